What follows belongs to an exercise in optimizing a design on an open flow for small area; a production flow would make more cautious choices.
Where RTL was checked, it was by simulation tests only, not by an equivalence proof against the original.
Runs are listed by start time; runs that overlapped did not see each other's results, and the first one shown may already differ from the original design.
Some runs may be left out. An edit can pass the tests and still lose a function that they never use.
The RTL of run 5 was laid out without a check of its function.
Power is estimated from default activity; no workload was simulated.

$ cat config.mk
export PLATFORM = sky130hd
export DESIGN_NAME = odrive_periph
export DESIGN_NICKNAME = odrive_periph
export VERILOG_FILES = /design/flow/design.v
export SDC_FILE = /design/flow/constraint.sdc
export NUM_CORES = 4
export LEC_CHECK = 0
export CAP_MARGIN = 20
export CORE_MARGIN = 2
export CORE_UTILIZATION = 40
export SLEW_MARGIN = 20
$ cat constraint.sdc
create_clock -name core_clock -period 10.0 [get_ports {clk}]
set_input_delay 2.0000 -clock core_clock [delete_from_list [all_inputs] [get_ports {clk}]]
set_output_delay 2.0000 -clock core_clock [all_outputs]
set_load 0.01 [all_outputs]
$ cat design.v
`timescale 1 ps / 1 ps
module Servo  (
		input  wire        clk,            
		input  wire        reset_n,        
		input  wire [3:0]  MMS_addr,       
		input  wire        MMS_write,      
		input  wire [31:0] MMS_writedata,  
		output reg  [0:2]  Udrive,       
		output reg  [0:2]  Ldrive,       
		output reg         irqout        
	);
	reg [15:0] compvalhightoset[2:0];
	reg [15:0] compvallowtoset[2:0];
	reg [15:0] maxctrvaltoset;
	reg updateon0;
	reg updateonmax;
	reg trigon0;
	reg trigonmax;
	reg update;
	reg updateAck;
	integer i;
	reg CPUDone;
	reg En;
	always @(posedge clk or negedge reset_n) begin : proc_MMSinterface
		if(~reset_n) begin
			for (i = 0; i < 3; i = i + 1) begin
				compvalhightoset[i] <= 16'hFFFF;
				compvallowtoset[i] <= 16'h0000;
			end
			maxctrvaltoset <= 16'hFFFF;
			updateon0 <= 1'b0;
			updateonmax <= 1'b0;
			trigon0 <= 1'b0;
			trigonmax <= 1'b0;
			update <= 1'b0;
			En <= 1'b0;
			CPUDone <= 1'b0;
		end else begin
			if(updateAck) begin
				update <= 1'b0;
				CPUDone <= 1'b1;
			end else begin
				if(irqout) begin
					if(!CPUDone) begin
						En <= 1'b0;
					end
					CPUDone <= 1'b0;
				end
			end
			if(MMS_write) begin
				case (MMS_addr)
					4'h0:
						compvallowtoset[0] <= MMS_writedata[15:0];
					4'h1:
						compvalhightoset[0] <= MMS_writedata[15:0];
					4'h2:
						compvallowtoset[1] <= MMS_writedata[15:0];
					4'h3:
						compvalhightoset[1] <= MMS_writedata[15:0];
					4'h4:
						compvallowtoset[2] <= MMS_writedata[15:0];
					4'h5:
						compvalhightoset[2] <= MMS_writedata[15:0];
					4'h8:
						maxctrvaltoset <= MMS_writedata[15:0];
					4'h9:
						En <= MMS_writedata[0];
					4'hA:
						updateon0 <= MMS_writedata[0];
					4'hB:
						updateonmax <= MMS_writedata[0];
					4'hC:
						trigon0 <= MMS_writedata[0];
					4'hD:
						trigonmax <= MMS_writedata[0];
					4'hF:
						update <= MMS_writedata[0];
					default :  ;
				endcase
			end
		end
	end
	reg [15:0] compvalhigh[2:0];
	reg [15:0] compvallow[2:0];
	reg [15:0] ctr;
	reg [15:0] maxctrval;
	reg countup;
	always @(posedge clk or negedge reset_n) begin : proc_modulator
		if(~reset_n) begin
			ctr <= 16'h0000;
			countup <= 1'b1;
			for (i = 0; i < 3; i = i + 1) begin
				compvalhigh[i] <= 16'hFFFF;
				compvallow[i] <= 16'h0000;
			end
			maxctrval <= 16'hFFFF;
			updateAck <= 1'b0;
			irqout <= 1'b0;
		end else begin
			irqout <= 1'b0;
			if(!update) begin
				updateAck <= 1'b0;
			end
			if(countup) begin
				if(ctr == maxctrval) begin
					countup <= 0;
					if(update & !updateAck & updateonmax) begin
						updateAck <= 1'b1;
						for (i = 0; i < 3; i = i + 1) begin
							compvalhigh[i] <= compvalhightoset[i];
							compvallow[i] <= compvallowtoset[i];
						end
					end
					if(trigonmax) begin
						irqout <= 1'b1;
					end
				end else begin
					ctr <= ctr + 1;
				end
			end else begin
				if(ctr == 16'h0000) begin
					countup <= 1;
					if(update & !updateAck & updateon0) begin
						updateAck <= 1'b1;
						for (i = 0; i < 3; i = i + 1) begin
							compvalhigh[i] <= compvalhightoset[i];
							compvallow[i] <= compvallowtoset[i];
						end
					end
					if(trigon0) begin
						irqout <= 1'b1;
					end
				end else begin
					ctr <= ctr - 1;
				end
			end
			if(maxctrvaltoset != maxctrval) begin
				maxctrval <= maxctrvaltoset;
				ctr <= 16'h0000;
				countup <= 1'b1;
			end
		end
	end
	always @(posedge clk or negedge reset_n) begin : proc_compare
		if(~reset_n) begin
			Udrive[0] <= 1'b0;
			Ldrive[0] <= 1'b0;
			Udrive[1] <= 1'b0;
			Ldrive[1] <= 1'b0;
			Udrive[2] <= 1'b0;
			Ldrive[2] <= 1'b0;
		end else begin
			Udrive[0] <= (ctr > compvalhigh[0]) & En;
			Ldrive[0] <= (ctr < compvallow[0] ) & En;
			Udrive[1] <= (ctr > compvalhigh[1]) & En;
			Ldrive[1] <= (ctr < compvallow[1] ) & En;
			Udrive[2] <= (ctr > compvalhigh[2]) & En;
			Ldrive[2] <= (ctr < compvallow[2] ) & En;
		end
	end
endmodule
`timescale 1 ps / 1 ps
module QEI #(
		parameter AUTO_CLOCK_SINK_CLOCK_RATE = "-1"
	) (
		input  wire        clk,           
		input  wire        reset_n,       
		input  wire        MMS_read,      
		output reg [31:0] MMS_readdata,  
		input  wire        MMS_write,
		input  wire [31:0] MMS_writedata,
		input  wire [1:0]  MMS_addr,
		input  wire [0:2]  encABZ          
	);
	reg [31:0] count;
	reg clearOnZ;
	reg revDir;
	reg quadA;
	reg quadB;
	reg encZ;
	reg encAreg;
	reg encBreg;
	reg encZreg;
	always @(posedge clk) encAreg <= encABZ[0];
	always @(posedge clk) encBreg <= encABZ[1];
	always @(posedge clk) encZreg <= encABZ[2];
	always @(posedge clk) quadA <= encAreg;
	always @(posedge clk) quadB <= encBreg;
	always @(posedge clk) encZ <= encZreg;
	reg quadA_delayed, quadB_delayed;
	always @(posedge clk) quadA_delayed <= quadA;
	always @(posedge clk) quadB_delayed <= quadB;
	wire count_enable = quadA ^ quadA_delayed ^ quadB ^ quadB_delayed;
	wire count_direction = quadA ^ quadB_delayed;
	always @(posedge clk or negedge reset_n) begin : proc_count
		if(~reset_n) begin
			count <= 32'h00000000;
			clearOnZ <= 1'b0;
			revDir <= 1'b0;
		end else begin
			if(count_enable) begin
				if(count_direction ^ revDir)
					count<=count+1;
				else
					count<=count-1;
			end
			if(clearOnZ & encZ) begin
				count <= 32'h00000000;
				clearOnZ <= 1'b0;
			end
			if(MMS_write) begin
				case (MMS_addr)
					2'h0:
						count <= MMS_writedata;
					2'h1:
						clearOnZ <= MMS_writedata[0];
					2'h2:
						revDir <= MMS_writedata[0];
					default :  ;
				endcase
			end
		end
	end
	always @(*) begin : proc_MMSread
		MMS_readdata <= 32'h00000000;
		case (MMS_addr)
			2'h0:
				MMS_readdata <= count;
			2'h1:
				MMS_readdata[0] <= clearOnZ;
			2'h2:
				MMS_readdata[0] <= revDir;
			default :  ;
		endcase
	end
endmodule
`timescale 1 ps / 1 ps
module Triggered_ADC_Sequencer 
	(
		input  wire        clk,                  
		input  wire        reset_n,              
		input  wire        chout_ready,          
		output wire        chout_valid,          
		output wire [4:0]  chout_data,           
		output wire        chout_startofpacket,  
		output wire        chout_endofpacket,    
		output reg         irq_out,              
		input  wire        MMS_read,             
		input  wire        MMS_write,            
		input  wire [4:0]  MMS_address,          
		output reg [31:0] MMS_readdata,         
		input  wire [31:0] MMS_writedata,        
		input  wire        resp_valid,           
		input  wire [11:0] resp_data,            
		input  wire [4:0]  resp_channel,         
		input  wire        resp_startofpacket,   
		input  wire        resp_endofpacket,     
		input  wire        trig_in               
	);
	localparam REG_EN = 5'h0;
	localparam REG_IRQFLAG = 5'h1;
	localparam REG_MAXSEQ = 5'h2;
	reg [11:0] samp_store [0:7];
	reg En;
	reg [2:0] max_seq;
	reg [4:0] ch_map [0:7];
	always @(posedge clk or negedge reset_n) begin : proc_MMSwrite
		if(~reset_n) begin
			max_seq <= 3'd0;
			irq_out <= 1'b0;
			En <= 1'b0;
		end else begin
			if(MMS_write) begin
				if(MMS_address < 5'h10) begin
					case (MMS_address)
						REG_EN:
							En <= MMS_writedata[0];
						REG_IRQFLAG:
							irq_out <= MMS_writedata[0];
						REG_MAXSEQ:
							max_seq <= MMS_writedata[2:0];
					endcase
				end else if(MMS_address >= 5'h10 && MMS_address < 5'h18) begin
					ch_map[MMS_address & 5'h0F] <= MMS_writedata[4:0];
				end
			end
			if(resp_endofpacket & resp_valid) begin
				irq_out <= 1'b1;
			end
		end
	end
	always @(*) begin : proc_MMSread
		MMS_readdata <= 32'b00000000000000000000000000000000;
		if(MMS_address < 5'h10) begin
			case (MMS_address)
				REG_EN:
					MMS_readdata[0]  <= En;
				REG_IRQFLAG:
					MMS_readdata[0]  <= irq_out;
				REG_MAXSEQ:
					MMS_readdata[2:0]  <= max_seq;
			endcase
		end else if(MMS_address >= 5'h10 && MMS_address < 5'h18) begin
			MMS_readdata[4:0] <= ch_map[MMS_address & 5'h0F];
		end else if(MMS_address >= 5'h18) begin
			MMS_readdata[11:0] <= samp_store[MMS_address[2:0]];
		end
	end
	reg [2:0] sequence_ctr;
	reg seq_running;
	always @(posedge clk or negedge reset_n) begin : proc_sequence
		if(~reset_n) begin
			sequence_ctr <= 3'b000;
			seq_running <= 1'b0;
		end else begin
			if(~En | chout_endofpacket & chout_valid & chout_ready) begin
				seq_running <= 1'b0;
			end
			if(trig_in & En) begin
				seq_running <= 1'b1;
			end
			if(chout_valid & chout_ready) begin
				sequence_ctr <= sequence_ctr + 3'd1;
				if(sequence_ctr == max_seq) begin
					sequence_ctr <= 3'd0;
				end
			end
			if(~En) begin
				sequence_ctr <= 3'b000;
			end
		end
	end
	assign chout_data = ch_map[sequence_ctr];
	assign chout_valid = seq_running;
	assign chout_startofpacket = sequence_ctr == 3'b000;
	assign chout_endofpacket = sequence_ctr == max_seq;
	reg [2:0] resp_ctr;
	always @(posedge clk or negedge reset_n) begin : proc_resp
		if(~reset_n) begin
			resp_ctr <= 3'b000;
		end else begin
			if(resp_startofpacket) begin
				samp_store[3'd0] <= resp_data;
				resp_ctr <= 3'd1;
			end else if(resp_valid) begin
				samp_store[resp_ctr] <= resp_data;
				resp_ctr <= resp_ctr + 3'd1;
			end
		end
	end
endmodule
`timescale 1 ps / 1 ps
module odrive_periph (
		input  wire        clk,
		input  wire        reset_n,
		input  wire [7:0]  addr,
		input  wire        wr,
		input  wire        rd,
		input  wire [31:0] wdata,
		output reg  [31:0] rdata,
		output wire [11:0] pwm_u,
		output wire [11:0] pwm_l,
		output wire [3:0]  pwm_irq,
		input  wire [1:0]  enc_a,
		input  wire [1:0]  enc_b,
		input  wire [1:0]  enc_z,
		input  wire [1:0]  adc_cmd_ready,
		output wire [1:0]  adc_cmd_valid,
		output wire [9:0]  adc_cmd_ch,
		output wire [1:0]  adc_cmd_sop,
		output wire [1:0]  adc_cmd_eop,
		input  wire [1:0]  adc_resp_valid,
		input  wire [23:0] adc_resp_data,
		input  wire [1:0]  adc_resp_sop,
		input  wire [1:0]  adc_resp_eop,
		output wire [1:0]  adc_irq
	);
	wire sel_adc1 = addr[7:5] == 3'b000;
	wire sel_adc0 = addr[7:5] == 3'b001;
	wire [3:0] sel_pwm;
	assign sel_pwm[0] = addr[7:4] == 4'h7;
	assign sel_pwm[1] = addr[7:4] == 4'h6;
	assign sel_pwm[2] = addr[7:4] == 4'h5;
	assign sel_pwm[3] = addr[7:4] == 4'h4;
	wire sel_qei1 = addr[7:2] == 6'b100010;
	wire sel_qei0 = addr[7:2] == 6'b100011;
	genvar k;
	generate
		for (k = 0; k < 4; k = k + 1) begin : g_pwm
			wire [0:2] u;
			wire [0:2] l;
			Servo u_pwm (
				.clk           (clk),
				.reset_n       (reset_n),
				.MMS_addr      (addr[3:0]),
				.MMS_write     (wr & sel_pwm[k]),
				.MMS_writedata (wdata),
				.Udrive        (u),
				.Ldrive        (l),
				.irqout        (pwm_irq[k])
			);
			assign pwm_u[3*k+0] = u[0];
			assign pwm_u[3*k+1] = u[1];
			assign pwm_u[3*k+2] = u[2];
			assign pwm_l[3*k+0] = l[0];
			assign pwm_l[3*k+1] = l[1];
			assign pwm_l[3*k+2] = l[2];
		end
	endgenerate
	wire [31:0] qei_rd [0:1];
	wire [1:0] sel_qei = {sel_qei1, sel_qei0};
	generate
		for (k = 0; k < 2; k = k + 1) begin : g_qei
			QEI u_qei (
				.clk           (clk),
				.reset_n       (reset_n),
				.MMS_read      (rd & sel_qei[k]),
				.MMS_readdata  (qei_rd[k]),
				.MMS_write     (wr & sel_qei[k]),
				.MMS_writedata (wdata),
				.MMS_addr      (addr[1:0]),
				.encABZ        ({enc_a[k], enc_b[k], enc_z[k]})
			);
		end
	endgenerate
	wire [31:0] adc_rd [0:1];
	wire [1:0] sel_adc = {sel_adc1, sel_adc0};
	wire [1:0] adc_trig = {pwm_irq[2], pwm_irq[0]};
	generate
		for (k = 0; k < 2; k = k + 1) begin : g_adc
			Triggered_ADC_Sequencer u_adc (
				.clk                 (clk),
				.reset_n             (reset_n),
				.chout_ready         (adc_cmd_ready[k]),
				.chout_valid         (adc_cmd_valid[k]),
				.chout_data          (adc_cmd_ch[5*k +: 5]),
				.chout_startofpacket (adc_cmd_sop[k]),
				.chout_endofpacket   (adc_cmd_eop[k]),
				.irq_out             (adc_irq[k]),
				.MMS_read            (rd & sel_adc[k]),
				.MMS_write           (wr & sel_adc[k]),
				.MMS_address         (addr[4:0]),
				.MMS_readdata        (adc_rd[k]),
				.MMS_writedata       (wdata),
				.resp_valid          (adc_resp_valid[k]),
				.resp_data           (adc_resp_data[12*k +: 12]),
				.resp_channel        (5'd0),
				.resp_startofpacket  (adc_resp_sop[k]),
				.resp_endofpacket    (adc_resp_eop[k]),
				.trig_in             (adc_trig[k])
			);
		end
	endgenerate
	always @(*) begin
		rdata = 32'h00000000;
		if (sel_adc0) rdata = adc_rd[0];
		if (sel_adc1) rdata = adc_rd[1];
		if (sel_qei0) rdata = qei_rd[0];
		if (sel_qei1) rdata = qei_rd[1];
	end
endmodule
$ cat run.sh
#!/bin/bash
# synth_recipe.tcl (not shown) runs the flow's synth.tcl, then flattens the netlist and writes it again
# the make line also repeats each setting of config.mk as NAME=value (left out here)
make -C /OpenROAD-flow-scripts/flow DESIGN_CONFIG=/design/flow/config.mk WORK_HOME=/design/flow/orfs CLKGATE_MAP_FILE= SYNTH_SCRIPT=/design/flow/synth_recipe.tcl finish
==> run notes, run 1 <==
The flow ran to the end and the layout has no timing, DRC or antenna violations. Of all nets on the critical path, the largest fanout is 26. The number of buffers inserted during clock tree synthesis is 155. The synthesized netlist net count is 6861. During I/O placement, the number of pins put on the boundary was 160. Summing all multi-input logic gate instances after layout gives 0.0299 sq mm. The data arrival time of the critical path is 5.79 ns. For this design, the sink count on the clock tree is 1404. Measured along the x axis, the die boundary spans 422 microns. Input and output buffers added on the ports amount to 158. The final count of pins violating max slew is 0. The post-route netlist has 22.3% of its cells at a drive strength greater than 1. The upper clock frequency limit is 0.128 GHz. Counting flops with a built-in enable in the synthesized netlist gives 272. The area growth from synthesis to layout came out at 12.8%. The number of standard cells after synthesis is 6321. The number of rows in the core area is 153. In the final layout, flip-flops and latches occupy 0.0371 sq mm.

CTS built an H-tree with a depth of 4. The part of the Yosys area used for sequential elements came out at 53.0%. The setup clock skew after layout is 0.0361 ns. After layout, the worst path uses 77.9% of the clock period. The number of register bits inferred by synthesis is 1404. After clock tree synthesis, the setup repair step added 0 buffers. The detailed placement HPWL is 124000 microns.

The power share of the combinational group came out at 21.8%. The number of global-route vias before repair came out at 47763. The critical path class is in -> out. Once detail routing completed, the nets flagged for antenna violations numbered 0. For this design the ratio of total power to cell area is 207 mW/mm^2. The quantity of gates resized following cts came out at 0.

The number of nets at the end of the flow came out at 6857. The post-synthesis cell area came out at 0.0699 sq mm. The number of antenna violations at the first check in global routing is 10. At the worst endpoint, the required time is 8.00 ns. The number of setup violations in the final report came out at 0. The largest buffer count on any clock path is 3. The detail-routed via count per cell is 5.48. The most used flip-flop cell after synthesis is dfrtp_1. The leakage power total came out at 33.0 nW. The last weighted congestion value of the routability-driven placer came out at 0.874.

The fraction of synthesis flops using an asynchronous set or reset pin is 79.5%. The number of design-rule violations left by the first detailed-router iteration came out at 4043. Setup repair after global routing left no endpoint under its margin.

The clock slew at the register clock pins of the worst setup and hold paths came out at 0.06 ns. The height of the die came out at 422 microns. The cell internal power dissipation is 0.0111 W.

The analysis attributes to net switching a power of 0.00516 W. The sort of element at the end of the critical path is a primary output. The number of hold violations in the final report came to 0.

The sum of routed wire length over all layers came out at 193000 microns. Averaged over all synthesized cells, the footprint is 11.1 sq um. The final core area utilization is 45.4%.

The die outline area is 0.178 sq mm. The pin count of the biggest net entering global routing came out at 179. The worst hold path belongs to the class reg -> reg. TritonCTS built the clock tree. The root buffer cell is clkbuf_16. The total overflow left after global routing is 0. The Yosys warning count came out at 10. The hold buffer count at cts is 0. The total via count after detailed routing came out at 48120.

The first detailed-routing pass took 5 iterations. The time the final worst path needs with I/O delays and setup came out at 7.79 ns. The number of distinct library cell variants in the gate-level netlist after synthesis came out at 75. The largest voltage drop on the vdd net is 197 uV. Once the floorplan was initialized, standard cells occupied 40.2% of the core. Sequential cells account for 42.2% of the total power. The combined global-route utilization of all metal layers came out at 21.5%.

The latest clock arrival within the worst-skew pair came out at 0.82 ns. The worst max-slew margin expressed relative to the limit is 25.7%. The DRC violation count after routing is 0. The transition at the pin with the smallest max-transition slack came out at 1.11 ns. Counting the fill cells in the layout gives 16214.

STA classifies the critical path startpoint as an input pin. The max-capacitance violation count is 0. The core region is 0.174 sq mm. Of the total power, the clock network draws 36.0%. The final routed wire length divided by cell count is 22.0 microns. The global-route wire length before repair is 295000 microns. The sum of negative setup slack is 0 ns. The switching share of power is 31.7%.
final timing paths:
| kind | start | endpoint | slack, ns | depth (start not counted) |
|---|---|---|---|---|
| max | addr[0] | rdata[9] | 2.21 | 9 |
| min | g_qei[1].u_qei.encAreg | g_qei[1].u_qei.quadA | 0.33 | 0 |
| max reg2reg | g_pwm[0].u_pwm.ctr[5] | g_pwm[0].u_pwm.compvallow[2][0] | 5.54 | 8 |
| min reg2reg | g_qei[1].u_qei.encAreg | g_qei[1].u_qei.quadA | 0.33 | 0 |
| max in group asynchronous | reset_n | g_pwm[3].u_pwm.compvallow[2][5] | 6.23 | 4 |
| min in group asynchronous | reset_n | g_pwm[2].u_pwm.Ldrive[2] | 1.13 | 1 |
power groups by stage:
stage                     Clock, W  Sequential [W]  Combinational [W]
final                      0.00587         0.00688            0.00355
after global routing       0.00624         0.00693            0.00398
after CTS                  0.00600         0.00687            0.00356
after detailed placement         0         0.00697            0.00354
after global placement           0         0.00697            0.00346
after floorplan                  0         0.00653            0.00276
synthesized netlist by cell type (all sizes together) (7+ instances only):
cell | number | share of area [%]
o31a | 14 | 0.18
nand4 | 106 | 0.95
and3 | 40 | 0.36
a22o | 17 | 0.21
clkbuf | 356 | 1.9
o21bai | 13 | 0.14
or2 | 19 | 0.17
xor2 | 141 | 1.8
nor3 | 96 | 0.69
o41ai | 13 | 0.16
a211oi | 60 | 0.64
nand2 | 646 | 3.5
or3 | 19 | 0.18
a21o | 104 | 1.1
nor4 | 69 | 0.63
and2 | 18 | 0.16
o31ai | 23 | 0.25
a221oi | 37 | 0.46
dfrtp | 600 | 21
or4 | 13 | 0.15
and4b | 13 | 0.19
a21oi | 199 | 1.4
ha | 454 | 8.1
inv | 406 | 2.2
a222oi | 11 | 0.16
buf | 48 | 0.35
nand3 | 89 | 0.64
dfstp | 516 | 19
nor2 | 268 | 1.4
o22ai | 17 | 0.15
nand2b | 29 | 0.26
a31oi | 25 | 0.22
xnor2 | 119 | 1.5
o211ai | 13 | 0.14
a22oi | 46 | 0.49
a221o | 16 | 0.23
dfxtp | 16 | 0.46
mux2 | 516 | 8.3
nand3b | 7 | 0.075
mux2i | 71 | 1.0
edfxtp | 272 | 12
nor2b | 42 | 0.38
o21ai | 567 | 4.1
o21a | 86 | 0.92
o2111ai | 14 | 0.18
through the flow:
step | setup slack [ns] | cell area, sq um | total power (W) | hold WS, ns | std cells
2_1_floorplan | 3.87 | 69900 | 0.00929 | 0.310 | 6321
3_3_place_gp | 2.40 | 73500 | 0.0104 | 0.313 | 8484
3_5_place_dp | 2.28 | 73500 | 0.0105 | 0.313 | 8484
4_1_cts | 2.28 | 78800 | 0.0164 | 0.327 | 8774
5_1_grt | 2.08 | 78800 | 0.0172 | 0.332 | 8776
6_report | 2.21 | 78800 | 0.0163 | 0.325 | 8776
worst max-delay path, cell delays in order:
cell	delay [ns]
buf_2	0.55
and2_1	0.55
and2_1	0.88
a22oi_1	0.15
a31oi_1	0.25
nor3_1	0.08
nor3_1	0.50
a221o_1	0.26
clkdlybuf4s50_1	0.56
routing by layer:
metal	global-route usage, %	vias up	wire, microns
met1	28.7	24273	85000
met5	0	-	31
met2	35.7	1195	92300
met3	2.77	324	8830
li1	-	22324	-
met4	7.86	4	6630
layout make-up:
type	instances	area share, %
Timing Repair Buffer	243	2.78
Antenna cell	1	0.00317
Multi-Input combinational cell	4106	37.9
Clock buffer	231	5.77
Sequential cell	1404	47.0
Clock inverter	59	0.951
Tap cell	2325	3.69
Inverter	407	1.94
cell usage in the layout, fill, tap and decap left out, types with 46 or more instances in the layout:
master           count
dfstp_2            516
xnor2_1            118
edfxtp_1           272
ha_1               454
nor3_1              80
inv_1              406
a21oi_1            198
nor4_1              67
dfrtp_1            600
nand3_1             89
mux2i_1             71
mux2_2             516
o21ai_0            558
nand2_1            646
clkbuf_16          158
buf_4               84
xor2_1             141
nor2_1             267
a211oi_1            60
a22oi_1             46
nand4_1            106
a21o_1             104
o21a_1              86
clkdlybuf4s50_1    137
kinds of logic after synthesis:
kind of cell               count (synthesis)  share of synthesized area, %
and+or+nand+nor                         1491                          9.93
AOI/OAI and AO/OA                       1300                          11.5
xor gates and xnor gates                 264                          3.39
adders and majority gates                458                          8.24
muxes                                    593                          9.52
buffers and inverters                    811                          4.45
DFF                                     1404                          53.0
flip-flops by register name, summed over array words and instances (netlist names), 6 cells and up:
signal and flops:
g_pwm.u_pwm.compvallowtoset 192, g_pwm.u_pwm.maxctrval 64, g_pwm.u_pwm.compvallow 192, g_adc.u_adc.resp_ctr 6, g_qei.u_qei.count 64, g_pwm.u_pwm.ctr 64
g_pwm.u_pwm.maxctrvaltoset 64, g_pwm.u_pwm.compvalhightoset 192, g_adc.u_adc.ch_map 80, g_adc.u_adc.max_seq 6, g_pwm.u_pwm.Ldrive 12, g_pwm.u_pwm.Udrive 12
g_adc.u_adc.samp_store 192, g_adc.u_adc.sequence_ctr 6, g_pwm.u_pwm.compvalhigh 192
==> run 2, diff against run 1 <==
--- a/design.v
+++ b/design.v
@@ -1,33 +1,47 @@
 `timescale 1 ps / 1 ps
 module Servo  (
-		input  wire        clk,            
-		input  wire        reset_n,        
-		input  wire [3:0]  MMS_addr,       
-		input  wire        MMS_write,      
-		input  wire [31:0] MMS_writedata,  
-		output reg  [0:2]  Udrive,       
-		output reg  [0:2]  Ldrive,       
-		output reg         irqout        
+		input  wire        clk,
+		input  wire        reset_n,
+		input  wire [3:0]  MMS_addr,
+		input  wire        MMS_write,
+		input  wire [31:0] MMS_writedata,
+		output reg  [0:2]  Udrive,
+		output reg  [0:2]  Ldrive,
+		output reg         irqout
 	);
-	reg [15:0] compvalhightoset[2:0];
-	reg [15:0] compvallowtoset[2:0];
+	wire [15:0] wd = MMS_writedata[15:0];
+	reg [15:0] stg_h0, stg_h1, stg_h2, stg_l0, stg_l1, stg_l2;
+	reg [15:0] act_h0, act_h1, act_h2, act_l0, act_l1, act_l2;
+	reg [2:0]  sv_h, sv_l;    
+	reg [2:0]  av_h, av_l;    
 	reg [15:0] maxctrvaltoset;
-	reg updateon0;
-	reg updateonmax;
-	reg trigon0;
-	reg trigonmax;
-	reg update;
-	reg updateAck;
-	integer i;
-	reg CPUDone;
-	reg En;
+	reg updateon0, updateonmax, trigon0, trigonmax;
+	reg update, updateAck, CPUDone, En;
+	reg [15:0] ctr;
+	reg countup;
+	reg chg;      
+	reg atmax;    
+	wire wr_h0 = MMS_write & (MMS_addr == 4'h1);
+	wire wr_h1 = MMS_write & (MMS_addr == 4'h3);
+	wire wr_h2 = MMS_write & (MMS_addr == 4'h5);
+	wire wr_l0 = MMS_write & (MMS_addr == 4'h0);
+	wire wr_l1 = MMS_write & (MMS_addr == 4'h2);
+	wire wr_l2 = MMS_write & (MMS_addr == 4'h4);
+	wire wr_max = MMS_write & (MMS_addr == 4'h8);
+	always @(posedge clk) begin
+		if (wr_h0) stg_h0 <= wd;
+		if (wr_h1) stg_h1 <= wd;
+		if (wr_h2) stg_h2 <= wd;
+		if (wr_l0) stg_l0 <= wd;
+		if (wr_l1) stg_l1 <= wd;
+		if (wr_l2) stg_l2 <= wd;
+	end
 	always @(posedge clk or negedge reset_n) begin : proc_MMSinterface
 		if(~reset_n) begin
-			for (i = 0; i < 3; i = i + 1) begin
-				compvalhightoset[i] <= 16'hFFFF;
-				compvallowtoset[i] <= 16'h0000;
-			end
+			sv_h <= 3'b000;
+			sv_l <= 3'b000;
 			maxctrvaltoset <= 16'hFFFF;
+			chg <= 1'b0;
 			updateon0 <= 1'b0;
 			updateonmax <= 1'b0;
 			trigon0 <= 1'b0;
@@ -47,115 +61,92 @@
 					CPUDone <= 1'b0;
 				end
 			end
+			sv_h <= sv_h | {wr_h2, wr_h1, wr_h0};
+			sv_l <= sv_l | {wr_l2, wr_l1, wr_l0};
+			chg <= wr_max & (wd != maxctrvaltoset);
+			if (wr_max) maxctrvaltoset <= wd;
 			if(MMS_write) begin
 				case (MMS_addr)
-					4'h0:
-						compvallowtoset[0] <= MMS_writedata[15:0];
-					4'h1:
-						compvalhightoset[0] <= MMS_writedata[15:0];
-					4'h2:
-						compvallowtoset[1] <= MMS_writedata[15:0];
-					4'h3:
-						compvalhightoset[1] <= MMS_writedata[15:0];
-					4'h4:
-						compvallowtoset[2] <= MMS_writedata[15:0];
-					4'h5:
-						compvalhightoset[2] <= MMS_writedata[15:0];
-					4'h8:
-						maxctrvaltoset <= MMS_writedata[15:0];
-					4'h9:
-						En <= MMS_writedata[0];
-					4'hA:
-						updateon0 <= MMS_writedata[0];
-					4'hB:
-						updateonmax <= MMS_writedata[0];
-					4'hC:
-						trigon0 <= MMS_writedata[0];
-					4'hD:
-						trigonmax <= MMS_writedata[0];
-					4'hF:
-						update <= MMS_writedata[0];
-					default :  ;
+					4'h9: En <= MMS_writedata[0];
+					4'hA: updateon0 <= MMS_writedata[0];
+					4'hB: updateonmax <= MMS_writedata[0];
+					4'hC: trigon0 <= MMS_writedata[0];
+					4'hD: trigonmax <= MMS_writedata[0];
+					4'hF: update <= MMS_writedata[0];
+					default : ;
 				endcase
 			end
 		end
 	end
-	reg [15:0] compvalhigh[2:0];
-	reg [15:0] compvallow[2:0];
-	reg [15:0] ctr;
-	reg [15:0] maxctrval;
-	reg countup;
+	function automatic gt16(input [15:0] a, input [15:0] b);
+		integer i;
+		reg g;
+		begin
+			g = 1'b0;
+			for (i = 0; i < 16; i = i + 1)
+				g = (a[i] & ~b[i]) | ((a[i] | ~b[i]) & g);
+			gt16 = g;
+		end
+	endfunction
+	wire at0 = (ctr == 16'h0000);
+	wire at_end = countup ? atmax : at0;
+	wire copy = at_end & update & ~updateAck & (countup ? updateonmax : updateon0);
+	wire irq_n = at_end & (countup ? trigonmax : trigon0);
+	reg [15:0] ctr_step;
+	reg tgl;
+	integer b;
+	always @(*) begin
+		tgl = 1'b1;
+		for (b = 0; b < 16; b = b + 1) begin
+			ctr_step[b] = ctr[b] ^ tgl;
+			tgl = tgl & ~(ctr[b] ^ countup);
+		end
+	end
+	wire [15:0] ctr_n = chg ? 16'h0000 : (at_end ? ctr : ctr_step);
+	wire countup_n = chg | (at_end ? ~countup : countup);
 	always @(posedge clk or negedge reset_n) begin : proc_modulator
 		if(~reset_n) begin
 			ctr <= 16'h0000;
 			countup <= 1'b1;
-			for (i = 0; i < 3; i = i + 1) begin
-				compvalhigh[i] <= 16'hFFFF;
-				compvallow[i] <= 16'h0000;
-			end
-			maxctrval <= 16'hFFFF;
+			atmax <= 1'b0;
+			av_h <= 3'b000;
+			av_l <= 3'b000;
 			updateAck <= 1'b0;
 			irqout <= 1'b0;
 		end else begin
-			irqout <= 1'b0;
-			if(!update) begin
-				updateAck <= 1'b0;
-			end
-			if(countup) begin
-				if(ctr == maxctrval) begin
-					countup <= 0;
-					if(update & !updateAck & updateonmax) begin
-						updateAck <= 1'b1;
-						for (i = 0; i < 3; i = i + 1) begin
-							compvalhigh[i] <= compvalhightoset[i];
-							compvallow[i] <= compvallowtoset[i];
-						end
-					end
-					if(trigonmax) begin
-						irqout <= 1'b1;
-					end
-				end else begin
-					ctr <= ctr + 1;
-				end
-			end else begin
-				if(ctr == 16'h0000) begin
-					countup <= 1;
-					if(update & !updateAck & updateon0) begin
-						updateAck <= 1'b1;
-						for (i = 0; i < 3; i = i + 1) begin
-							compvalhigh[i] <= compvalhightoset[i];
-							compvallow[i] <= compvallowtoset[i];
-						end
-					end
-					if(trigon0) begin
-						irqout <= 1'b1;
-					end
-				end else begin
-					ctr <= ctr - 1;
-				end
-			end
-			if(maxctrvaltoset != maxctrval) begin
-				maxctrval <= maxctrvaltoset;
-				ctr <= 16'h0000;
-				countup <= 1'b1;
+			ctr <= ctr_n;
+			countup <= countup_n;
+			atmax <= (ctr_n == maxctrvaltoset);
+			irqout <= irq_n;
+			if (copy) updateAck <= 1'b1;
+			else if (!update) updateAck <= 1'b0;
+			if (copy) begin
+				av_h <= sv_h;
+				av_l <= sv_l;
 			end
 		end
 	end
+	always @(posedge clk) begin
+		if (copy) begin
+			act_h0 <= stg_h0;
+			act_h1 <= stg_h1;
+			act_h2 <= stg_h2;
+			act_l0 <= stg_l0;
+			act_l1 <= stg_l1;
+			act_l2 <= stg_l2;
+		end
+	end
 	always @(posedge clk or negedge reset_n) begin : proc_compare
 		if(~reset_n) begin
-			Udrive[0] <= 1'b0;
-			Ldrive[0] <= 1'b0;
-			Udrive[1] <= 1'b0;
-			Ldrive[1] <= 1'b0;
-			Udrive[2] <= 1'b0;
-			Ldrive[2] <= 1'b0;
+			Udrive <= 3'b000;
+			Ldrive <= 3'b000;
 		end else begin
-			Udrive[0] <= (ctr > compvalhigh[0]) & En;
-			Ldrive[0] <= (ctr < compvallow[0] ) & En;
-			Udrive[1] <= (ctr > compvalhigh[1]) & En;
-			Ldrive[1] <= (ctr < compvallow[1] ) & En;
-			Udrive[2] <= (ctr > compvalhigh[2]) & En;
-			Ldrive[2] <= (ctr < compvallow[2] ) & En;
+			Udrive[0] <= gt16(ctr, act_h0) & av_h[0] & En;
+			Ldrive[0] <= gt16(act_l0, ctr) & av_l[0] & En;
+			Udrive[1] <= gt16(ctr, act_h1) & av_h[1] & En;
+			Ldrive[1] <= gt16(act_l1, ctr) & av_l[1] & En;
+			Udrive[2] <= gt16(ctr, act_h2) & av_h[2] & En;
+			Ldrive[2] <= gt16(act_l2, ctr) & av_l[2] & En;
 		end
 	end
 endmodule
@@ -192,18 +183,24 @@
 	always @(posedge clk) quadB_delayed <= quadB;
 	wire count_enable = quadA ^ quadA_delayed ^ quadB ^ quadB_delayed;
 	wire count_direction = quadA ^ quadB_delayed;
+	wire up = count_direction ^ revDir;
+	reg [31:0] count_step;
+	reg tgl;
+	integer b;
+	always @(*) begin
+		tgl = count_enable;
+		for (b = 0; b < 32; b = b + 1) begin
+			count_step[b] = count[b] ^ tgl;
+			tgl = tgl & ~(count[b] ^ up);
+		end
+	end
 	always @(posedge clk or negedge reset_n) begin : proc_count
 		if(~reset_n) begin
 			count <= 32'h00000000;
 			clearOnZ <= 1'b0;
 			revDir <= 1'b0;
 		end else begin
-			if(count_enable) begin
-				if(count_direction ^ revDir)
-					count<=count+1;
-				else
-					count<=count-1;
-			end
+			count <= count_step;
 			if(clearOnZ & encZ) begin
 				count <= 32'h00000000;
 				clearOnZ <= 1'b0;
==> run 2 against run 1 <==
Effect of this change: worst setup slack got worse by 0.044 ns; sequential power rose by 3.3%; clock power shrank 8.3%; clock-buffer cell count down 29; largest cell class unchanged; highest routed layer unchanged; via count shrank 25%; die area shrank 15%; critical path depth grew 4; critical path type unchanged; sequential share of layout area rose by 12 points; synthesized cell count fell by 31%.
==> run notes, run 2 <==
The run finished with no timing, DRC or antenna violations. Ranked by flip-flop count, first place goes to g_adc.u_adc.samp_store. The number of gates resized after CTS was 0.

For the pin with the worst max-slew slack, the measured transition is 1.08 ns. The I/O pin total is 160. The area growth from synthesis to layout is 14.6%.

Yosys instantiated no cell more often than edfxtp_1. The largest registers in the layout are g_adc.u_adc.samp_store (192), g_adc.u_adc.ch_map (80). The number of distinct library cell variants in the gate-level netlist after synthesis came out at 98. The number of global-route vias before repair is 36648. By startpoint and endpoint, the worst setup path is classified as in -> out. Broken down by cell family, the worst path's largest delay share belongs to buffers and inverters. After detailed routing, the total wire length is 147000 microns. The total via count after detailed routing is 36240. The leakage power total came out at 23.6 nW. The worst max-slew margin expressed relative to the limit is 27.7%.

The switching share of power is 29.0%. The worst setup path is launched from an input pin. The largest buffer count on any clock path came out at 3. Max-cap violations in this run came to 0. In the synthesized netlist the dominant register cell turns out to be edfxtp_1. The detailed router used layers up to and including met5. The core footprint is 0.147 sq mm.

The power dissipated by switching net loads is 0.00434 W. For this run, the post-layout net count is 4674. TritonCTS built the clock tree. For this run, asynchronously set or reset flops after synthesis account for 24.4%. The sort of element at the end of the critical path is a primary output. Counting the fill cells in the layout gives 13115.

The worst path needs 7.83 ns of the cycle, external delays included. The DRC violation count after routing came out at 0. The data arrival time of the critical path is 5.83 ns. The number of flip-flops in the largest register is 192. The part of the Yosys area used for sequential elements is 67.7%. The worst path required time came out at 8.00 ns.

Port buffering added 158 buffers. The starting utilization of the core area came out at 40.2%. The number of hold violations in the final report came out at 0. TritonCTS created 150 clock buffers. The share of the clock period used by the worst path after layout came out at 78.3%.

The number of rows in the core area came out at 141. On the worst path, the slowest cell contributes a delay of 0.62 ns. The synthesized netlist net count is 4491. The hold buffer count at cts came out at 0. In the post-synthesis netlist, the biggest area contributors are edfxtp_1, dfrtp_1, xnor2_1. The first detailed-routing pass ran for 6 iterations.

The largest individual stage delay along the critical path comes from the cell buf_4. The number of H-tree levels is 4. The number of setup buffers added after CTS came out at 0. Together, buffers and inverters on the worst path number 5.

After detailed routing, the average wire length per cell comes to 22.2 microns. Dividing the detail-routed via count by the number of cells gives 5.47. Dividing the synthesized area by the synthesized cell count gives 13.5 sq um. For this design, the sink count on the clock tree is 1396.

The top cell types in the final layout, fill and taps aside, are edfxtp_1, nand2_1, dfrtp_1. The number of setup violations in the final report came out at 0. Summed over all failing endpoints, the final setup total negative slack is 0 ns. The detailed route wirelength on metal2 came out at 71100 microns. The number of standard cells after synthesis is 4385. VDD sags by at most 134 uV. After detailed routing, the wire length on met1 is 63500 microns. From left edge to right edge, the die measures 389 microns. The post-synthesis cell area is 0.0593 sq mm.

The upper clock frequency limit is 0.128 GHz. Counting flops and latches in the post-synthesis netlist gives 1396. The final antenna-violating net count came out at 0. The detailed-routed wire length on met3 is 7710 microns. Measured along the y axis, the die boundary spans 389 microns.

Yosys mapped a number of flops with a built-in enable equal to 1040. The clock network power share came out at 36.0%. The peak fanout along the critical path is 46.

The top cell type's share of synthesized area came out at 52.7%. The global-route wire length before repair came out at 224000 microns. The clock arrives with 0.0223 ns of skew. The total grt overflow came out at 0. The root buffer cell is clkbuf_16.

For this design the ratio of total power to cell area is 220 mW/mm^2. The last weighted congestion value of the routability-driven placer came out at 0.831. Yosys printed 6 warnings. The cell that appears most often on the critical path is buf_4. Traced cell by cell, the critical path runs through buf_4 > buf_4 > nor2b_1 > buf_4 > a211oi_1 > a21oi_1 > a221o_1 > a22oi_1 > a21oi_1 > o21ai_0 > o311ai_0 > buf_4 > clkdlybuf4s50_1. The most common library cell in the layout ignoring fill and taps is edfxtp_1. The worst hold path belongs to the class reg -> reg. The clock slew at the register clock pins of the worst setup and hold paths is 0.06 ns. The pin count of the biggest net entering global routing is 168. The number of antenna violations at the first check in global routing came to 6. The combined global-route utilization of all metal layers is 19.3%. The worst slack on hold paths is 0.325 ns. In the final layout, the share of cells above drive strength 1 is 13.7%. Setup repair after global routing left no endpoint under its margin.

The final count of pins violating max slew came out at 0. The largest total area in the synthesized netlist belongs to edfxtp_1. The power share of the combinational group came out at 16.4%. The number of design-rule violations left by the first detailed-router iteration came out at 3003. Cell internal power was estimated by the tool at 0.0106 W. The detailed placement HPWL is 95700 microns.

The latest clock arrival within the worst-skew pair came out at 0.77 ns. Of the total power, registers draw 47.6%. By count the netlist is led by edfxtp_1, nand2_1, dfrtp_1. The die outline area came out at 0.151 sq mm.
[run 2: cell types whose count changed after synthesis, moves of 97 or more]
cell	change
nand2_1	-303
dfrtp_1	-328
inv_1	-244
edfxtp_1	+768
dfstp_2	-448
clkbuf_1	-201
ha_1	-430
a21o_1	-97
xnor2_1	+103
o21ai_0	-371
mux2_2	-406
[run 2: metal layers]
layer | GRT usage, % | vias up
met3 | 3.11 | 276
met4 | 6.91 | 4
met5 | 0 | -
li1 | - | 16671
met1 | 25.6 | 18306
met2 | 32.1 | 983
[run 2: cells by family after synthesis]
kind of cell    share of synthesized area (%)
mux                                      3.82
flops                                    67.7
compound gates                           9.54
simple gates                             9.64
xor+xnor                                 4.69
buf+inv                                  2.67
fa+ha+maj                                1.93
[run 2: worst paths after layout]
path                       cells after the start                    from                   endpoint  slack (ns)
max                                           13                 addr[1]                   rdata[0]        2.17
min                                            0  g_qei[1].u_qei.encBreg       g_qei[1].u_qei.quadB        0.33
max reg2reg                                    6   g_pwm[3].u_pwm.ctr[8]  g_pwm[3].u_pwm.act_l2[12]        5.77
min reg2reg                                    0  g_qei[1].u_qei.encBreg       g_qei[1].u_qei.quadB        0.33
max in group asynchronous                      3                 reset_n   g_qei[0].u_qei.count[12]        7.13
min in group asynchronous                      1                 reset_n   g_pwm[3].u_pwm.Udrive[0]        1.09
[run 2: layout make-up]
cell class / instances / area [sq um] / area share (%)
Antenna cell: 1 / 2.50 / 0.00368
Clock buffer: 202 / 4180 / 6.16
Clock inverter: 74 / 601 / 0.884
Inverter: 183 / 697 / 1.03
Multi-Input combinational cell: 2589 / 17700 / 26.1
Sequential cell: 1396 / 40100 / 59.1
Tap cell: 1930 / 2410 / 3.55
Timing Repair Buffer: 248 / 2180 / 3.21
[run 2: through the flow]
| stage | instances | area [sq um] | power [W] | utilization [%] | worst slack (ns) |
|---|---|---|---|---|---|
| final | 6623 | 67900 | 0.0149 | 46.1 | 2.17 |
| after global routing | 6623 | 67900 | 0.0156 | 46.1 | 1.95 |
| after CTS | 6622 | 67900 | 0.0151 | 46.1 | 2.10 |
| after detailed placement | 6346 | 63100 | 0.00968 | 42.8 | 2.08 |
| after global placement | 6346 | 63100 | 0.00961 | 42.8 | 2.09 |
| after floorplan | 4385 | 59300 | 0.00883 | - | 3.81 |
[run 2: power groups by stage]
stage	Combinational, W	Clock, W	Sequential [W]
global route	0.00274	0.00574	0.00717
detailed placement	0.00246	0	0.00721
global placement	0.00241	0	0.00720
floorplan	0.00206	0	0.00677
finish	0.00245	0.00538	0.00711
CTS	0.00248	0.00552	0.00710
==> run 3, diff against run 2 <==
==> flow/run.sh (new file) <==
#!/bin/bash
set -e
bash standard.sh > standard.log 2>&1
==> standard.sh (new file) <==
#!/bin/bash
# synth_recipe.tcl (not shown) runs the flow's synth.tcl, then flattens the netlist and writes it again
# the make line also repeats each setting of config.mk as NAME=value (left out here)
make -C /OpenROAD-flow-scripts/flow DESIGN_CONFIG=/design/flow/config.mk WORK_HOME=/design/flow/orfs CLKGATE_MAP_FILE= SYNTH_SCRIPT=/design/flow/synth_recipe.tcl "${@:-finish}"
removed: run.sh
==> run 3 against run 2 <==
Effect of this change: synthesized area is the same; non-clock buffer count unchanged; die area is the same; via count unchanged; clock-buffer cell count unchanged; first-iteration DRC count stayed put; routed wire length unchanged; final area stayed put; sequential share of layout area unchanged; fmax unchanged; register-to-register slack about the same; clock skew stayed put.
==> run notes, run 3 <==
Counting instances, the worst hold path has a depth of 0. The startpoint type of the worst setup path is an input pin. The quantity of gates resized following cts came out at 0.

The detailed placement HPWL came out at 95700 microns. The worst setup path is captured at a primary output. The clock reaches the later pin of the worst-skew pair after 0.77 ns. The number of rows in the core area is 141. The area growth from synthesis to layout is 14.6%.

The post-route netlist has 13.7% of its cells at a drive strength greater than 1. Entering global routing, the biggest net connects 168 pins. The root buffer cell is clkbuf_16.

g_adc.u_adc.samp_store holds more flip-flops than any other register. The commonest cells after synthesis are edfxtp_1, nand2_1, dfrtp_1. In this run the mean area of a mapped cell was 13.5 sq um. The core region is 0.147 sq mm. The final count of pins violating max slew came out at 0.

The least setup slack across all paths after layout is 2.17 ns. Power spread over the standard cell area amounts to 220 mW/mm^2. The routed design could run at a clock period as short as 7.83 ns. The count of port buffers added during placement came out at 158.

The number of standard cells after synthesis came out at 4385. The worst register-to-register path ends at g_pwm[3].u_pwm.act_l2[12]. In this run the worst setup path terminates at rdata[0]. Of the available clock period, the critical path in the final layout requires 78.3%.

Global routing used 19.3% of the available tracks across all layers. The last weighted congestion value of the routability-driven placer is 0.831. The area taken by multi-input logic gates came out at 0.0177 sq mm.

The fraction of synthesis flops using an asynchronous set or reset pin came out at 24.4%. The data arrival time of the critical path is 5.83 ns. The total power came out at 0.0149 W.

Yosys instantiated no cell more often than edfxtp_1. The tightest min-delay check is of the reg -> reg type. The number of nets at the end of the flow is 4674. The setup slack after placement came out at 2.08 ns. The part of the Yosys area used for sequential elements came out at 67.7%. The most common library cell in the layout ignoring fill and taps is edfxtp_1.

The synthesized netlist net count came out at 4491. The DRC violation count after routing came out at 0. The detailed router finished its first iteration with 3003 violations. The count of clock tree sinks came out at 1396. The detail-routed via count per cell is 5.47. The slowest stage of the critical path is the buf_4 cell. The transition at the pin with the smallest max-transition slack is 1.08 ns. The floorplan step set the die width to 389 microns. The upper clock frequency limit is 0.128 GHz.

In the final layout, the registers with the most flip-flops are g_adc.u_adc.samp_store (192), g_adc.u_adc.ch_map (80). The worst stage delay on the critical path came out at 0.62 ns. The number of flip-flops in the largest register came out at 192. The clock passes through at most 3 buffers. The final routed wire length divided by cell count came out at 22.2 microns. The register-to-register path setup slack came out at 5.77 ns. Traced cell by cell, the critical path runs through buf_4 > buf_4 > nor2b_1 > buf_4 > a211oi_1 > a21oi_1 > a221o_1 > a22oi_1 > a21oi_1 > o21ai_0 > o311ai_0 > buf_4 > clkdlybuf4s50_1.

The number of distinct library cell variants in the gate-level netlist after synthesis is 98. The number of hold violations in the final report was 0. The max-capacitance violation count is 0. Setup violations remaining at the end of the flow were counted as 0.

The post-synthesis cell area came out at 0.0593 sq mm. The number of global-route vias before repair is 36648. The number of buffers inserted during clock tree synthesis is 150. The clock arrives with 0.0223 ns of skew. The storage element area came out at 0.0401 sq mm. The top cell types in the final layout, fill and taps aside, are edfxtp_1, nand2_1, dfrtp_1. The leakage power total came out at 23.6 nW. The die outline area came out at 0.151 sq mm. The final antenna-violating net count came out at 0. The worst path required time is 8.00 ns. The clock slew at the register clock pins of the worst setup and hold paths came out at 0.06 ns. The tightest hold path in the finished design has a slack of 0.325 ns.

The CTS tree is built. After clock tree synthesis, the setup repair step added 0 buffers. The largest total area in the synthesized netlist belongs to edfxtp_1.

The I/O pin total came out at 160. The die is 389 microns tall. The peak fanout along the critical path came out at 46. After filler insertion, the fill cell instance count of the layout stands at 13115.

The worst reg-to-reg path cell count came out at 6. The number of register bits inferred by synthesis came out at 1396. The worst setup path is of the in -> out kind. The sum of routed wire length over all layers is 147000 microns. Ranked by total cell area, the synthesized netlist is headed by edfxtp_1, dfrtp_1, xnor2_1. The timing startpoint of the critical path is addr[1].

The global-route wire length before repair is 224000 microns. The number of enable flip-flop cells after synthesis came out at 1040. The hold buffer count at cts came out at 0.

The top cell type's share of synthesized area came out at 52.7%. The starting utilization of the core area came out at 40.2%. The worst flop-to-flop path startpoint is g_pwm[3].u_pwm.ctr[8]. The number of antenna violations at the first check in global routing came to 6.

Setup total negative slack on the finished layout was measured at 0 ns. Setup repair after global routing left no endpoint under its margin. The length of the first detailed-routing pass in iterations came out at 6. Among all flip-flop cells after synthesis, the most frequent one is edfxtp_1.

The worst max-slew margin expressed relative to the limit came out at 27.7%. During synthesis, Yosys emitted a total of 6 warnings. The run finished with no timing, DRC or antenna violations. For this run the aggregate overflow at the end of global routing stands at 0. The largest voltage drop on the vdd net is 134 uV. The cell seen most often among critical-path stages is buf_4. The total via count after detailed routing came out at 36240. The H-tree generated during clock tree synthesis spans 4 levels.
-- run 3: cell counts after synthesis --
Identical to the previous run, type by type.
-- run 3: critical path: cells and delay by family --
kind                   cells  cell delay (ns)
AO/OA/AOI/OAI              7             1.47
buffers and inverters      5             2.02
AND/OR/NAND/NOR            1             0.32
-- run 3: stage by stage --
step | instance area (sq um) | util, % | std cells
after global routing | 67900 | 46.1 | 6623
after CTS | 67900 | 46.1 | 6622
final | 67900 | 46.1 | 6623
after detailed placement | 63100 | 42.8 | 6346
after global placement | 63100 | 42.8 | 6346
after floorplan | 59300 | - | 4385
-- run 3: cells by family after synthesis --
kind of cell	Yosys count	synth area share, %
flip-flops	1396	67.7
AND/OR/NAND/NOR	1161	9.64
AO/OA/AOI/OAI	810	9.54
multiplexers	200	3.82
XOR/XNOR	311	4.69
adder cells (fa/ha/maj)	107	1.93
buffers and inverters	400	2.67
-- run 3: worst min-delay path by stage --
stage                                 from                   end
finish              g_qei[1].u_qei.encBreg  g_qei[1].u_qei.quadB
global route        g_qei[0].u_qei.encZreg   g_qei[0].u_qei.encZ
CTS                 g_qei[1].u_qei.encBreg  g_qei[1].u_qei.quadB
detailed placement  g_qei[0].u_qei.encBreg  g_qei[0].u_qei.quadB
global placement    g_qei[1].u_qei.encAreg  g_qei[1].u_qei.quadA
floorplan           g_qei[0].u_qei.encZreg   g_qei[0].u_qei.encZ
-- run 3: power breakdown --
group / switching, W / leakage (nW) / internal [W]
Sequential: 0.000628 / 13.6 / 0.00648
Combinational: 0.00141 / 7.65 / 0.00104
Clock: 0.00230 / 2.33 / 0.00309
-- run 3: layout make-up --
class | count | share of cell area, %
Tap cell | 1930 | 3.55
Sequential cell | 1396 | 59.1
Inverter | 183 | 1.03
Clock buffer | 202 | 6.16
Timing Repair Buffer | 248 | 3.21
Clock inverter | 74 | 0.884
Antenna cell | 1 | 0.00368
Multi-Input combinational cell | 2589 | 26.1
-- run 3: per-layer routing --
metal | track usage (%) | up-vias | routed length, microns
li1 | - | 16671 | -
met1 | 25.6 | 18306 | 63500
met2 | 32.1 | 983 | 71100
met3 | 3.11 | 276 | 7710
met4 | 6.91 | 4 | 4380
met5 | 0 | - | 29
==> run 4, diff against run 3 <==
==> flow/run.sh (replaced) <==
#!/bin/bash
set -euo pipefail
export CTS_ARGS="-sink_clustering_enable -repair_clock_nets -dont_use_dummy_load -buf_list {sky130_fd_sc_hd__clkbuf_4 sky130_fd_sc_hd__clkbuf_8}"
export BUFFER_PORTS_ARGS="-buffer_cell sky130_fd_sc_hd__buf_1"
bash standard.sh > standard.log 2>&1
--- a/config.mk
+++ b/config.mk
@@ -7,5 +7,6 @@
 export LEC_CHECK = 0
 export CAP_MARGIN = 20
 export CORE_MARGIN = 2
-export CORE_UTILIZATION = 40
+export CORE_UTILIZATION = 55
+export PLACE_DENSITY = 0.65
 export SLEW_MARGIN = 20
==> run 4 against run 3 <==
Effect of this change: final cell count is 8.8% lower; synthesized cell count unchanged; clock power is 29% lower; global-route usage is 5.8 points higher; worst hold slack worse by 0.0080 ns; die area shrank 27%; clock skew is 0.033 ns higher; largest power group unchanged; still clean; worst setup slack improved by 0.31 ns; critical path type unchanged; core utilization up 14 points.
==> run notes, run 4 <==
The flow ran to the end and the layout has no timing, DRC or antenna violations. The latest clock arrival within the worst-skew pair is 0.86 ns. The register-to-register path setup slack is 5.84 ns. STA classifies the critical path startpoint as an input pin. The height of the die is 332 microns. The peak fanout along the critical path came out at 33. The length of the first detailed-routing pass in iterations is 6. The upper clock frequency limit came out at 0.133 GHz. The worst setup path is of the in -> out kind.

The XOR/XNOR share of the synthesized area is 4.69%. The max-capacitance violation count came out at 0. The instance count along the most critical hold path is 0.

The clock slew at the register clock pins of the worst setup and hold paths came out at 0.06 ns. Between clock sinks in the finished design, the worst skew comes to 0.0552 ns. Sequential cells were found to cover 67.7% of the synthesized design area.

TritonCTS built the clock tree. The hold buffer count at cts came out at 0. The number of enable flip-flop cells after synthesis is 1040.

Entering global routing, the biggest net connects 89 pins. The final standard cell area without fillers came out at 0.0647 sq mm. The largest total area in the synthesized netlist belongs to edfxtp_1.

Ranked by total cell area, the synthesized netlist is headed by edfxtp_1, dfrtp_1, xnor2_1. The endpoint identified for the worst register-to-register timing path is g_pwm[0].u_pwm.act_h2[8]. edfxtp_1 is the most common cell in the netlist.

The number of design-rule violations left by the first detailed-router iteration is 2934. The startpoint identified for the worst register-to-register timing path is g_pwm[0].u_pwm.ctr[11]. The final routed wire length divided by cell count came out at 22.9 microns.

In this run the cell area of the synthesized design comes to 0.0593 sq mm. In this run, synthesis produced a sequential element count of 1396. The total via count after detailed routing came out at 36236. The fraction of the mapped netlist area in simple logic gates came out at 9.64%. For this run, the leading register cell type out of synthesis is edfxtp_1.

The final count of pins violating max slew is 0. The share of the synthesized area in compound gates (AO/OA/AOI/OAI) is 9.54%. The number of setup violations in the final report is 0.

In the final layout, the registers with the most flip-flops are g_adc.u_adc.samp_store (192), g_adc.u_adc.ch_map (80). The root buffer cell is clkbuf_8. The die is 332 microns wide. The total grt overflow is 0. The area growth from synthesis to layout came out at 9.04%. The mean instance size in the synthesized netlist came out at 13.5 sq um. In the layout the commonest cells are edfxtp_1, nand2_1, dfrtp_1.

After synthesis, the largest family of logic cells by area is simple AND/OR/NAND/NOR gates. The number of antenna violations at the first check in global routing came to 6. Summed over all layers, the routed wires come to 138000 microns. The starting utilization of the core area came out at 55.4%. The leakage power total came out at 22.5 nW. The register bank with the most flops is g_adc.u_adc.samp_store. The quantity of gates resized following cts is 0. The combined global-route utilization of all metal layers came out at 25.1%. VDD sags by at most 123 uV. Counting the buffers created by CTS gives 220. The worst reg-to-reg path cell count is 8.

The area of placed instances came out at 0.0616 sq mm. The worst stage delay on the critical path is 0.96 ns. The number of hold violations in the final report came to 0.

The transition at the pin with the smallest max-transition slack came out at 1.15 ns. Setup repair after global routing left no endpoint under its margin. In the synthesized netlist the async set-or-reset flop fraction comes to 24.4%. The final core area utilization is 60.4%. By count the netlist is led by edfxtp_1, nand2_1, dfrtp_1.

STA classifies the critical path endpoint as a primary output. The number of nets at the end of the flow came out at 4744. Port buffering added 158 buffers. The end point of the worst hold path is g_qei[0].u_qei.encZ. For this design, the slowest cell found on the critical path is and2_1. The worst max-slew margin expressed relative to the limit is 23.5%. The detail-routed via count per cell came out at 6.00. No sink is reached through more buffers than the 3 on the longest clock path. The number of buffer and inverter instances along the worst setup path is 2.

The share of cell area taken by muxes after synthesis came out at 3.82%. By instance count, the cell type seen most on the critical path is o21ai_0. The first global-routing pass estimated 213000 microns of wire. The number of rows in the core area came out at 120. The DRC violation count after routing is 0. The number of setup buffers added after CTS came out at 0. The signal on the critical path passes through clkbuf_4 > nor2_1 > and2_1 > a22oi_1 > nand3_1 > a221oi_1 > o21ai_0 > o21ai_0 > o32a_1 > o21ai_0 > buf_1. The share of post-route cells with drive strength above 1 came out at 13.8%. The worst hold path begins at g_qei[0].u_qei.encZreg.

The core footprint came out at 0.107 sq mm. The number of global-route vias before repair was 36375. The total power density per cell area is 207 mW/mm^2. The I/O pin total is 160.

The sum of negative setup slack is 0 ns. The number of flip-flops in the largest register is 192. In this run the worst hold path is classified as reg -> reg. The share of the clock period used by the worst path after layout is 75.3%. After legalization and detailed placement, the total HPWL measured 90000 microns. For the worst setup path, the data arrival time is 5.53 ns. For this run, the number of Yosys warnings is 6.

The synthesized netlist net count came out at 4491. Summed over its instances, the top area cell type makes up 52.7% of the synthesized netlist area. The clock net in this run drives a total of 1396 sinks. The number of H-tree levels is 4. The die outline area is 0.110 sq mm. The last weighted congestion value of the routability-driven placer is 0.848.

The count of nets left with antenna violations once routing finished came out at 0. The time the final worst path needs with I/O delays and setup is 7.53 ns. The adder-cell share of the synthesized area is 1.93%. The number of distinct library cell variants in the gate-level netlist after synthesis came out at 98. The worst path required time is 8.00 ns.

The library cell used most frequently in the layout, excluding fill and tap cells, is edfxtp_1. In this design, the largest share of critical-path delay is due to simple AND/OR/NAND/NOR gates. Synthesis handed over a netlist of 4385 instances.
==> run 4: cell counts after synthesis <==
No cell type changed its count.
==> run 4: worst reg2reg max path: cells and delay by family (launching register included) <==
family,cells,cell delay [ns]
AOI/OAI and AO/OA,1,0.05
buffers and inverters,3,1.36
DFF,1,0.58
and+or+nand+nor,4,1.77
==> run 4: cell type report <==
type	count	area (sq um)
repair buffers	248	1310
fillers	8369	42400
multi-input cells	2589	17700
clock buffers	220	3030
inverters	183	697
flip-flops and latches	1396	40100
well taps	1403	1760
diodes	4	10.0
==> run 4: through the flow <==
stage	setup slack, ns	hold slack, ns	cells	power, W
after global routing	2.26	0.332	6042	0.0140
after global placement	2.58	0.314	5819	0.00957
after CTS	2.49	0.317	6039	0.0135
after detailed placement	2.51	0.312	5819	0.00963
after floorplan	3.81	0.310	4385	0.00883
final	2.47	0.317	6043	0.0134
==> run 4: report_power, final <==
part	internal (W)	total [W]	leakage, nW	switching, W
registers	0.00648	0.00709	13.6	0.000606
clock network	0.00192	0.00384	1.58	0.00192
logic	0.00102	0.00243	7.30	0.00141
==> run 4: worst max-delay path by stage <==
stage	startpoint	endpoint	slack, ns	cells past startpoint
floorplan	addr[0]	rdata[0]	3.81	9
global placement	addr[1]	rdata[2]	2.58	11
CTS	addr[1]	rdata[2]	2.49	11
detailed placement	addr[1]	rdata[2]	2.51	11
global route	addr[1]	rdata[2]	2.26	11
finish	addr[1]	rdata[2]	2.47	11
==> run 4: kinds of logic after synthesis <==
| kind of cell | count (synthesis) |
|---|---|
| DFF | 1396 |
| and+or+nand+nor | 1161 |
| AOI/OAI and AO/OA | 810 |
| buffers and inverters | 400 |
| xor gates and xnor gates | 311 |
| muxes | 200 |
| adders and majority gates | 107 |
==> run 4: layer usage <==
metal | share of wire [%] | track usage (%) | up-vias
met3 | 5.6 | 4.02 | 285
met2 | 48 | 41.4 | 1139
met4 | 3.6 | 10.2 | 2
li1 | - | - | 16661
met1 | 43 | 33.5 | 18149
met5 | 0.0094 | 0 | -
==> run 5, diff against run 4 <==
--- a/design.v
+++ b/design.v
@@ -10,8 +10,10 @@
 		output reg         irqout
 	);
 	wire [15:0] wd = MMS_writedata[15:0];
-	reg [15:0] stg_h0, stg_h1, stg_h2, stg_l0, stg_l1, stg_l2;
-	reg [15:0] act_h0, act_h1, act_h2, act_l0, act_l1, act_l2;
+	reg [15:0] stg_h0, stg_h1, stg_h2;  
+	reg [15:0] stg_l0, stg_l1, stg_l2;
+	reg [15:0] act_h0, act_h1, act_h2;  
+	reg [15:0] act_l0, act_l1, act_l2;
 	reg [2:0]  sv_h, sv_l;    
 	reg [2:0]  av_h, av_l;    
 	reg [15:0] maxctrvaltoset;
@@ -29,9 +31,9 @@
 	wire wr_l2 = MMS_write & (MMS_addr == 4'h4);
 	wire wr_max = MMS_write & (MMS_addr == 4'h8);
 	always @(posedge clk) begin
-		if (wr_h0) stg_h0 <= wd;
-		if (wr_h1) stg_h1 <= wd;
-		if (wr_h2) stg_h2 <= wd;
+		if (wr_h0) stg_h0 <= ~wd;
+		if (wr_h1) stg_h1 <= ~wd;
+		if (wr_h2) stg_h2 <= ~wd;
 		if (wr_l0) stg_l0 <= wd;
 		if (wr_l1) stg_l1 <= wd;
 		if (wr_l2) stg_l2 <= wd;
@@ -78,16 +80,17 @@
 			end
 		end
 	end
-	function automatic gt16(input [15:0] a, input [15:0] b);
+	function automatic gt16(input [15:0] a, input [15:0] nb);
 		integer i;
 		reg g;
 		begin
 			g = 1'b0;
 			for (i = 0; i < 16; i = i + 1)
-				g = (a[i] & ~b[i]) | ((a[i] | ~b[i]) & g);
+				g = (a[i] & nb[i]) | ((a[i] | nb[i]) & g);
 			gt16 = g;
 		end
 	endfunction
+	wire [15:0] nctr = ~ctr;
 	wire at0 = (ctr == 16'h0000);
 	wire at_end = countup ? atmax : at0;
 	wire copy = at_end & update & ~updateAck & (countup ? updateonmax : updateon0);
@@ -142,11 +145,11 @@
 			Ldrive <= 3'b000;
 		end else begin
 			Udrive[0] <= gt16(ctr, act_h0) & av_h[0] & En;
-			Ldrive[0] <= gt16(act_l0, ctr) & av_l[0] & En;
+			Ldrive[0] <= gt16(act_l0, nctr) & av_l[0] & En;
 			Udrive[1] <= gt16(ctr, act_h1) & av_h[1] & En;
-			Ldrive[1] <= gt16(act_l1, ctr) & av_l[1] & En;
+			Ldrive[1] <= gt16(act_l1, nctr) & av_l[1] & En;
 			Udrive[2] <= gt16(ctr, act_h2) & av_h[2] & En;
-			Ldrive[2] <= gt16(act_l2, ctr) & av_l[2] & En;
+			Ldrive[2] <= gt16(act_l2, nctr) & av_l[2] & En;
 		end
 	end
 endmodule
==> flow/run.sh (replaced) <==
#!/bin/bash
# The standard layout (standard.sh) with these changes:
#  - ABC maps the logic with an area-oriented script (flow/abc.script),
#    through a copy of the ORFS scripts folder that differs only in that
#    script; the synthesis is otherwise unchanged (same registers);
#  - the clock tree uses small clock buffers and no dummy loads;
#  - port buffers use the smallest buffer cell.
set -euo pipefail
rm -rf scripts_mod
cp -r "$FLOW_HOME/scripts" scripts_mod
cp flow/abc.script scripts_mod/abc_speed.script
cp flow/abc.script scripts_mod/abc_area.script
export SCRIPTS_DIR="$PWD/scripts_mod"
export CTS_ARGS="-sink_clustering_enable -repair_clock_nets -dont_use_dummy_load -buf_list {sky130_fd_sc_hd__clkbuf_4 sky130_fd_sc_hd__clkbuf_8}"
export BUFFER_PORTS_ARGS="-buffer_cell sky130_fd_sc_hd__buf_1"
bash standard.sh > standard.log 2>&1
==> flow/abc.script (new file) <==
&get -n
&st
&dch -f
&nf -a -R 1000
&put
strash
dch -f
map -a
topo
==> run 5 against run 4 <==
Effect of this change: combinational power fell by 39%; synthesized area fell by 6.0%; non-clock buffer count rose by 8; worst hold slack improved by 0.0068 ns; clock power hardly changed; worst setup slack worse by 0.29 ns; critical endpoint is now rdata[3]; final area down 4.3%; clock-buffer cell count fell by 2; sequential share of layout area increased by 2.8 points; critical path depth grew 2; via count increased by 2.1%; total power fell by 10%.
==> run notes, run 5 <==
The run finished with no timing, DRC or antenna violations. The first global-routing pass estimated 217000 microns of wire. The latest clock arrival within the worst-skew pair came out at 0.86 ns. The largest buffer count on any clock path is 3. The library cell used most frequently in the layout, excluding fill and tap cells, is edfxtp_1. The path class of the tightest hold or removal check is reg -> reg. The combined global-route utilization of all metal layers is 28.2%. In this design, the critical path's most frequently occurring cell is clkinv_1.

The total power density per cell area came out at 194 mW/mm^2. The count of clock tree sinks is 1396. The worst slack on hold paths is 0.324 ns. In this run the most critical hold path is launched from g_qei[1].u_qei.encBreg. The area growth from synthesis to layout came out at 11.0%. The height of the die is 322 microns. The layout filler cell count is 7864. The core footprint is 0.100 sq mm. For this configuration, the core starts out at a cell density of 55.6%. The number of global-route vias before repair came out at 35428. The worst stage delay on the critical path is 0.68 ns. Global routing used 44.7% of the available met2 tracks. The number of design-rule violations left by the first detailed-router iteration is 3856. The Yosys warning count came out at 6.

The library cells used most frequently in the layout, excluding fill and tap cells, are edfxtp_1, nand2_1, nor2_1. The setup clock skew after layout came out at 0.0602 ns. Routability-driven placement finished with a final weighted congestion of 0.917. At the worst endpoint, the required time is 8.00 ns.

The largest registers in the layout are g_adc.u_adc.samp_store (192), g_adc.u_adc.ch_map (80). The count of port buffers added during placement came out at 158. The final antenna-violating net count came out at 0. The sort of element at the end of the critical path is a primary output. The share of the clock period used by the worst path after layout came out at 78.2%. In this run, flip-flops and latches consume 56.0% of the power. The H-tree was split into 4 levels. Of the synthesized area, sequential elements account for 72.0%.

Wires add up to 145000 microns. The clock slew at the register clock pins of the worst setup and hold paths came out at 0.05 ns. The DRC violation count after routing is 0. The cell sitting at the root of the clock tree is a clkbuf_8. Together, buffers and inverters on the worst path number 6.

The length of the first detailed-routing pass in iterations came out at 6. The I/O pin total is 160. The mean instance size in the synthesized netlist came out at 12.8 sq um. The number of rows in the core area came out at 116.

STA classifies the critical path startpoint as an input pin. The synthesized design spends more area on one cell type than any other, namely edfxtp_1. The cell type of the slowest stage on the worst timing path is clkinv_1. The fraction of synthesis flops using an asynchronous set or reset pin came out at 24.4%. The switching share of power is 26.5%. The die outline area came out at 0.104 sq mm. The number of enable flip-flop cells after synthesis came out at 1040. The detailed placement HPWL is 94400 microns. The leakage power total is 21.1 nW. The quantity of gates resized following cts came out at 0. Among all cell types in the netlist, the one instantiated most often is edfxtp_1. Setup violations remaining at the end of the flow were counted as 0.

The worst hold path passes through 0 cells. The number of buffers inserted during clock tree synthesis came out at 218. Ranked by flip-flop count, first place goes to g_adc.u_adc.samp_store. The met3 track demand over resource in global routing is 5.51%. The clock network power share came out at 31.7%.

For this run, the post-layout net count is 4919. The share of synthesized area in the top cell type comes to 56.0%. The number of antenna violations at the first check in global routing is 14.

The met1 global-route usage is 39.1%. After synthesis, the most frequently instantiated cells are edfxtp_1, nand2_1, nor2_1. The worst flop-to-flop path startpoint is g_qei[0].u_qei.revDir. The final count of pins violating max slew is 0. The worst-case IR drop observed on VDD is 114 uV. Once the clock tree was built, the setup fixing pass inserted 0 buffers. The endpoint identified for the worst register-to-register timing path is g_qei[0].u_qei.count[30]. By area the synthesized netlist is led by edfxtp_1, dfrtp_1, o21ai_0.

The worst reg-to-reg path cell count came out at 32. The final routed wire length divided by cell count came out at 23.5 microns. The max-capacitance violation count came out at 0.

The hold buffer count at cts is 0. The total via count after detailed routing came out at 36990. The power dissipated by switching net loads came out at 0.00319 W.

Dividing the detail-routed via count by the number of cells gives 5.99. Based on the critical path, the design can be clocked at up to 0.128 GHz. The critical path is of the in -> out type. The internal portion of the total power is 0.00884 W.

Adding up every negative setup slack in the final design gives 0 ns. The synthesized netlist net count is 4455. Entering global routing, the biggest net connects 147 pins. The number of hold violations in the final report came to 0. Traced cell by cell, the critical path runs through buf_1 > clkinv_1 > nor2_1 > clkinv_1 > nor2_2 > buf_4 > clkinv_1 > o21ai_0 > a2111oi_0 > o21ai_0 > a22oi_1 > o211ai_1 > buf_1.

The power share of the combinational group is 12.4%. The peak fanout along the critical path is 31. The time the final worst path needs with I/O delays and setup came out at 7.82 ns.

At the worst endpoint, the arrival time is 5.82 ns. The post-synthesis cell area came out at 0.0558 sq mm. The number of standard cells after synthesis is 4349. The share of post-route cells with drive strength above 1 came out at 9.50%. Counting flops and latches in the post-synthesis netlist gives 1396. In this run the register-to-register setup slack is 3.67 ns. The end point of the worst hold path is g_qei[1].u_qei.quadB. In this run the tightest slew margin relative to its limit is 20.8%. The number of flip-flops in the largest register came out at 192. The CTS tree is built.

met2 is the most crowded layer. At the pin with the least slew margin, the transition time is 1.16 ns. The total grt overflow is 0. Setup repair after global routing left no endpoint under its margin. The die is 322 microns wide. The number of distinct library cell variants in the gate-level netlist after synthesis came out at 45. Among all flip-flop cells after synthesis, the most frequent one is edfxtp_1.

The kind of cell with the highest combined delay along the critical path is buffers and inverters.
-- run 5: changes by cell type in the layout (fill, tap and decap cells not counted), sizes merged, moves of 80 or more --
cell,before,now
clkinv,17,434
o21ai,196,375
nand2b,95,0
a21oi,138,233
maj3,83,0
nand2,343,470
a22oi,46,208
nor2,237,440
nor2b,106,0
xnor2,222,33
mux2i,80,0
inv,166,0
mux2,110,0
-- run 5: layout make-up --
| class | instances | area, sq um | share of cell area [%] |
|---|---|---|---|
| Timing Repair Buffer | 256 | 1400 | 2.26 |
| Multi-Input combinational cell | 2507 | 14000 | 22.6 |
| Clock buffer | 218 | 3000 | 4.85 |
| Sequential cell | 1396 | 40100 | 64.9 |
| Antenna cell | 5 | 12.5 | 0.0202 |
| Inverter | 434 | 1630 | 2.64 |
| Tap cell | 1357 | 1700 | 2.74 |
-- run 5: per-stage QoR --
stage	power (W)	area [sq um]	std cells	utilization [%]	worst slack [ns]
after floorplan	0.00775	55800	4349	-	2.68
after global placement	0.00827	58800	5947	58.6	2.30
after detailed placement	0.00831	58800	5949	58.7	2.30
after CTS	0.0121	61800	6167	61.7	2.29
after global routing	0.0126	61900	6171	61.7	2.00
final	0.0120	61900	6173	61.7	2.18
-- run 5: worst max path at each step --
stage	depth (start not counted)	from	end	slack, ns
global route	15	addr[0]	rdata[0]	2.00
floorplan	8	addr[1]	rdata[1]	2.68
finish	13	addr[0]	rdata[3]	2.18
CTS	13	addr[0]	rdata[3]	2.29
global placement	13	addr[0]	rdata[3]	2.30
detailed placement	13	addr[0]	rdata[3]	2.30
-- run 5: routing by layer --
metal	vias to the layer above	part of all wire [%]
li1	17079	-
met5	-	0.024
met2	1427	47
met3	271	7.9
met1	18207	42
met4	6	3.1
-- run 5: cells by family after synthesis --
family	count (synthesis)	synth area share, %
and+or+nand+nor	1124	8.22
AOI/OAI and AO/OA	1215	13.9
buffers and inverters	446	3.08
xor gates and xnor gates	144	2.26
DFF	1396	72.0
adders and majority gates	24	0.539
-- run 5: power by group through the flow --
| stage | clock network (W) | registers (W) | logic, W |
|---|---|---|---|
| global route | 0.00414 | 0.00676 | 0.00167 |
| global placement | 0 | 0.00683 | 0.00144 |
| detailed placement | 0 | 0.00684 | 0.00148 |
| finish | 0.00381 | 0.00673 | 0.00149 |
| floorplan | 0 | 0.00672 | 0.00103 |
| CTS | 0.00390 | 0.00673 | 0.00148 |
==> run 6, diff against run 5 <==
--- a/design.v
+++ b/design.v
@@ -10,10 +10,8 @@
 		output reg         irqout
 	);
 	wire [15:0] wd = MMS_writedata[15:0];
-	reg [15:0] stg_h0, stg_h1, stg_h2;  
-	reg [15:0] stg_l0, stg_l1, stg_l2;
-	reg [15:0] act_h0, act_h1, act_h2;  
-	reg [15:0] act_l0, act_l1, act_l2;
+	reg [15:0] stg_h0, stg_h1, stg_h2, stg_l0, stg_l1, stg_l2;
+	reg [15:0] act_h0, act_h1, act_h2, act_l0, act_l1, act_l2;
 	reg [2:0]  sv_h, sv_l;    
 	reg [2:0]  av_h, av_l;    
 	reg [15:0] maxctrvaltoset;
@@ -31,9 +29,9 @@
 	wire wr_l2 = MMS_write & (MMS_addr == 4'h4);
 	wire wr_max = MMS_write & (MMS_addr == 4'h8);
 	always @(posedge clk) begin
-		if (wr_h0) stg_h0 <= ~wd;
-		if (wr_h1) stg_h1 <= ~wd;
-		if (wr_h2) stg_h2 <= ~wd;
+		if (wr_h0) stg_h0 <= wd;
+		if (wr_h1) stg_h1 <= wd;
+		if (wr_h2) stg_h2 <= wd;
 		if (wr_l0) stg_l0 <= wd;
 		if (wr_l1) stg_l1 <= wd;
 		if (wr_l2) stg_l2 <= wd;
@@ -80,17 +78,16 @@
 			end
 		end
 	end
-	function automatic gt16(input [15:0] a, input [15:0] nb);
+	function automatic gt16(input [15:0] a, input [15:0] b);
 		integer i;
 		reg g;
 		begin
 			g = 1'b0;
 			for (i = 0; i < 16; i = i + 1)
-				g = (a[i] & nb[i]) | ((a[i] | nb[i]) & g);
+				g = (a[i] & ~b[i]) | ((a[i] | ~b[i]) & g);
 			gt16 = g;
 		end
 	endfunction
-	wire [15:0] nctr = ~ctr;
 	wire at0 = (ctr == 16'h0000);
 	wire at_end = countup ? atmax : at0;
 	wire copy = at_end & update & ~updateAck & (countup ? updateonmax : updateon0);
@@ -145,11 +142,11 @@
 			Ldrive <= 3'b000;
 		end else begin
 			Udrive[0] <= gt16(ctr, act_h0) & av_h[0] & En;
-			Ldrive[0] <= gt16(act_l0, nctr) & av_l[0] & En;
+			Ldrive[0] <= gt16(act_l0, ctr) & av_l[0] & En;
 			Udrive[1] <= gt16(ctr, act_h1) & av_h[1] & En;
-			Ldrive[1] <= gt16(act_l1, nctr) & av_l[1] & En;
+			Ldrive[1] <= gt16(act_l1, ctr) & av_l[1] & En;
 			Udrive[2] <= gt16(ctr, act_h2) & av_h[2] & En;
-			Ldrive[2] <= gt16(act_l2, nctr) & av_l[2] & En;
+			Ldrive[2] <= gt16(act_l2, ctr) & av_l[2] & En;
 		end
 	end
 endmodule
==> flow/run.sh (replaced) <==
#!/bin/bash
# The standard layout (standard.sh) with these changes:
#  - ABC maps the logic with an area-oriented script (flow/abc.script),
#    through a copy of the ORFS scripts folder that differs only in that
#    script; the synthesis is otherwise unchanged (same registers);
#  - the clock tree uses clkbuf_8 buffers, clusters of at most 14 sinks
#    within 60 um, and no dummy loads;
#  - port buffers use the smallest buffer cell.
set -euo pipefail
rm -rf scripts_mod
cp -r "$FLOW_HOME/scripts" scripts_mod
cp flow/abc.script scripts_mod/abc_speed.script
cp flow/abc.script scripts_mod/abc_area.script
export SCRIPTS_DIR="$PWD/scripts_mod"
export CTS_ARGS="-sink_clustering_enable -repair_clock_nets -dont_use_dummy_load -buf_list {sky130_fd_sc_hd__clkbuf_8} -sink_clustering_size 14 -sink_clustering_max_diameter 60"
export BUFFER_PORTS_ARGS="-buffer_cell sky130_fd_sc_hd__buf_1"
bash standard.sh > standard.log 2>&1
==> run 6 against run 5 <==
Effect of this change: still clean; synthesized cell count shrank 2.1%; non-clock buffer count shrank 12; total power shrank 9.6%; critical path depth shrank 2; critical path type unchanged; largest cell class unchanged.
==> run notes, run 6 <==
After clock tree synthesis, the setup repair step added 0 buffers. Averaged over all synthesized cells, the footprint is 13.0 sq um. In this run the cell area of the synthesized design comes to 0.0555 sq mm. In this run the core area contains 116 standard-cell rows. The worst setup path is launched from an input pin. The path class of the lowest-slack min-delay path is reg -> reg. The setup clock skew after layout came out at 0.0566 ns. The part of the Yosys area used for sequential elements is 72.3%. Summed over all cells, the static leakage comes to 20.3 nW.

The horizontal die dimension is 322 microns. The number of design-rule violations left by the first detailed-router iteration came out at 3727. The most common library cell in the layout ignoring fill and taps is edfxtp_1. The final routed wire length divided by cell count came out at 23.2 microns.

The area growth from synthesis to layout is 8.16%. The number of antenna violations at the first check in global routing came out at 8. The synthesized netlist net count came out at 4362. The met1 global-route usage is 37.3%. The Yosys warning count came out at 6.

Leaving out fill and tap cells, the most frequent cells in the layout are edfxtp_1, nand2_1, clkinv_1. The I/O pin total came out at 160. The number of buffer and inverter instances along the worst setup path is 6. The number of placed instances, taps included, is 5785. The number of global-route vias before repair came out at 34874.

The met2 track demand over resource came out at 43.6%. In the global route stage, met3 resource usage came out at 3.62%. The DRC violation count after routing is 0. During placement, the flow inserted port buffers numbering 158.

The area taken by multi-input logic gates came out at 0.0138 sq mm. The latest clock arrival within the worst-skew pair is 0.79 ns. Entering global routing, the biggest net connects 91 pins. The storage element area came out at 0.0401 sq mm.

The height of the die is 322 microns. For this run, the detailed router's first-pass iteration total came to 6. The most heavily used metal layer in global routing is met2. Summed over its instances, the top area cell type makes up 56.3% of the synthesized netlist area. Summed over all nets, the switching power comes to 0.00295 W. The clock network power share is 25.3%. The critical path class is in -> out. The worst path required time is 8.00 ns. The power share of the combinational group is 14.5%. The final antenna-violating net count came out at 0. The number of distinct library cell variants in the gate-level netlist after synthesis came out at 42. The number of hold violations in the final report is 0. Ranked by flip-flop count, first place goes to g_adc.u_adc.samp_store.

The share of the clock period used by the worst path after layout came out at 76.0%. The max-capacitance violation count is 0. The starting utilization of the core area is 55.5%. The detail-routed via count per cell came out at 6.12. The final count of pins violating max slew is 0. Of the total power, the share spent switching nets is 27.1%. The final non-filler cell total is 5905. Cells with a size suffix above 1 make up 7.38% of the layout. Once layout is complete, the utilization of the core stands at 60.0%.

On the critical path the largest part of the delay comes from buffers and inverters. Headroom to the max-slew limit came out at 35.0%. The number of standard cells after synthesis is 4256. The congestion estimate from routability-driven global placement came to 0.868. The sort of element at the end of the critical path is a primary output.

The number of setup violations in the final report came out at 0. Summed over all failing endpoints, the final setup total negative slack is 0 ns. The most frequently used flop master after synthesis is edfxtp_1.

The transition at the pin with the smallest max-transition slack is 0.970 ns. The number of flip-flops in the largest register is 192. The combined global-route utilization of all metal layers is 26.7%. After synthesis, the most frequently instantiated cells are edfxtp_1, nand2_1, clkinv_1. The synthesized design contains 1040 enable-type register cells. The count of clock tree sinks came out at 1396.

For this run, the slowest stage of the critical path takes 0.48 ns. The number of nets at the end of the flow came out at 4713. Among all stages on the critical path, the largest delay is contributed by clkinv_1. Traced cell by cell, the critical path runs through buf_1 > nor2_1 > clkinv_1 > nor2_2 > clkinv_1 > nor2_1 > clkinv_1 > nor2_1 > clkinv_1 > o221ai_1 > buf_1. The total power came out at 0.0109 W.

The cell type contributing the most total cell area after synthesis is edfxtp_1. The die covers 0.103 sq mm. The largest voltage drop on the vdd net came out at 129 uV. The internal portion of the total power is 0.00793 W.

The part of the power in registers came out at 60.3%. For the finished layout, the period the worst path requires is 7.60 ns. The clock passes through at most 3 buffers. The number of buffers inserted during clock tree synthesis is 117. Yosys attributes the largest share of cell area to edfxtp_1, dfrtp_1, dfstp_2. The core footprint came out at 0.100 sq mm. Hold repair after CTS inserted 0 buffers.

The layout filler cell count is 7774. Of all flip-flops after synthesis, the portion carrying an async set or reset was 24.4%. TritonCTS built the clock tree. Setup repair after global routing left no endpoint under its margin. The number of register bits inferred by synthesis came out at 1396. Yosys instantiated no cell more often than edfxtp_1. The detailed placement HPWL came out at 87800 microns. The root buffer cell is clkbuf_8. The first global-routing pass estimated 208000 microns of wire. The sum of routed wire length over all layers is 137000 microns. The total grt overflow came out at 0.

Along the worst path, the maximum fanout reaches 10. The quantity of gates resized following cts came out at 0. The number of H-tree levels came out at 3. The cell seen most often among critical-path stages is clkinv_1. The largest registers in the layout are g_adc.u_adc.samp_store (192), g_adc.u_adc.ch_map (80).

The run finished with no timing, DRC or antenna violations. Across all hold checks on the routed design, the worst slack comes to 0.328 ns. Derived from the worst setup path, the maximum achievable clock frequency is 0.131 GHz. Power spread over the standard cell area amounts to 181 mW/mm^2. The data arrival time of the critical path came out at 5.60 ns. The detailed router placed 36119 vias in this run. The clock slew at the register clock pins of the worst setup and hold paths came out at 0.08 ns.
## run 6: cell families after synthesis
logic type	count (synthesis)	synth area share (%)
adder cells (fa/ha/maj)	24	0.541
XOR/XNOR	142	2.24
AND/OR/NAND/NOR	1001	7.34
buffers and inverters	431	3.00
flip-flops	1396	72.3
AO/OA/AOI/OAI	1262	14.5
## run 6: power groups by stage
stage	sequential (W)	clock, W	combinational [W]
2_1_floorplan	0.00664	0	0.00105
3_3_place_gp	0.00667	0	0.00153
3_5_place_dp	0.00668	0	0.00157
4_1_cts	0.00656	0.00283	0.00158
5_1_grt	0.00658	0.00304	0.00176
6_report	0.00656	0.00275	0.00157
## run 6: layer usage
layer,up-vias,share of wire (%)
met4,4,2.8
met2,1409,48
met3,224,7.5
met5,-,0.017
met1,17867,42
li1,16615,-
## run 6: path summary, 6_finish.rpt
path	from	cells after the start	slack, ns	end
min in group asynchronous	reset_n	1	1.25	g_pwm[0].u_pwm.updateAck
min reg2reg	g_qei[1].u_qei.encAreg	0	0.33	g_qei[1].u_qei.quadA
min	g_qei[1].u_qei.encAreg	0	0.33	g_qei[1].u_qei.quadA
max	addr[1]	11	2.40	rdata[4]
max in group asynchronous	reset_n	4	6.07	g_pwm[1].u_pwm.chg
max reg2reg	g_qei[1].u_qei.revDir	33	3.71	g_qei[1].u_qei.count[31]
## run 6: metrics by stage
step                cell area (sq um)  setup slack (ns)
finish                          60000              2.40
global route                    60000              2.20
CTS                             60000              2.57
detailed placement              58400              2.57
global placement                58400              2.63
floorplan                       55500             0.881
## run 6: worst register-to-register path: cells and delay by family (launching register included)
kind                      cells  cell delay (ns)
AOI/OAI and AO/OA             6             0.67
xor gates and xnor gates      1             0.15
buffers and inverters        10             1.85
and+or+nand+nor              16             3.07
DFF                           1             0.40
## run 6: final cells by class
type / instances / area share (%)
Timing Repair Buffer: 244 / 2.12
Tap cell: 1298 / 2.71
Antenna cell: 2 / 0.00834
Clock buffer: 117 / 2.68
Multi-Input combinational cell: 2429 / 23.0
Sequential cell: 1396 / 66.9
Inverter: 419 / 2.62
==> run 7, diff against run 6 <==
==> flow/abc.script (replaced) <==
&get -n
&st
&dch -f
&nf -a -R 1000
&put
strash
dch -f
map -a
topo
strash
&get -n
&st
&dch -f
&nf -a -R 1000
&put
strash
dch -f
map -a
topo
strash
&get -n
&st
&dch -f
&nf -a -R 1000
&put
strash
dch -f
map -a
topo
strash
&get -n
&st
&dch -f
&nf -a -R 1000
&put
--- a/config.mk
+++ b/config.mk
@@ -7,6 +7,6 @@
 export LEC_CHECK = 0
 export CAP_MARGIN = 20
 export CORE_MARGIN = 2
-export CORE_UTILIZATION = 55
-export PLACE_DENSITY = 0.65
+export CORE_UTILIZATION = 70
+export PLACE_DENSITY = 0.78
 export SLEW_MARGIN = 20
==> run 7 against run 6 <==
Effect of this change: via count is 4.1% lower; worst hold slack better by 0.0067 ns; synthesized cell count is 10% lower; non-clock buffer count increased by 1; register-to-register slack lost 0.45 ns; sequential share of layout area grew 0.88 points; worst setup slack improved by 0.066 ns; critical path depth unchanged; critical path type unchanged; highest routed layer unchanged.
==> run notes, run 7 <==
The clock reaches the later pin of the worst-skew pair after 0.77 ns. The met1 wire length came out at 51100 microns. g_adc.u_adc.samp_store holds more flip-flops than any other register.

The family with the most delay on the worst path is simple AND/OR/NAND/NOR gates. The area growth from synthesis to layout is 7.49%. At the worst endpoint, the arrival time is 5.54 ns.

Yosys instantiated no cell more often than edfxtp_1. The detailed route wirelength on metal2 came out at 60300 microns. The top cell type's share of synthesized area is 56.7%. The path class of the lowest-slack min-delay path is reg -> reg. The least setup slack across all paths after layout is 2.46 ns.

The clock net in this run drives a total of 1396 sinks. The time the final worst path needs with I/O delays and setup is 7.54 ns. TritonCTS built the clock tree. The largest buffer count on any clock path came out at 3.

The number of buffer and inverter instances along the worst setup path is 3. The hold buffer count at cts came out at 0. The final non-filler cell total came out at 5222. The worst stage delay on the critical path is 0.88 ns. Once the floorplan was initialized, standard cells occupied 70.9% of the core. The final antenna-violating net count is 0.

160 I/O pins were placed. The worst reg-to-reg path cell count is 25. Clock tree synthesis selected as its root buffer the cell clkbuf_8. The biggest area contributor in the post-synthesis netlist is edfxtp_1. The library cells used most frequently in the layout, excluding fill and tap cells, are edfxtp_1, nand2_1, dfrtp_1.

Sorting the synthesized cells by area gives the leading types as edfxtp_1, dfrtp_1, dfstp_2. Of the total power, the share spent switching nets is 27.7%. STA classifies the critical path endpoint as a primary output.

The share of post-route cells with drive strength above 1 is 7.14%. The final count of pins violating max slew came out at 0. The most frequently used flop master after synthesis is edfxtp_1. The part of the Yosys area used for sequential elements is 72.8%. The total grt overflow is 0. The instance count along the most critical hold path came out at 0. Entering global routing, the biggest net connects 91 pins. The critical path goes through buf_1 > nor2b_1 > and2_1 > buf_4 > a22o_1 > a221oi_1 > nand3_1 > a221oi_1 > o21ai_0 > a221o_1 > buf_1. Global routing used 31.8% of the available tracks. The number of hold violations in the final report came out at 0.

The peak fanout along the critical path is 17. The mean instance size in the synthesized netlist came out at 14.4 sq um. Derived from the worst setup path, the maximum achievable clock frequency is 0.133 GHz. The quantity of gates resized following cts came out at 0. The fraction of synthesis flops using an asynchronous set or reset pin came out at 24.4%. The clock network power share came out at 23.7%. Signal routing reaches up to met5. The global-route wire length before repair came out at 196000 microns. The total placed cells including tap cells is 5102. The count of port buffers added during placement came out at 158. The worst max-slew margin expressed relative to the limit is 24.3%. The DRC violation count after routing came out at 0. The setup slack after placement came out at 2.66 ns. After floorplanning, the core was divided into 102 placement rows.

The final routed wire length divided by cell count is 24.8 microns. The most common library cell in the layout ignoring fill and taps is edfxtp_1. The detail-routed via count per cell came out at 6.64. The netlist uses 61 different library cells.

The number of setup buffers added after CTS is 0. Data on the critical path is required at its endpoint by 8.00 ns. The core footprint came out at 0.0777 sq mm.

The sum of negative setup slack came out at 0 ns. The final layout contains routed wiring with a total length of 129000 microns. The H-tree was split into 3 levels. The Yosys step of the flow raised 6 warnings.

The setup clock skew after layout came out at 0.0507 ns. At the pin with the least slew margin, the transition time is 1.13 ns. The floorplan step defined a die boundary enclosing 0.0810 sq mm. The critical path is of the in -> out type.

The commonest cells after synthesis are edfxtp_1, nand2_1, dfrtp_1. The clock slew at the register clock pins of the worst setup and hold paths came out at 0.08 ns. The power dissipated by switching net loads is 0.00311 W. The largest registers in the layout are g_adc.u_adc.samp_store (192), g_adc.u_adc.ch_map (80). The horizontal die dimension is 285 microns. The number of flip-flops in the largest register is 192.

The number of standard cells after synthesis came out at 3832. The number of nets at the end of the flow came out at 4284. The power share of the combinational group is 16.2%. The detailed placement HPWL came out at 81800 microns. The tool flagged a number of max-cap violations equal to 0. The part of the power in registers is 60.1%. The detailed-routed wire length on met3 came out at 12900 microns.

After the first detailed-routing iteration, the DRC count stood at 4002. Setup violations remaining at the end of the flow were counted as 0. The final critical path takes up 75.4% of the cycle. The number of antenna violations at the first check in global routing came to 19.

The number of global-route vias before repair came out at 33313. The length of the first detailed-routing pass in iterations came out at 8. The flow ran to the end and the layout has no timing, DRC or antenna violations.

The cell type of the slowest stage on the worst timing path is and2_1. The logic depth of the worst setup path including buffers is 11. The post-synthesis cell area came out at 0.0551 sq mm. Setup repair after global routing left no endpoint under its margin. The detailed router placed 34656 vias in this run. The total power density per cell area is 189 mW/mm^2.

The worst setup path is launched from an input pin. The number of register bits inferred by synthesis came out at 1396. In this run the static leakage power is 20.6 nW. The number of clock buffers added by TritonCTS is 111. The largest voltage drop on the vdd net came out at 144 uV.

The synthesized netlist net count came out at 3938. The synthesized design contains 1040 enable-type register cells. The height of the die is 285 microns.

The last weighted congestion value of the routability-driven placer is 0.890. Cell internal power was estimated by the tool at 0.00810 W.
-- run 7: stage by stage --
stage                     hold slack (ns)  util (%)  total power [W]  cell area [sq um]
after floorplan                     0.310         -          0.00803              55100
after global placement              0.311      74.2          0.00857              57600
after detailed placement            0.315      74.2          0.00865              57600
after CTS                           0.335      76.1           0.0112              59200
after global routing                0.341      76.2           0.0117              59200
final                               0.334      76.2           0.0112              59200
-- run 7: final cells by class --
type	instances	area, sq um
sequential	1396	40100
fill	4787	18500
antenna	6	15.0
inverter	137	522
clock buffer	111	1530
tap	1040	1300
multi-input combinational	2287	14400
timing repair buffer	245	1300
-- run 7: kinds of logic after synthesis --
family	after synthesis	share of synthesized area [%]
DFF	1396	72.8
AOI/OAI and AO/OA	1145	13.9
and+or+nand+nor	854	7.15
xor gates and xnor gates	192	3.05
buffers and inverters	149	1.10
adders and majority gates	61	1.22
muxes	35	0.692
-- run 7: routing by layer --
layer  GRT usage, %  vias to the layer above
met2           49.6                     1662
met4           12.0                       22
met5              0                        -
met1           44.9                    17025
met3           6.79                      324
li1               -                    15623
-- run 7: worst reg2reg max path, cell delays in order, from the launching register on --
cell	delay, ns
dfrtp_1	0.41
xor2_1	0.30
xor2_2	0.16
buf_4	0.41
xnor2_1	0.19
and3_1	0.24
a21boi_0	0.45
and2_0	0.24
a21boi_0	0.31
and2_0	0.25
o211a_1	0.25
nand2_1	0.11
a211oi_1	0.40
and3_1	0.31
nand2_1	0.10
a21oi_1	0.22
and2_0	0.29
o211ai_1	0.25
a211oi_1	0.46
nand2_1	0.18
nor3_1	0.32
a21boi_0	0.31
and2_0	0.23
a21oi_1	0.08
o21ai_0	0.10
nand2_1	0.07
-- run 7: final timing paths --
check | startpoint | endpoint | slack, ns
worst max-delay path | addr[0] | rdata[2] | 2.46
worst min-delay path | g_qei[0].u_qei.encZreg | g_qei[0].u_qei.encZ | 0.33
worst max register to register | g_qei[1].u_qei.revDir | g_qei[1].u_qei.count[31] | 3.26
worst min register to register | g_qei[0].u_qei.encZreg | g_qei[0].u_qei.encZ | 0.33
max in group asynchronous | reset_n | g_pwm[0].u_pwm.ctr[1] | 6.35
min in group asynchronous | reset_n | g_pwm[1].u_pwm.Udrive[2] | 1.27
-- run 7: power groups by stage --
stage	registers [W]	clock network [W]	logic, W
CTS	0.00673	0.00269	0.00181
global placement	0.00684	0	0.00173
finish	0.00674	0.00265	0.00181
floorplan	0.00676	0	0.00127
global route	0.00677	0.00289	0.00200
detailed placement	0.00686	0	0.00180
==> run 8, diff against run 7 <==
==> flow/run.sh (replaced) <==
#!/bin/bash
# The standard layout (standard.sh) with these changes:
#  - ABC maps the logic with an area-oriented script (flow/abc.script),
#    through a copy of the ORFS scripts folder that differs only in that
#    script; the synthesis is otherwise unchanged (same registers);
#  - the clock tree uses clkbuf_8 buffers, clusters of at most 16 sinks
#    within 60 um, and no dummy loads;
#  - port buffers use the smallest buffer cell.
set -euo pipefail
rm -rf scripts_mod
cp -r "$FLOW_HOME/scripts" scripts_mod
cp flow/abc.script scripts_mod/abc_speed.script
cp flow/abc.script scripts_mod/abc_area.script
export SCRIPTS_DIR="$PWD/scripts_mod"
export CTS_ARGS="-sink_clustering_enable -repair_clock_nets -dont_use_dummy_load -buf_list {sky130_fd_sc_hd__clkbuf_8} -sink_clustering_size 16 -sink_clustering_max_diameter 60"
export BUFFER_PORTS_ARGS="-buffer_cell sky130_fd_sc_hd__buf_1"
bash standard.sh > standard.log 2>&1
--- a/config.mk
+++ b/config.mk
@@ -5,8 +5,10 @@
 export SDC_FILE = /design/flow/constraint.sdc
 export NUM_CORES = 4
 export LEC_CHECK = 0
-export CAP_MARGIN = 20
+export CAP_MARGIN = 10
 export CORE_MARGIN = 2
 export CORE_UTILIZATION = 70
+export GPL_ROUTABILITY_DRIVEN = 0
+export GPL_TIMING_DRIVEN = 0
 export PLACE_DENSITY = 0.78
-export SLEW_MARGIN = 20
+export SLEW_MARGIN = 10
==> run 8 against run 7 <==
Effect of this change: still clean; clock power fell by 4%; core utilization is 0.54 points higher; critical path depth decreased by 2; first-iteration DRC count rose by 2.9%; clock-buffer cell count shrank 10; highest routed layer unchanged.
==> run notes, run 8 <==
The run finished with no timing, DRC or antenna violations. Setup repair after global routing left no endpoint under its margin. The share of post-route cells with drive strength above 1 is 7.50%. Dividing the detail-routed wire length by the instance count gives 24.8 microns.

The most common library cell in the layout ignoring fill and taps is edfxtp_1. The number of distinct library cell variants in the gate-level netlist after synthesis is 61. The most heavily used metal layer in global routing is met2. By area, the combinational part of the netlist is dominated by compound AO/OA/AOI/OAI gates. The data arrival time of the critical path came out at 6.82 ns.

By count the netlist is led by edfxtp_1, nand2_1, dfrtp_1. The detailed router finished its first iteration with 4117 violations. The layout filler cell count came out at 4694. The post-synthesis cell area is 0.0551 sq mm. Based on the critical path, the design can be clocked at up to 0.113 GHz. The worst slack on hold paths is 0.300 ns. The final core area utilization came out at 76.8%. The worst stage delay on the critical path came out at 1.12 ns. The most common cell in the synthesized netlist is edfxtp_1.

The total power density per cell area came out at 187 mW/mm^2. The number of global-route vias before repair came out at 33668. Max-cap violations in this run came to 0.

The routed design has 129000 microns of wire. The number of rows in the core area came out at 102. For met1 alone, demand over resource in global routing was 45.0%. Of the total synthesized cell area, the portion taken by AND, OR, NAND and NOR gates is 7.15%.

The number of flip-flops in the largest register is 192. The final count of pins violating max slew came out at 0. The global-route wire length before repair came out at 197000 microns. Summing the areas of all compound-gate instances in the mapped netlist gives 13.9% of the synthesized area. The cell type contributing the most total cell area after synthesis is edfxtp_1. The part of the Yosys area used for sequential elements came out at 72.8%.

Yosys attributes the largest share of cell area to edfxtp_1, dfrtp_1, dfstp_2. The die is 285 microns tall. Setup violations remaining at the end of the flow were counted as 0. The number of antenna violations at the first check in global routing came out at 11. The detail-routed via count per cell came out at 6.71. For the worst-skew pair, the clock arrives at the later sink with an insertion delay of 0.77 ns. TritonCTS built the clock tree.

The number of standard cells after synthesis came out at 3832. The top cell type's share of synthesized area came out at 56.7%. The least setup slack across all paths after layout came out at 1.18 ns.

The setup clock skew after layout came out at 0.0596 ns. The total grt overflow is 0. Summing the areas of all fa, ha and maj instances in the mapped netlist gives 1.22% of the synthesized area. The number of nets at the end of the flow came out at 4256. Walking the worst path, the cells encountered are buf_1 > clkinv_1 > nand2_1 > nor3_1 > a21oi_1 > nor3_1 > a221oi_1 > o21ai_0 > buf_1. Summing internal, switching and leakage power gives 0.0111 W. Of all flip-flops after synthesis, the portion carrying an async set or reset was 24.4%. For this design, the CTS-stage hold fixing added 0 buffers. The count of port buffers added during placement is 158. The largest voltage drop on the vdd net is 125 uV. The I/O pin total came out at 160. Entering global routing, the biggest net connects 103 pins. The number of register bits inferred by synthesis is 1396.

The final standard cell area without fillers is 0.0597 sq mm. The number of buffers inserted during clock tree synthesis came out at 101. The met3 track demand over resource in global routing is 6.83%. The time the final worst path needs with I/O delays and setup is 8.82 ns. The starting utilization of the core area is 70.9%. The DRC violation count after routing came out at 0. The share of the clock period used by the worst path after layout came out at 88.2%. The Yosys warning count is 6. After synthesis, the share of cell area in mux cells is 0.692%. Clock tree synthesis selected as its root buffer the cell clkbuf_8. The transition at the pin with the smallest max-transition slack came out at 1.31 ns. Compared with the post-synthesis result, the final layout area differs by 8.25%. The worst hold path belongs to the class reg -> reg. The horizontal die dimension is 285 microns.

STA classifies the critical path endpoint as a primary output. The met2 track demand over resource came out at 49.4%. Before antenna repair, the detailed router went through 6 iterations.

Once detail routing completed, the nets flagged for antenna violations numbered 0. The largest registers in the layout are g_adc.u_adc.samp_store (192), g_adc.u_adc.ch_map (80). The startpoint type of the worst setup path is an input pin.

The number of H-tree levels is 3. The number of hold violations in the final report is 0. Leaving out fill and tap cells, the most frequent cells in the layout are edfxtp_1, nand2_1, dfrtp_1.

The total via count after detailed routing is 34876. The die outline area is 0.0810 sq mm. Clock-pin slew was measured on the worst setup and hold paths at 0.08 ns. The synthesized netlist net count came out at 3938. Before CTS, the worst setup slack after placement is 1.48 ns. The cell type of the slowest stage on the worst timing path is clkinv_1. The core footprint came out at 0.0777 sq mm. By startpoint and endpoint, the worst setup path is classified as in -> out.

Buffers added to address setup during post-CTS repair amount to 0. At the worst endpoint, the required time is 8.00 ns. For this design the static power due to leakage is 20.6 nW.

Measured against its own limit, the worst slew margin works out to 12.7%. The mean instance size in the synthesized netlist is 14.4 sq um. The combined global-route utilization of all metal layers came out at 31.9%.

The most frequently used flop master after synthesis is edfxtp_1. The quantity of gates resized following cts is 0. The synthesized design contains 1040 enable-type register cells. The HPWL after detailed placement is 86100 microns. After detailed placement, the total cell area comes to 0.0582 sq mm. The largest buffer count on any clock path came out at 3. Counting every sink on the clock net gives 1396. Counting flops per register, the top entry is g_adc.u_adc.samp_store. Summing the areas of all xor and xnor instances in the mapped netlist gives 3.05% of the synthesized area. The peak fanout along the critical path is 31.
-- run 8: cell count changes in the layout (fill, tap and decap cells not counted), sizes merged --
cell	before	now
clkbuf	128	102
inv	2	0
clkinv	135	137
buf	228	226
-- run 8: logic make-up after synthesis --
family | after synthesis
mux | 35
flops | 1396
xor+xnor | 192
compound gates | 1145
fa+ha+maj | 61
buf+inv | 149
simple gates | 854
-- run 8: per-layer routing --
| metal | part of all wire (%) | vias to the layer above |
|---|---|---|
| met4 | 4.3 | 8 |
| met5 | 0.038 | - |
| li1 | - | 15556 |
| met1 | 40 | 17269 |
| met3 | 9.4 | 352 |
| met2 | 47 | 1691 |
-- run 8: metrics by stage --
stage / cells / TNS (ns)
after floorplan: 3832 / 0
after detailed placement: 5085 / 0
after CTS: 5186 / 0
after global routing: 5190 / 0
final: 5194 / 0
after global placement: 5030 / -6342.75
-- run 8: layout make-up --
cell class	count	area, sq um	area share, %
Sequential cell	1396	40100	67.3
Multi-Input combinational cell	2287	14600	24.4
Timing Repair Buffer	215	1630	2.72
Clock buffer	101	1390	2.33
Tap cell	1040	1300	2.18
Inverter	137	534	0.896
Buffer	12	90.1	0.151
Antenna cell	6	15.0	0.0252
-- run 8: final timing paths --
check,cells after the start,endpoint,from,slack (ns)
max,9,rdata[1],addr[2],1.18
min,0,g_qei[0].u_qei.quadA,g_qei[0].u_qei.encAreg,0.30
max reg2reg,20,g_qei[0].u_qei.count[31],g_qei[0].u_qei.revDir,2.98
min reg2reg,0,g_qei[0].u_qei.quadA,g_qei[0].u_qei.encAreg,0.30
max in group asynchronous,6,g_qei[1].u_qei.count[24],reset_n,7.03
min in group asynchronous,1,g_pwm[1].u_pwm.Udrive[2],reset_n,1.24
-- run 8: power by group --
| part | internal, W | switching [W] |
|---|---|---|
| registers | 0.00643 | 0.000315 |
| logic | 0.000710 | 0.00113 |
| clock network | 0.000903 | 0.00165 |
-- run 8: critical path: cells and delay by family --
kind            cells  cell delay, ns
buf+inv             3            1.95
compound gates      3            1.33
simple gates        3            1.53
==> run 9, diff against run 8 <==
--- a/config.mk
+++ b/config.mk
@@ -8,7 +8,5 @@
 export CAP_MARGIN = 10
 export CORE_MARGIN = 2
 export CORE_UTILIZATION = 70
-export GPL_ROUTABILITY_DRIVEN = 0
-export GPL_TIMING_DRIVEN = 0
 export PLACE_DENSITY = 0.78
 export SLEW_MARGIN = 10
==> run 9 against run 8 <==
Effect of this change: largest power group unchanged; still clean; global-route usage down 0.16 points; total power decreased by 0.33%; via count decreased by 0.88%; critical endpoint is now rdata[2]; synthesized area did not move.
==> run notes, run 9 <==
The final core area utilization came out at 76.0%. The power dissipated by switching net loads came out at 0.00308 W. The time the final worst path needs with I/O delays and setup came out at 7.53 ns.

The Yosys step of the flow raised 6 warnings. The library cells used most frequently in the layout, excluding fill and tap cells, are edfxtp_1, nand2_1, dfrtp_1. In this run the cell area of the synthesized design comes to 0.0551 sq mm. The initial utilization of the core area, before any placement, comes to 70.9%. In the synthesized netlist, the number of instances is 3832. The peak fanout along the critical path came out at 17. The height of the die came out at 285 microns.

The transition at the pin with the smallest max-transition slack is 1.16 ns. The top cell type's share of synthesized area came out at 56.7%. After synthesis, the most frequently instantiated cells are edfxtp_1, nand2_1, dfrtp_1. The instance count along the most critical hold path came out at 0. After detailed routing, the total wire length is 129000 microns. The area growth from synthesis to layout is 7.17%.

The largest registers in the layout are g_adc.u_adc.samp_store (192), g_adc.u_adc.ch_map (80). Across the run, the number of max-cap violations was 0. The most frequently used flop master after synthesis is edfxtp_1. The most common library cell in the layout ignoring fill and taps is edfxtp_1.

The die covers 0.0810 sq mm. The latest clock arrival within the worst-skew pair is 0.74 ns. The number of setup violations in the final report came out at 0. The cell sitting at the root of the clock tree is a clkbuf_8.

The startpoint type of the worst setup path is an input pin. The synthesized netlist contains 61 unique library cells. Of the synthesized area, sequential elements account for 72.8%.

The worst max-slew margin expressed relative to the limit is 22.4%. The layout filler cell count is 4802. The setup clock skew after layout came out at 0.0456 ns. The detailed placement HPWL came out at 81800 microns.

For this design, the CTS-stage hold fixing added 0 buffers. The quantity of gates resized following cts came out at 0. The area taken by multi-input logic gates is 0.0144 sq mm.

The clock slew at the register clock pins of the worst setup and hold paths is 0.08 ns. Of all cell types, the one taking the most synthesized area is edfxtp_1. The data arrival time of the critical path is 5.53 ns. Global routing finished with a remaining overflow of 0. The number of antenna violations at the first check in global routing is 18. The storage element area is 0.0401 sq mm. The pin count of the biggest net entering global routing came out at 91.

By area the synthesized netlist is led by edfxtp_1, dfrtp_1, dfstp_2. The clock network power share came out at 22.9%. The detail-routed via count per cell is 6.64. The number of design-rule violations left by the first detailed-router iteration came out at 4260. Setup repair after global routing left no endpoint under its margin. For this run, the top clock speed supported by timing is 0.133 GHz. In this run switching power makes up 27.8% of total power. The endpoint identified for the worst register-to-register timing path is g_qei[1].u_qei.count[31]. The total power density per cell area came out at 188 mW/mm^2. The design draws 0.0111 W.

The run finished with no timing, DRC or antenna violations. The number of buffers inserted during clock tree synthesis is 101. The worst flop-to-flop path startpoint is g_qei[1].u_qei.revDir.

The largest voltage drop on the vdd net is 152 uV. The analysis attributes to cell leakage a power of 20.5 nW. The sort of element at the end of the critical path is a primary output. The setup slack after placement is 2.66 ns. The number of enable flip-flop cells after synthesis is 1040. Once the clock tree was built, the setup fixing pass inserted 0 buffers. The final antenna-violating net count is 0. The total via count after detailed routing is 34568. After floorplanning, the core was divided into 102 placement rows.

The register bank with the most flops is g_adc.u_adc.samp_store. The worst reg-to-reg path cell count came out at 25. The number of global-route vias before repair is 33248.

The count of port buffers added during placement is 158. The I/O pin total is 160. The most critical setup path has its endpoint at rdata[2].

The least setup slack across all paths after layout is 2.47 ns. In this run the worst hold path is classified as reg -> reg. The post-route netlist has 6.87% of its cells at a drive strength greater than 1. The critical path starts at addr[0]. Summed over all failing endpoints, the final setup total negative slack is 0 ns.

The combined global-route utilization of all metal layers came out at 31.8%. The register-to-register path setup slack came out at 3.20 ns. The critical path is of the in -> out type. The core footprint came out at 0.0777 sq mm. The worst slack on hold paths came out at 0.335 ns. Cell internal power was estimated by the tool at 0.00801 W. The DRC violation count after routing is 0. The final routed wire length divided by cell count came out at 24.8 microns. The largest buffer count on any clock path is 3. The number of hold violations in the final report is 0. The part of the power in registers is 60.7%. The synthesized netlist net count came out at 3938. The synthesized design contains 1396 register bits.

The congestion estimate from routability-driven global placement came to 0.890. The CTS tree is built. The register with the most flip-flops in the layout has 192 of them.

By instance count, the leading cell after synthesis is edfxtp_1. The fraction of synthesis flops using an asynchronous set or reset pin is 24.4%. The horizontal die dimension came out at 285 microns. The length of the first detailed-routing pass in iterations came out at 7. The mean instance size in the synthesized netlist is 14.4 sq um. The share of the clock period used by the worst path after layout came out at 75.3%. For the worst setup path, the data required time is 8.00 ns. The final count of pins violating max slew came out at 0.

The first global-routing pass estimated 195000 microns of wire. The power share of the combinational group is 16.4%. The number of nets at the end of the flow is 4272. The number of H-tree levels came out at 3. The count of clock tree sinks came out at 1396.
## run 9: cell counts after synthesis
Identical to the previous run, type by type.
## run 9: power groups by stage
stage | Combinational [W] | Sequential [W] | Clock [W]
6_report | 0.00181 | 0.00674 | 0.00254
2_1_floorplan | 0.00127 | 0.00676 | 0
3_3_place_gp | 0.00173 | 0.00684 | 0
3_5_place_dp | 0.00180 | 0.00686 | 0
4_1_cts | 0.00181 | 0.00673 | 0.00259
5_1_grt | 0.00200 | 0.00677 | 0.00278
## run 9: logic make-up after synthesis
kind of cell             share of synthesized area (%)
adder cells (fa/ha/maj)                           1.22
multiplexers                                     0.692
AND/OR/NAND/NOR                                   7.15
AO/OA/AOI/OAI                                     13.9
XOR/XNOR                                          3.05
flip-flops                                        72.8
buffers and inverters                             1.10
## run 9: per-layer routing
metal | up-vias | part of all wire [%] | track usage, %
met1 | 17069 | 40 | 45.0
li1 | 15569 | - | -
met5 | - | 0.12 | 0
met4 | 24 | 3.8 | 11.8
met2 | 1583 | 47 | 49.7
met3 | 323 | 9.5 | 6.30
## run 9: worst min path at each step
stage,start,endpoint,slack (ns)
after floorplan,g_qei[0].u_qei.encZreg,g_qei[0].u_qei.encZ,0.31
after global placement,g_qei[0].u_qei.encZreg,g_qei[0].u_qei.encZ,0.31
after detailed placement,g_qei[0].u_qei.encZreg,g_qei[0].u_qei.encZ,0.32
after CTS,g_qei[0].u_qei.encZreg,g_qei[0].u_qei.encZ,0.34
after global routing,g_qei[0].u_qei.encZreg,g_qei[0].u_qei.encZ,0.34
final,g_qei[0].u_qei.encZreg,g_qei[0].u_qei.encZ,0.34
## run 9: worst max-delay path, cell delays in order
cell and delay, ns:
buf_1 0.32, nor2b_1 0.53, and2_1 0.88, buf_4 0.39, a22o_1 0.16, a221oi_1 0.04
nand3_1 0.21, a221oi_1 0.14, o21ai_0 0.44, a221o_1 0.17, buf_1 0.24
## run 9: stage by stage
stage | cells | instance area, sq um
2_1_floorplan | 3832 | 55100
3_3_place_gp | 5102 | 57600
3_5_place_dp | 5102 | 57600
4_1_cts | 5203 | 59000
5_1_grt | 5207 | 59100
6_report | 5208 | 59100
## run 9: cell type report
class | count | area share, %
diodes | 4 | 0.0169
clock buffers | 101 | 2.35
inverters | 137 | 0.883
multi-input cells | 2287 | 24.4
flip-flops and latches | 1396 | 68.0
well taps | 1040 | 2.20
repair buffers | 243 | 2.15
==> run 10, diff against run 9 <==
--- a/config.mk
+++ b/config.mk
@@ -7,6 +7,6 @@
 export LEC_CHECK = 0
 export CAP_MARGIN = 10
 export CORE_MARGIN = 2
-export CORE_UTILIZATION = 70
-export PLACE_DENSITY = 0.78
+export CORE_UTILIZATION = 80
+export PLACE_DENSITY = 0.86
 export SLEW_MARGIN = 10
==> run 10 against run 9 <==
Effect of this change: via count up 5.9%; die area down 12%; critical path type unchanged; worst setup slack worse by 0.12 ns; critical endpoint is now rdata[5]; fmax down 1.5%; clock power about the same.
==> run notes, run 10 <==
Across the run, the number of max-cap violations was 0. In this run the static leakage power is 20.5 nW. Of the available clock period, the critical path in the final layout requires 76.4%.

The number of rows in the core area came out at 96. The synthesized netlist occupies a cell area of 0.0551 sq mm. After technology mapping, the gate count stands at 3832.

By count the netlist is led by edfxtp_1, nand2_1, dfrtp_1. The part of the Yosys area used for sequential elements is 72.8%. Setup repair after global routing left no endpoint under its margin.

The clock reaches the later pin of the worst-skew pair after 0.77 ns. The number of register bits inferred by synthesis is 1396. The count of clock tree sinks came out at 1396. Port buffering added 158 buffers. The die covers 0.0710 sq mm.

The detailed placement HPWL came out at 88900 microns. In this run the remaining antenna-violating nets after routing total 0. The clock slew at the register clock pins of the worst setup and hold paths came out at 0.09 ns. The worst slack on hold paths came out at 0.332 ns. For this design, the CTS-stage hold fixing added 0 buffers. The critical path class is in -> out.

TritonCTS built the clock tree. Leaving out fill and tap cells, the most frequent cell in the layout is edfxtp_1. After global routing, the most crowded layer is met2. The peak fanout along the critical path came out at 26.

Power spread over the standard cell area amounts to 190 mW/mm^2. The worst stage delay on the critical path came out at 0.66 ns. The die is 266 microns wide. The number of nets handed over by synthesis was 3938. The pin count of the biggest net entering global routing is 103.

The most common cell in the synthesized netlist is edfxtp_1. The number of buffers inserted during clock tree synthesis came out at 98. The largest buffer count on any clock path came out at 3. The root buffer cell is clkbuf_8.

In the synthesized netlist the dominant register cell turns out to be edfxtp_1. The final routed wire length divided by cell count came out at 27.7 microns. For this run, the post-layout net count is 4267.

The met2 track demand over resource came out at 62.6%. Of all cell types, the one taking the most synthesized area is edfxtp_1. The number of design-rule violations left by the first detailed-router iteration is 5998. During I/O placement, the number of pins put on the boundary was 160. The starting utilization of the core area is 80.6%. The height of the die came out at 266 microns.

The final count of pins violating max slew is 0. The total power came out at 0.0112 W. Based on the critical path, the design can be clocked at up to 0.131 GHz.

After routing, the total negative slack on setup checks comes to 0 ns. The number of distinct library cell variants in the gate-level netlist after synthesis came out at 61. After filler insertion, the fill cell instance count of the layout stands at 3022.

The worst path required time came out at 8.00 ns. The run finished with no timing, DRC or antenna violations. The largest registers in the layout are g_adc.u_adc.samp_store (192), g_adc.u_adc.ch_map (80).

The number of antenna violations at the first check in global routing came out at 16. Walking the worst path, the cells encountered are buf_1 > nor2b_1 > and2_1 > buf_4 > a22o_1 > a221oi_1 > a21oi_1 > nor3_1 > nor3_1 > a221o_1 > buf_1. For this run, the detailed router's first-pass iteration total came to 9. The sum of routed wire length over all layers came out at 140000 microns. The global-route wire length before repair came out at 210000 microns.

The area growth from synthesis to layout came out at 6.67%. The synthesized design contains 1040 enable-type register cells. Across all layers, the routed design uses 36602 vias. The quantity of gates resized following cts is 0.

The mean instance size in the synthesized netlist is 14.4 sq um. The share of post-route cells with drive strength above 1 is 6.76%. After synthesis, the share of flip-flops with an asynchronous set or reset is 24.4%.

The number of global-route vias before repair came out at 36246. Global routing consumed, on the met1 layer, 52.3% of the routing resources. The number of hold violations in the final report came out at 0. The setup clock skew after layout came out at 0.0600 ns. On the critical path, the stage with the largest delay is an instance of and2_1. The worst max-slew margin expressed relative to the limit is 13.9%. The DRC violation count after routing came out at 0. STA classifies the critical path endpoint as a primary output. Routability-driven placement finished with a final weighted congestion of 0.922. The worst setup path is launched from an input pin. The number of flip-flops in the largest register is 192. At the pin with the least slew margin, the transition time is 1.29 ns. The number of H-tree levels came out at 3. The path class of the lowest-slack min-delay path is reg -> reg. Yosys printed 6 warnings. The top cell type's share of synthesized area is 56.7%. Global routing used 39.5% of the available tracks across all layers. The time the final worst path needs with I/O delays and setup is 7.64 ns. Sorting the synthesized cells by area gives the leading types as edfxtp_1, dfrtp_1, dfstp_2. The total grt overflow is 0. The number of setup buffers added after CTS came out at 0. VDD sags by at most 163 uV. For the worst setup path, the data arrival time is 5.64 ns. Dividing the detail-routed via count by the number of cells gives 7.25. The number of setup violations in the final report came out at 0. In the layout the commonest cells are edfxtp_1, nand2_1, dfrtp_1. The register bank with the most flops is g_adc.u_adc.samp_store.

The met3 track demand over resource in global routing is 9.97%. In this run the standard cell core region covers 0.0683 sq mm.
-- run 10: changes by cell type in the layout (fill, tap and decap cells not counted), moves of 2 or more --
cell,before,now
buf_4,83,80
nor2_2,1,5
buf_6,1,3
nor3_2,5,2
clkbuf_8,101,98
nor2_4,2,0
clkinv_2,2,4
inv_4,2,0
nor2_1,204,202
nor3_1,81,84
-- run 10: through the flow --
stage	area (sq um)	utilization, %	std cells	setup WS [ns]
floorplan	55100	-	3832	2.48
global placement	57400	84.0	4940	2.77
detailed placement	57400	84.0	4940	2.64
CTS	58700	85.9	5038	2.60
global route	58800	86.0	5045	2.08
finish	58800	86.0	5046	2.36
-- run 10: final timing paths --
path	startpoint	end	slack (ns)	depth (start not counted)
max	addr[0]	rdata[5]	2.36	11
max in group asynchronous	reset_n	g_pwm[2].u_pwm.updateon0	6.77	3
min	g_qei[0].u_qei.encAreg	g_qei[0].u_qei.quadA	0.33	0
max reg2reg	g_qei[0].u_qei.quadA	g_qei[0].u_qei.count[29]	2.73	20
min reg2reg	g_qei[0].u_qei.encAreg	g_qei[0].u_qei.quadA	0.33	0
min in group asynchronous	reset_n	g_pwm[1].u_pwm.Ldrive[1]	1.29	1
-- run 10: power by group --
part | switching, W | leakage (nW) | total [W] | internal, W
Clock | 0.00165 | 0.705 | 0.00253 | 0.000877
Combinational | 0.00120 | 5.97 | 0.00189 | 0.000685
Sequential | 0.000328 | 13.8 | 0.00675 | 0.00643
-- run 10: metal layers --
metal | up-vias | share of wire, %
li1 | 15579 | -
met1 | 17770 | 34
met2 | 2720 | 48
met3 | 521 | 13
met4 | 12 | 5.2
met5 | - | 0.054
-- run 10: logic make-up after synthesis --
family | share of synthesized area [%]
XOR/XNOR | 3.05
flip-flops | 72.8
adder cells (fa/ha/maj) | 1.22
buffers and inverters | 1.10
AO/OA/AOI/OAI | 13.9
multiplexers | 0.692
AND/OR/NAND/NOR | 7.15
-- run 10: critical path: cells and delay by family --
kind / cells / cell delay, ns
compound gates: 4 / 0.77
buf+inv: 3 / 1.11
simple gates: 4 / 1.75
-- run 10: layout make-up --
class / count / area (sq um) / share of cell area (%)
Clock buffer: 98 / 1350 / 2.29
Antenna cell: 5 / 12.5 / 0.0213
Multi-Input combinational cell: 2287 / 14400 / 24.5
Sequential cell: 1396 / 40100 / 68.3
Timing Repair Buffer: 241 / 1250 / 2.13
Inverter: 137 / 519 / 0.883
Tap cell: 882 / 1100 / 1.88
==> run 11, diff against run 10 <==
--- a/design.v
+++ b/design.v
@@ -7,7 +7,9 @@
 		input  wire [31:0] MMS_writedata,
 		output reg  [0:2]  Udrive,
 		output reg  [0:2]  Ldrive,
-		output reg         irqout
+		output reg         irqout,
+		output wire [15:0] maxset,
+		input  wire        wd_eq_max
 	);
 	wire [15:0] wd = MMS_writedata[15:0];
 	reg [15:0] stg_h0, stg_h1, stg_h2, stg_l0, stg_l1, stg_l2;
@@ -28,6 +30,7 @@
 	wire wr_l1 = MMS_write & (MMS_addr == 4'h2);
 	wire wr_l2 = MMS_write & (MMS_addr == 4'h4);
 	wire wr_max = MMS_write & (MMS_addr == 4'h8);
+	assign maxset = maxctrvaltoset;
 	always @(posedge clk) begin
 		if (wr_h0) stg_h0 <= wd;
 		if (wr_h1) stg_h1 <= wd;
@@ -63,7 +66,7 @@
 			end
 			sv_h <= sv_h | {wr_h2, wr_h1, wr_h0};
 			sv_l <= sv_l | {wr_l2, wr_l1, wr_l0};
-			chg <= wr_max & (wd != maxctrvaltoset);
+			chg <= wr_max & ~wd_eq_max;
 			if (wr_max) maxctrvaltoset <= wd;
 			if(MMS_write) begin
 				case (MMS_addr)
@@ -381,6 +384,9 @@
 	assign sel_pwm[3] = addr[7:4] == 4'h4;
 	wire sel_qei1 = addr[7:2] == 6'b100010;
 	wire sel_qei0 = addr[7:2] == 6'b100011;
+	wire [15:0] pwm_max [0:3];
+	wire [15:0] max_sel = pwm_max[~addr[5:4]];
+	wire wd_eq_max = (wdata[15:0] == max_sel);
 	genvar k;
 	generate
 		for (k = 0; k < 4; k = k + 1) begin : g_pwm
@@ -394,7 +400,9 @@
 				.MMS_writedata (wdata),
 				.Udrive        (u),
 				.Ldrive        (l),
-				.irqout        (pwm_irq[k])
+				.irqout        (pwm_irq[k]),
+				.maxset        (pwm_max[k]),
+				.wd_eq_max     (wd_eq_max)
 			);
 			assign pwm_u[3*k+0] = u[0];
 			assign pwm_u[3*k+1] = u[1];
==> run 11 against run 10 <==
Effect of this change: sequential share of layout area up 0.073 points; first-iteration DRC count is 6.9% lower; final area down 0.11%; core utilization grew 0.060 points; synthesized area decreased by 0.36%; fmax is 1.9% lower; total power rose by 2.4%; via count down 0.11%; routed wire length increased by 0.34%; sequential power increased by 0.6%; clock skew fell by 0.0039 ns; critical endpoint is now rdata[11].
==> run notes, run 11 <==
The root buffer cell is clkbuf_8. The total grt overflow is 0. The starting utilization of the core area came out at 80.5%. Post-CTS timing repair inserted 0 buffers for setup.

The number of flip-flops in the largest register came out at 192. From bottom edge to top edge, the die measures 266 microns. The DRC violation count after routing is 0.

The synthesized netlist net count came out at 3855. The detailed route wirelength on metal2 came out at 67500 microns. The number of enable flip-flop cells after synthesis is 1040. The quantity of gates resized following cts is 0. The routed design has 140000 microns of wire. Leaving out fill and tap cells, the most frequent cells in the layout are edfxtp_1, nand2_1, dfrtp_1.

The sort of element at the end of the critical path is a primary output. The number of nets at the end of the flow is 4188. The largest registers in the layout are g_adc.u_adc.samp_store (192), g_adc.u_adc.ch_map (80). The I/O pin total is 160. The post-synthesis cell area is 0.0549 sq mm. The time the final worst path needs with I/O delays and setup came out at 7.79 ns. The biggest area contributor in the post-synthesis netlist is edfxtp_1.

The number of distinct library cell variants in the gate-level netlist after synthesis came out at 60. For the worst-skew pair, the clock arrives at the later sink with an insertion delay of 0.77 ns. The detailed-routed wire length on met3 is 17500 microns. The die outline area came out at 0.0707 sq mm.

The run finished with no timing, DRC or antenna violations. For the worst setup path, the data arrival time is 5.79 ns. Row generation in the floorplan step produced 96 rows. The start point of the worst hold path is g_qei[0].u_qei.encZreg. The horizontal die dimension is 266 microns. The floorplan step defined a core boundary enclosing 0.0682 sq mm. The number of hold violations in the final report came out at 0. The first routing iteration left 5583 violations. STA classifies the critical path startpoint as an input pin. The met1 wire length came out at 48100 microns.

The hold buffer count at cts is 0. The worst max-slew margin expressed relative to the limit is 14.9%. The count of port buffers added during placement came out at 158. TritonCTS built the clock tree. The highest metal layer with signal wires is met5. The mean instance size in the synthesized netlist came out at 14.6 sq um.

The min-delay analysis places its worst path in the category reg -> reg. The final core area utilization is 86.1%. The pin count of the biggest net entering global routing is 102.

Yosys attributes the largest share of cell area to edfxtp_1, dfrtp_1, dfstp_2. The global-route wire length before repair came out at 210000 microns. The length of the first detailed-routing pass in iterations came out at 10.

The commonest cells after synthesis are edfxtp_1, nand2_1, dfrtp_1. The final count of pins violating max slew came to 0. Setup repair after global routing left no endpoint under its margin.

More flip-flops sit in one register than any other, and that register is g_adc.u_adc.samp_store. The share of post-route cells with drive strength above 1 is 7.52%. The critical path class is in -> out. Synthesis produced a netlist whose cell count is 3749. The detailed placement HPWL is 89100 microns. The share of the clock period used by the worst path after layout came out at 77.9%. The number of buffers inserted during clock tree synthesis is 98.

The area growth from synthesis to layout came out at 6.94%. The clock slew at the register clock pins of the worst setup and hold paths is 0.10 ns. The count of clock tree sinks is 1396.

The number of antenna violations at the first check in global routing is 6. Dividing the detail-routed via count by the number of cells gives 7.36. The worst-case IR drop observed on VDD is 224 uV. The last weighted congestion value of the routability-driven placer came out at 0.955. The peak fanout along the critical path came out at 24. The clock passes through at most 3 buffers. In this run the critical register-to-register path is launched from g_qei[1].u_qei.revDir. The number of setup violations in the final report came out at 0. The synthesized design devotes to its leading area cell type 56.9% of total area. The leakage power total came out at 20.5 nW. Dividing the detail-routed wire length by the instance count gives 28.2 microns. The sum of negative setup slack came out at 0 ns. The number of global-route vias before repair came out at 36455. Leaving out fill and tap cells, the most frequent cell in the layout is edfxtp_1. In this run the power density over the cells is 195 mW/mm^2. The max-capacitance violation count came out at 0. Clock skew on the completed layout was measured at 0.0561 ns.

The combined global-route utilization of all metal layers came out at 39.8%. The part of the Yosys area used for sequential elements is 73.1%. The final antenna-violating net count came out at 0.

The number of H-tree levels is 3. The worst path required time came out at 8.00 ns. The upper clock frequency limit came out at 0.128 GHz.

The routed layout has 36562 vias. The transition at the pin with the smallest max-transition slack is 1.28 ns. The Yosys step of the flow raised 6 warnings. Tracing the worst setup path back leads to its startpoint at addr[2]. The number of register bits inferred by synthesis is 1396.

The most repeated cell in the gate-level netlist after synthesis is edfxtp_1. In the synthesized netlist the async set-or-reset flop fraction comes to 24.4%. In the synthesized netlist the dominant register cell turns out to be edfxtp_1.
## run 11: changes by cell type in the layout (fill, tap and decap cells not counted), moves of 18 or more
cell      delta
mux2_1      +45
nor2_1      -35
o22ai_1     -33
nor3_1      -22
maj3_1      +20
xor2_1      -20
a221oi_1    -19
a22oi_1     +19
xnor2_1     -19
clkinv_1    -18
## run 11: per-stage QoR
step                      power, W  setup WS [ns]  std cells  area (sq um)  hold WS [ns]
after floorplan            0.00818           2.98       3749         54900         0.310
after global placement     0.00872           2.49       4864         57300         0.315
after detailed placement   0.00892           2.35       4864         57300         0.316
after CTS                   0.0114           2.41       4962         58700         0.339
after global routing        0.0118           1.97       4964         58700         0.346
final                       0.0114           2.21       4969         58700         0.339
## run 11: metal layers
metal  track usage, %  vias up
met3             9.10      530
li1                 -    15346
met4             19.5        4
met5                0        -
met1             52.1    17875
met2             64.4     2807
## run 11: final cells by class
type / count / area, sq um
inverter: 118 / 448
timing repair buffer: 245 / 1270
fill: 3009 / 9510
antenna: 7 / 17.5
multi-input combinational: 2223 / 14400
clock buffer: 98 / 1350
tap: 882 / 1100
sequential: 1396 / 40100
## run 11: final timing paths
check                                                 to  slack [ns]  cells past startpoint
worst max-delay path                           rdata[11]        2.21                     10
worst min-delay path                 g_qei[0].u_qei.encZ        0.34                      0
worst max register to register  g_qei[1].u_qei.count[31]        2.50                     25
worst min register to register       g_qei[0].u_qei.encZ        0.34                      0
max in group asynchronous       g_pwm[2].u_pwm.Ldrive[0]        6.74                      3
min in group asynchronous         g_pwm[1].u_pwm.av_h[1]        1.29                      1
## run 11: cell families (layout without fill, tap and decap cells)
logic type	after synthesis	after routing	synth area share [%]
muxes	77	77	1.56
buffers and inverters	130	461	0.971
and+or+nand+nor	815	815	6.85
AOI/OAI and AO/OA	1097	1097	13.5
adders and majority gates	81	81	1.59
xor gates and xnor gates	153	153	2.44
other	0	7	0
DFF	1396	1396	73.1
## run 11: power breakdown
part           switching (W)  internal, W
sequential          0.000354      0.00644
combinational        0.00137     0.000742
clock                0.00166     0.000878
total                0.00338      0.00805
## run 11: critical path: stages
cell and delay [ns]:
buf_1 0.43, clkinv_1 0.59, nor2_2 0.78, buf_4 0.48, a222oi_1 0.17, a31oi_1 0.26
nor3_1 0.09, nor3_1 0.57, a221o_1 0.24, buf_1 0.17

==> re-timing with driven ports <==
How much do the figures lean on ideal ports? The routed layouts below were timed once more, with nothing changed but the port constraints.
Step 1 sets driving cells, clkbuf_16 on the clock port and buf_2 on the other inputs (assumed; they add their load-dependent delay and slew).
Step 2 also shifts input and output timing later by t, the mid clock arrival at the registers, as if the neighbouring blocks saw the same clock.
Slacks: no drivers / after step 1 / after step 2; pairs: no drivers / after step 1.
run	t, ns	setup slack, ns	latest minus earliest clock arrival (ns)	worst slew at a driven data input, ns	pins driven straight from the clock port
run 1	0.876	2.210 / 2.183 / 2.183	0.043 / 0.044	0.12	1
run 2	0.831	2.166 / 2.098 / 2.098	0.031 / 0.031	0.12	1
run 3	0.831	2.166 / 2.098 / 2.098	0.031 / 0.031	0.12	1
run 4	0.903	2.472 / 2.453 / 2.453	0.077 / 0.077	0.07	1
run 5	0.916	2.180 / 2.157 / 2.157	0.090 / 0.089	0.16	1
run 6	0.839	2.395 / 2.366 / 2.366	0.061 / 0.061	0.10	1
run 7	0.806	2.461 / 2.373 / 2.373	0.057 / 0.057	0.15	1
run 8	0.805	1.176 / 1.145 / 1.145	0.073 / 0.073	0.14	1
run 9	0.785	2.475 / 2.392 / 2.392	0.053 / 0.054	0.13	1
run 10	0.804	2.359 / 2.291 / 2.291	0.065 / 0.065	0.13	1
run 11	0.800	2.211 / 2.110 / 2.110	0.063 / 0.063	0.10	1
After both steps every run listed still meets setup and hold. For run 11, which loses most, drivers alone change the setup slack by -0.101 ns; drivers and shift together by -0.101 ns.
